This is an optimization exercise on Yosys and OpenROAD, whose aim is small area, a short achievable clock period and few clock cycles, not a production implementation.
Function was checked by simulation only, so behaviour that the tests miss may differ from the original.
Runs are listed by start time; runs that overlapped did not see each other's results, and the first one shown may already differ from the original design.
The series may have gaps, and a smaller design here may also do less where the tests do not look.
Power is estimated from default activity; no workload was simulated. No driver is modelled on the clock port, so clocking that relies on it looks cheaper here than on a real chip.

==> design.v <==
`timescale 1 ns / 1 ps
module dec4
(
input [3:0] a,
output [15:0] y
);
assign y = 16'b1 << a;
endmodule
module rctl
(
input [3:0] c,
input rw,
output [15:0] lo,
output [15:0] hi
);
genvar b;
generate
for (b = 0; b < 16; b = b + 1) begin : g
  assign lo[b] = ~rw & (c <= b);
  assign hi[b] = ~rw & (c > b);
end
endgenerate
endmodule
module wctl
(
input [3:0] c,
input [3:0] ctrl,
input we,
output [15:0] lo,
output [15:0] hi
);
genvar b;
generate
for (b = 0; b < 16; b = b + 1) begin : g
  wire [3:0] off = b - c;
  wire in = we & (off < ctrl);
  assign lo[b] = in & (c <= b);
  assign hi[b] = in & (c > b);
end
endgenerate
endmodule
module selgen
(
input [15:0] oh,
input lo,
input hi,
output [15:0] y
);
assign y = ({16{lo}} & oh) | ({16{hi}} & {oh[14:0], 1'b0});
endmodule
module mxi
(
input a,
input b,
input s,
input sn,
output y
);
assign y = ~((a & s) | (b & sn));
endmodule
module mxo
(
input an,
input bn,
input n1,
input n2,
output y
);
assign y = ~((an | n1) & (bn | n2));
endmodule
module rot16
(
input [127:0] x,
input [3:0] s,
input [15:0] keep,
output [127:0] y
);
wire [127:0] t1n, t2, t4n;
wire [3:0] sn = ~s;
wire [15:0] n1 = ~(keep & {16{sn[3]}});
wire [15:0] n2 = ~(keep & {16{s[3]}});
genvar k, i;
generate
for (k = 0; k < 16; k = k + 1) begin : by
  for (i = 0; i < 8; i = i + 1) begin : bi
    mxi m1(.a(x [8*((k + 1) % 16) + i]), .b(x [8*k + i]), .s(s[0]), .sn(sn[0]), .y(t1n[8*k + i]));
    mxi m2(.a(t1n[8*((k + 2) % 16) + i]), .b(t1n[8*k + i]), .s(s[1]), .sn(sn[1]), .y(t2[8*k + i]));
    mxi m4(.a(t2 [8*((k + 4) % 16) + i]), .b(t2 [8*k + i]), .s(s[2]), .sn(sn[2]), .y(t4n[8*k + i]));
    mxo m8(.an(t4n[8*k + i]), .bn(t4n[8*((k + 8) % 16) + i]), .n1(n1[k]), .n2(n2[k]), .y(y[8*k + i]));
  end
end
endgenerate
endmodule
`timescale 1 ns / 1 ps
module slave_bank
(
input clk,
input a_rst,
input [15:0] wen,
input [7:0] wd,
input [15:0] rsel,
input [7:0] din,
output [7:0] x
);
wire [127:0] rows;
reg [7:0] acc;
integer r;
genvar g;
generate
for (g = 0; g < 16; g = g + 1) begin : row
  reg [7:0] q;
  always @(posedge clk, posedge a_rst)
    if (a_rst)
      q <= 8'd0;
    else if (wen[g])
      q <= wd;
  assign rows[8*g +: 8] = q;
end
endgenerate
always @* begin
  acc = din;
  for (r = 0; r < 16; r = r + 1)
    acc = acc | (rows[8*r +: 8] & {8{rsel[r]}});
end
assign x = acc;
endmodule
`timescale 1 ns / 1 ps
module memsys
(
input clk,
input a_rst,
input CMD_RCVD,
input rw,
input [7:0] addr,
input [3:0] ctrl,
input [119:0] data15,
output done,
output [119:0] answer
);
wire go = CMD_RCVD & ~a_rst;
wire we = go & rw;
assign done = go;
wire [3:0] c = addr[3:0];    
wire [15:0] oh;              
dec4 drow(.a(addr[7:4]), .y(oh));
wire [15:0] rlo, rhi, wlo, whi;
rctl rc(.c(c), .rw(rw), .lo(rlo), .hi(rhi));
wctl wc(.c(c), .ctrl(ctrl), .we(we), .lo(wlo), .hi(whi));
wire [15:0] keep;
genvar k;
generate
for (k = 0; k < 16; k = k + 1) begin : kp
  assign keep[k] = rw | (k < ctrl);
end
endgenerate
wire [127:0] x;     
wire [127:0] y;     
wire [127:0] din = rw ? {8'b0, data15} : 128'd0;
rot16 rot(.x(x), .s(rw ? 4'd0 - c : c), .keep(keep), .y(y));
assign answer = y[119:0];
genvar b;
generate
for (b = 0; b < 16; b = b + 1) begin : bank
  wire [15:0] wen, rsel;
  selgen ws(.oh(oh), .lo(wlo[b]), .hi(whi[b]), .y(wen));
  selgen rs(.oh(oh), .lo(rlo[b]), .hi(rhi[b]), .y(rsel));
  slave_bank sb(.clk(clk), .a_rst(a_rst), .wen(wen), .wd(y[8*b +: 8]),
                .rsel(rsel), .din(din[8*b +: 8]), .x(x[8*b +: 8]));
end
endgenerate
endmodule
==> run.sh <==
#!/bin/bash
# synth_recipe.tcl (not shown) runs the flow's synth.tcl, then flattens the netlist and writes it again
# the make line also repeats each setting of config.mk as NAME=value (left out here)
make -C /OpenROAD-flow-scripts/flow DESIGN_CONFIG=/design/flow/config.mk WORK_HOME=/design/flow/orfs CLKGATE_MAP_FILE= SYNTH_SCRIPT=/design/flow/synth_recipe.tcl finish
==> config.mk <==
export PLATFORM = sky130hd
export DESIGN_NAME = memsys
export DESIGN_NICKNAME = memsys
export VERILOG_FILES = /design/flow/design.v
export SDC_FILE = /design/flow/constraint.sdc
export NUM_CORES = 4
export LEC_CHECK = 0
export CAP_MARGIN = 30
export CORE_MARGIN = 2
export CORE_UTILIZATION = 30
export SETUP_SLACK_MARGIN = 2.5
export SLEW_MARGIN = 40
export SYNTH_HIERARCHICAL = 1
export SYNTH_MINIMUM_KEEP_SIZE = 0
==> constraint.sdc <==
create_clock -name core_clock -period 9.0 [get_ports {clk}]
set_input_delay 1.8000 -clock core_clock [delete_from_list [all_inputs] [get_ports {clk}]]
set_output_delay 1.8000 -clock core_clock [all_outputs]
set_load 0.01 [all_outputs]
==> impl_metrics.yaml, run 1 <==
grt:
  grt_usage_pct: 23.9
  grt_pass1_wl_mm: 608
  antenna_found_initial: 26
  first_global_vias: 79300
  grtUsageMet2_pct: 35.9
  gr-max-usage-layer: "met2"
  use_met1_pct: 30.8
  met3_usage_pct: 5.69
  grt_max_degree: 129
  overflow: 0
sta:
  period_needed_ns: 7.46
  fmax_mhz: 134
  slew_violations: 0
  setup_viol: 0
  final.setup_skew_ns: 0.120
  timing.final.crit_share_pct: 82.8
  worst_pin_slew_ns: 1.02
  setup_ws_ns: 1.54
  hold_viol: 0
  slew_headroom_pct: 31.7
  grt_setup_unrepaired: "true"
  tns_ns: 0
detailed_routing:
  wirelength_mm: 429
  ant_nets: 0
  num_vias: 78500
  wl_per_cell_microns: 32.4
  routed_via_density: 5.92
  drt_first_iter_violations: 9213
  drc: 0
  drt_first_pass_iters: 7
layout:
  drive_gt1_share_pct: 55.7
  area_growth_pct: 26.3
  finalNonFillerCells: 13300
  largest_reg_flops: 2048
  final_area_sq_um: 130000
  regMostFlops: "bank.sb.row.q"
  largestRegisters: "bank.sb.row.q x2048"
  layout_common_cells: "2048 x mux2_2, 2048 x dfrtp_1, 720 x buf_4, 455 x a22oi_2, 441 x a22oi_1"
  final_nets: 8671
floorplanning:
  die_h_microns: 591
  initial_core_util_pct: 30.1
  core_sq_um: 343000
  io_pins: 257
  row_count: 215
  die_w_microns: 591
  die-area_sq_um: 349000
pwr:
  p_switching_mw: 8.04
  irDropWorstVdd_v: 0.000177
  swShare_pct: 30.2
  total_power_mw: 26.6
  p_per_area_nw_per_um2: 204
  p_comb_share_pct: 21.5
  intPower_mw: 18.5
  p_leak_nw: 58.0
  seqPwrFrac_pct: 42.0
  p_clk_share_pct: 36.5
clocking:
  clkTransAtPathRegs_ns: 0.05
  cts-root-buf: "clkbuf_16"
  hold_buffers: 0
  htree_num_levels: 4
  tritoncts: "built"
  cts.sinks: 2048
  clk_path_buf_depth: 4
  cts_made_buffers: 222
  clk_latency_ns: 0.96
synth:
  yosysSeqAreaShare_pct: 49.6
  synth-seq-cells: 2048
  syn_avg_cell_area_sq_um: 13.5
  synth-edff-count: 0
  synthCells: 7653
  synth_area_sq_um: 103000
  synth_ff_type: "dfrtp_1"
  async_flop_share_pct: 100
  ys_warn_count: 7
  yosys.cell_types.count: 70
placed_design:
  dp_slack_ns: 0.0244
  hpwl_mm: 287
  gp_congestion: 0.958
  portBuffers: 256
  place_area_sq_um: 112000
  dp_cells: 12200
critical_path:
  end_kind: "primary output"
  cp.required_ns: 7.20
  critPathLaunchType: "primary input"
  path_class: "in -> out"
  worstPathArrival_ns: 5.66
  path_max_fanout: 7
hold_path:
  hold_path_class: "reg -> reg"
flow_run:
  maxCapViolCount: 0
status:
  outcome: "timing/DRC/antenna clean"
[power groups by stage]
stage,clock network [mW],logic (mW),registers (mW)
3_5_place_dp,0,4.75,11.3
6_report,9.70,5.72,11.2
2_1_floorplan,0,2.68,11.1
5_1_grt,10.2,5.91,11.3
3_3_place_gp,0,4.64,11.2
4_1_cts,9.80,5.47,11.1
[worst max-delay path, cell delays in order]
cell and delay [ns]:
buf_12 0.12, buf_6 0.12, and4bb_4 0.29, buf_6 0.18, buf_8 0.14, a22o_4 0.28, a222oi_1 0.46, nand4_1 0.57
buf_4 0.36, a22oi_2 0.20, buf_4 0.15, a22oi_2 0.05, buf_4 0.18, a22oi_2 0.26, o22ai_4 0.23, buf_6 0.23
[worst paths after layout]
path | slack [ns] | from | cells after the start | endpoint
worst max-delay path | 1.54 | addr[4] | 16 | answer[58]
worst min-delay path | 0.50 | bank[6].sb.row[15].q[5] | 1 | bank[6].sb.row[15].q[5]
worst max register to register | 5.27 | bank[4].sb.row[6].q[2] | 11 | bank[7].sb.row[10].q[2]
worst min register to register | 0.50 | bank[6].sb.row[15].q[5] | 1 | bank[6].sb.row[15].q[5]
max in group asynchronous | 5.79 | a_rst | 5 | bank[15].sb.row[0].q[1]
min in group asynchronous | 1.56 | a_rst | 3 | bank[7].sb.row[9].q[1]
[cell type report]
class / count / area (sq um)
Inverter: 54 / 277
Multi-Input combinational cell: 4784 / 51000
Timing Repair Buffer: 1383 / 14500
Clock buffer: 317 / 6490
Clock inverter: 98 / 1230
Sequential cell: 2048 / 51200
Antenna cell: 16 / 40.0
Tap cell: 4557 / 5700
Fill cell: 32200 / 212000
[cells in the mapped netlist (129+ instances only)]
cell type	count	share of area [%]
a22oi_2	384	4.7
a22o_1	480	4.1
buf_2	316	1.5
a21oi_1	151	0.73
and4_1	129	1.1
dfrtp_1	2048	50
mux2_2	2048	22
a22oi_1	512	3.7
clkbuf_1	148	0.54
[metrics by stage]
stage	util [%]	hold slack [ns]
floorplan	-	0.480
global placement	32.7	0.487
detailed placement	32.7	0.495
CTS	37.6	0.509
global route	38.1	0.515
finish	38.1	0.504
[Yosys stat by module (local to each module, per instance)]
module / cell area, sq um / cells inside / times used / flip-flops and latches
rot16: 189 / 38 / 1 / 0
dec4: 226 / 20 / 1 / 0
slave_bank: 5530 / 377 / 16 / 128
rctl: 323 / 54 / 1 / 0
mxi: 12.5 / 1 / 384 / 0
selgen: 181 / 19 / 32 / 0
wctl: 1590 / 214 / 1 / 0
mxo: 6.26 / 1 / 128 / 0
memsys: 1050 / 175 / 1 / 0
[layer usage]
metal / routed length (microns) / vias up
li1: - / 31600
met1: 171000 / 41700
met2: 187000 / 4100
met3: 38400 / 1034
met4: 32700 / 16
met5: 110 / -
[timing repair]
action	CTS	global route
setup buffers	499	104
gates resized for setup	1412	144
pin swaps	442	212
hold endpoints to repair	0	0
endpoints found under the setup margin	120	120
cloned	37	0
[cell families after synthesis]
kind of cell / share of synthesized area [%]
AO/OA/AOI/OAI: 18.7
XOR/XNOR: 0.119
adder cells (fa/ha/maj): 0.509
buffers and inverters: 4.90
flip-flops: 49.6
multiplexers: 22.3
other: 0.0109
AND/OR/NAND/NOR: 3.78
Testbench counts, summed over its fixed seeds: cycles 4,800.
==> run 2: changes to the inputs <==
==> flow/run.sh (new file) <==
#!/bin/bash
# Layout flow: the standard synthesis, then the standard ORFS layout
# with two changes: the port buffers are buf_4 cells (the default choice is
# a slow delay cell), and the resizer may swap cells across footprints.
set -euo pipefail
bash standard.sh synth > synth.log 2>&1
bash standard.sh 'BUFFER_PORTS_ARGS=-buffer_cell sky130_fd_sc_hd__buf_4' \
  MATCH_CELL_FOOTPRINT=0 finish > layout.log 2>&1
test -s out/final.def
==> standard.sh (new file) <==
#!/bin/bash
# synth_recipe.tcl (not shown) runs the flow's synth.tcl, then flattens the netlist and writes it again
# the make line also repeats each setting of config.mk as NAME=value (left out here)
make -C /OpenROAD-flow-scripts/flow DESIGN_CONFIG=/design/flow/config.mk WORK_HOME=/design/flow/orfs CLKGATE_MAP_FILE= SYNTH_SCRIPT=/design/flow/synth_recipe.tcl "${@:-finish}"
--- a/config.mk
+++ b/config.mk
@@ -9,3 +9,3 @@
 export CORE_MARGIN = 2
-export CORE_UTILIZATION = 30
+export CORE_UTILIZATION = 65
 export SETUP_SLACK_MARGIN = 2.5
removed: run.sh
==> run 2 against run 1 <==
  * Combinational power down 5.4%
  * Global-route usage is 24 points higher
  * Power fell by 4.7%
  * Maximum frequency rose by 4.8%
  * Hold slack better by 0.0017 ns
  * Register-to-register slack improved by 0.17 ns
  * Utilization rose by 40 points
==> impl_metrics.yaml, run 2 <==
status:
  outcome: "timing/DRC/antenna clean"
placed_design:
  dp_slack_ns: 0.657
  gp_congestion: 1.02
  dp_cells: 9514
  hpwl_mm: 250
  portBuffers: 256
synth:
  synth_area_sq_um: 103000
  async_flop_share_pct: 100
  yosys.cell_types.count: 70
  synth_top_area_share_pct: 49.6
  synth_ff_type: "dfrtp_1"
  syn_avg_cell_area_sq_um: 13.5
  synth_area_leader_cell: "dfrtp_1"
  yosysSeqAreaShare_pct: 49.6
  synth-edff-count: 0
  synth-seq-cells: 2048
  synthCells: 7653
  ys_warn_count: 7
  synthTopCellsByArea: "dfrtp_1 50%, mux2_2 22%, a22oi_2 4.7%"
  yosys-top-cells-count: "2048 x dfrtp_1, 2048 x mux2_2, 512 x a22oi_1, 480 x a22o_1, 384 x a22oi_2"
grt:
  grt_usage_pct: 47.8
  antenna_found_initial: 9
  grt_max_degree: 129
  overflow: 0
  met3_usage_pct: 14.8
  use_met1_pct: 61.2
  grt_pass1_wl_mm: 562
  gr-max-usage-layer: "met2"
  first_global_vias: 77500
  grtUsageMet2_pct: 68.3
clocking:
  clk_path_buf_depth: 3
  clk_latency_ns: 0.90
  tritoncts: "built"
  clkTransAtPathRegs_ns: 0.05
  htree_num_levels: 4
  cts_made_buffers: 206
  cts.sinks: 2048
  cts-root-buf: "clkbuf_16"
detailed_routing:
  num_vias: 78900
  ant_nets: 0
  drc: 0
  drt_first_iter_violations: 10800
  drt_first_pass_iters: 10
  routed_via_density: 7.53
  wl_per_cell_microns: 37.5
  wirelength_mm: 393
floorplanning:
  die_h_microns: 403
  core_sq_um: 158000
  die_w_microns: 403
  initial_core_util_pct: 65.4
  row_count: 146
  die-area_sq_um: 162000
  io_pins: 257
critical_path:
  cp.required_ns: 7.20
  critPathLaunchType: "primary input"
  cp-endpoint: "answer[6]"
  reg2reg_from: "bank[6].sb.row[0].q[6]"
  path_max_fanout: 7
  end_kind: "primary output"
  worstPathArrival_ns: 5.32
  r2r.worst_path.cells: 13
  worstSetupStartpoint: "addr[2]"
  reg2reg_slack_ns: 5.44
  path_class: "in -> out"
  reg2reg_to: "bank[7].sb.row[1].q[6]"
layout:
  layout_common_cells: "2048 x mux2_2, 2048 x dfrtp_1, 706 x buf_4, 456 x a22oi_1, 440 x a22oi_2"
  regMostFlops: "bank.sb.row.q"
  final_nets: 8415
  area_growth_pct: 19.6
  drive_gt1_share_pct: 55.3
  largestRegisters: "bank.sb.row.q x2048"
  largest_reg_flops: 2048
  finalNonFillerCells: 10500
pwr:
  irDropWorstVdd_v: 0.000242
  total_power_mw: 25.3
  p_leak_nw: 56.2
  p_per_area_nw_per_um2: 205
hold_path:
  hold_path_class: "reg -> reg"
  holdCritStartpoint: "bank[5].sb.row[2].q[4]"
flow_run:
  maxCapViolCount: 0
sta:
  slew_violations: 0
  hold_viol: 0
  tns_ns: 0
  timing.final.crit_share_pct: 79.1
  period_needed_ns: 7.12
  fmax_mhz: 141
  setup_ws_ns: 1.88
  worst_pin_slew_ns: 0.930
  setup_viol: 0
  grt_setup_unrepaired: "true"
  fin_hold_ws_ns: 0.506
  slew_headroom_pct: 38.0
  final.setup_skew_ns: 0.0629
==> run 2: cell count changes in the layout (fill, tap and decap cells not counted), moves of 15 or more <==
cell,delta
a22oi_1,+15
a22oi_2,-15
buf_12,-25
buf_6,-51
bufbuf_16,-16
clkbuf_1,+18
clkbuf_16,+16
clkdlybuf4s50_1,-126
clkinv_2,-29
==> run 2: kinds of logic after synthesis <==
group                    count (synthesis)  synth area share [%]
AO/OA/AOI/OAI                         2099                  18.7
buffers and inverters                  830                  4.90
AND/OR/NAND/NOR                        569                  3.78
multiplexers                          2048                  22.3
flip-flops                            2048                  49.6
adder cells (fa/ha/maj)                 42                 0.509
XOR/XNOR                                14                 0.119
other                                    3                0.0109
==> run 2: how the worst min path moves through the flow <==
stage	to	slack, ns	cells after the start
floorplan	bank[0].sb.row[10].q[0]	0.48	1
global placement	bank[5].sb.row[10].q[1]	0.49	1
detailed placement	bank[13].sb.row[10].q[0]	0.49	1
CTS	bank[15].sb.row[11].q[1]	0.51	1
global route	bank[8].sb.row[8].q[1]	0.51	1
finish	bank[5].sb.row[2].q[4]	0.51	1
==> run 2: what timing repair did <==
item,in CTS,in global routing
hold buffers,0,0
pin swaps,382,213
buffers inserted,449,91
endpoints found under the setup margin,120,120
cloned,44,1
gates resized for setup,815,165
==> run 2: critical path, stage by stage <==
cell and delay, ns:
buf_16 0.13, buf_12 0.14, nand2b_4 0.08, o21ai_4 0.09, buf_2 0.20, a22o_1 0.25, buf_4 0.20, a221oi_2 0.26
nand4_1 0.57, buf_4 0.38, a22oi_2 0.18, a22oi_2 0.16, a22oi_2 0.27, buf_6 0.16, o22ai_4 0.08, buf_12 0.20
buf_6 0.12
==> run 2: report_power, final <==
group          switching [mW]  internal [mW]  total (mW)
Sequential              0.766           10.4        11.2
Clock                    3.77           4.96        8.72
Combinational            3.11           2.30        5.41
Total                    7.64           17.7        25.3
==> run 2: final cells by class <==
cell class | count | area (sq um)
Antenna cell | 9 | 22.5
Clock buffer | 313 | 6110
Clock inverter | 56 | 656
Fill cell | 9511 | 34400
Inverter | 54 | 282
Multi-Input combinational cell | 4788 | 51000
Sequential cell | 2048 | 51200
Tap cell | 2072 | 2590
Timing Repair Buffer | 1139 | 11600
==> run 2: stage by stage <==
stage / instance area [sq um] / util, %
finish: 124000 / 78.2
global route: 124000 / 78.2
CTS: 122000 / 77.2
detailed placement: 107000 / 67.5
global placement: 106000 / 67.3
floorplan: 103000 / -
==> run 2: Yosys stat by module, one instance, submodules excluded <==
module	times used	flip-flops and latches
dec4	1	0
mxo	128	0
slave_bank	16	128
rctl	1	0
selgen	32	0
mxi	384	0
wctl	1	0
memsys	1	0
rot16	1	0
==> run 2: metal layers <==
| layer | routed length [microns] | share of wire [%] |
|---|---|---|
| met5 | 22 | 0.0056 |
| met4 | 37000 | 9.4 |
| met3 | 47600 | 12 |
| met2 | 166000 | 42 |
| met1 | 142000 | 36 |
==> run 3: changes to the inputs <==
--- a/design.v
+++ b/design.v
@@ -60,11 +60,11 @@
 endmodule
-module mxo
+module ao22
 (
-input an,
-input bn,
-input n1,
-input n2,
+input a,
+input b,
+input m1,
+input m2,
 output y
 );
-assign y = ~((an | n1) & (bn | n2));
+assign y = (a & m1) | (b & m2);
 endmodule
@@ -72,3 +72,3 @@
 (
-input [127:0] x,
+input [127:0] xn,
 input [3:0] s,
@@ -77,6 +77,6 @@
 );
-wire [127:0] t1n, t2, t4n;
+wire [127:0] t1, t2n, t4;
 wire [3:0] sn = ~s;
-wire [15:0] n1 = ~(keep & {16{sn[3]}});
-wire [15:0] n2 = ~(keep & {16{s[3]}});
+wire [15:0] mk1 = keep & {16{s[3]}};
+wire [15:0] mk2 = keep & {16{sn[3]}};
 genvar k, i;
@@ -85,6 +85,6 @@
   for (i = 0; i < 8; i = i + 1) begin : bi
-    mxi m1(.a(x [8*((k + 1) % 16) + i]), .b(x [8*k + i]), .s(s[0]), .sn(sn[0]), .y(t1n[8*k + i]));
-    mxi m2(.a(t1n[8*((k + 2) % 16) + i]), .b(t1n[8*k + i]), .s(s[1]), .sn(sn[1]), .y(t2[8*k + i]));
-    mxi m4(.a(t2 [8*((k + 4) % 16) + i]), .b(t2 [8*k + i]), .s(s[2]), .sn(sn[2]), .y(t4n[8*k + i]));
-    mxo m8(.an(t4n[8*k + i]), .bn(t4n[8*((k + 8) % 16) + i]), .n1(n1[k]), .n2(n2[k]), .y(y[8*k + i]));
+    mxi m1(.a(xn [8*((k + 1) % 16) + i]), .b(xn [8*k + i]), .s(s[0]), .sn(sn[0]), .y(t1[8*k + i]));
+    mxi m2(.a(t1 [8*((k + 2) % 16) + i]), .b(t1 [8*k + i]), .s(s[1]), .sn(sn[1]), .y(t2n[8*k + i]));
+    mxi m4(.a(t2n[8*((k + 4) % 16) + i]), .b(t2n[8*k + i]), .s(s[2]), .sn(sn[2]), .y(t4[8*k + i]));
+    ao22 m8(.a(t4 [8*((k + 8) % 16) + i]), .b(t4 [8*k + i]), .m1(mk1[k]), .m2(mk2[k]), .y(y[8*k + i]));
   end
@@ -102,8 +102,6 @@
 input [7:0] din,
-output [7:0] x
+output [7:0] xn
 );
 wire [127:0] rows;
-reg [7:0] acc;
-integer r;
-genvar g;
+genvar g, i, j;
 generate
@@ -118,9 +116,28 @@
 end
+for (i = 0; i < 8; i = i + 1) begin : rd
+  wire [7:0] l1;    
+  wire [1:0] p;     
+  for (j = 0; j < 7; j = j + 1) begin : pr
+    aoi22 u(.a1(rows[8*(2*j) + i]), .a2(rsel[2*j]),
+            .b1(rows[8*(2*j+1) + i]), .b2(rsel[2*j+1]), .y(l1[j]));
+  end
+  aoi221 u7(.a1(rows[8*14 + i]), .a2(rsel[14]), .b1(rows[8*15 + i]), .b2(rsel[15]),
+            .c1(din[i]), .y(l1[7]));
+  nand4g n0(.a(l1[0]), .b(l1[1]), .c(l1[2]), .d(l1[3]), .y(p[0]));
+  nand4g n1(.a(l1[4]), .b(l1[5]), .c(l1[6]), .d(l1[7]), .y(p[1]));
+  nor2g  o (.a(p[0]), .b(p[1]), .y(xn[i]));
+end
 endgenerate
-always @* begin
-  acc = din;
-  for (r = 0; r < 16; r = r + 1)
-    acc = acc | (rows[8*r +: 8] & {8{rsel[r]}});
-end
-assign x = acc;
+endmodule
+module aoi22 (input a1, input a2, input b1, input b2, output y);
+assign y = ~((a1 & a2) | (b1 & b2));
+endmodule
+module aoi221 (input a1, input a2, input b1, input b2, input c1, output y);
+assign y = ~((a1 & a2) | (b1 & b2) | c1);
+endmodule
+module nand4g (input a, input b, input c, input d, output y);
+assign y = ~(a & b & c & d);
+endmodule
+module nor2g (input a, input b, output y);
+assign y = ~(a | b);
 endmodule
@@ -155,6 +172,6 @@
 endgenerate
-wire [127:0] x;     
+wire [127:0] xn;    
 wire [127:0] y;     
 wire [127:0] din = rw ? {8'b0, data15} : 128'd0;
-rot16 rot(.x(x), .s(rw ? 4'd0 - c : c), .keep(keep), .y(y));
+rot16 rot(.xn(xn), .s(rw ? 4'd0 - c : c), .keep(keep), .y(y));
 assign answer = y[119:0];
@@ -167,3 +184,3 @@
   slave_bank sb(.clk(clk), .a_rst(a_rst), .wen(wen), .wd(y[8*b +: 8]),
-                .rsel(rsel), .din(din[8*b +: 8]), .x(x[8*b +: 8]));
+                .rsel(rsel), .din(din[8*b +: 8]), .xn(xn[8*b +: 8]));
 end
==> flow/run.sh (replaced) <==
#!/bin/bash
set -euo pipefail
bash standard.sh ABC_LOAD_IN_FF=0.5 synth > synth.log 2>&1
bash standard.sh 'BUFFER_PORTS_ARGS=-buffer_cell sky130_fd_sc_hd__buf_4' \
  MATCH_CELL_FOOTPRINT=0 finish > layout.log 2>&1
test -s out/final.def
==> run 3 against run 2 <==
  * Still clean
  * Register-to-register slack improved by 0.31 ns
  * Global-route usage down 3.0 points
  * Maximum frequency grew 2.3%
  * Critical path type unchanged
  * Critical endpoint is now answer[118]
  * Largest power group unchanged
==> impl_metrics.yaml, run 3 <==
detailed_routing:
  routed_via_density: 7.44
  drt_first_pass_iters: 9
  drc: 0
  wirelength_mm: 367
  wl_per_cell_microns: 35.9
  drt_first_iter_violations: 9220
  ant_nets: 0
  num_vias: 76000
critical_path:
  cp_cell_sequence: "buf_16, nand2b_4, buf_12, buf_6, o21ai_4, buf_8, a22o_4, a221oi_2, nand4_1, nor2_4, a22oi_1, a22oi_1, a22oi_2, buf_4, a22o_4, buf_4"
  critPathBufInv: 6
  crit_cells: 16
  r2r.worst_path.cells: 9
  reg2reg_from: "bank[14].sb.row[2].q[5]"
  path_max_fanout: 8
  cp-endpoint: "answer[118]"
  cp.required_ns: 7.20
  worstSetupStartpoint: "rw"
  cp_top_family: "compound AO/OA/AOI/OAI gates"
  reg2reg_to: "bank[15].sb.row[8].q[5]"
  end_kind: "primary output"
  critPathLaunchType: "primary input"
  reg2reg_slack_ns: 5.75
  slowest_delay_ns: 0.33
  path_class: "in -> out"
  cp_slowest_cell: "a22o_4"
  worstPathArrival_ns: 5.16
synth:
  synth_top_area_share_pct: 50.3
  synth_compound_area_share_pct: 16.5
  ys_warn_count: 7
  syn_avg_cell_area_sq_um: 13.5
  yosys.area_share.simple_pct: 3.98
  synth_top_family_by_area: "multiplexers"
  synth_mux_area_share_pct: 22.6
  synth.most_common_cell: "dfrtp_1"
  synthCells: 7525
  synth_ff_type: "dfrtp_1"
  synth-seq-cells: 2048
  synthTopCellsByArea: "dfrtp_1 50%, mux2_2 14%, a22oi_1 9.4%"
  synth_area_leader_cell: "dfrtp_1"
  yosys.cell_types.count: 62
  async_flop_share_pct: 100
  yosys-top-cells-count: "2048 x dfrtp_1, 1312 x mux2_2, 1280 x a22oi_1, 736 x mux2_1, 455 x buf_6"
  synth_xor_area_share_pct: 0.120
  synth_area_sq_um: 102000
  yosysSeqAreaShare_pct: 50.3
  synth-edff-count: 0
  synth_adder_area_share_pct: 0.516
layout:
  mostFrequentLayoutCell: "dfrtp_1"
  nFillCells: 9425
  finalNonFillerCells: 10200
  largestRegisters: "bank.sb.row.q x2048"
  final_nets: 8155
  drive_gt1_share_pct: 44.1
  regMostFlops: "bank.sb.row.q"
  area_growth_pct: 18.6
  utilization_pct: 77.5
  layout_common_cells: "2048 x dfrtp_1, 992 x mux2_2, 868 x a22oi_1, 736 x mux2_1, 500 x buf_4"
  final_area_sq_um: 121000
  largest_reg_flops: 2048
floorplanning:
  die_w_microns: 400
  die_h_microns: 400
  die-area_sq_um: 160000
  initial_core_util_pct: 65.3
  row_count: 145
  io_pins: 257
  core_sq_um: 156000
placed_design:
  gp_congestion: 1.05
  place_area_sq_um: 105000
  hpwl_mm: 233
  portBuffers: 256
  dp_cells: 9572
  dp_slack_ns: 0.682
clocking:
  tritoncts: "built"
  clk_latency_ns: 0.89
  clkTransAtPathRegs_ns: 0.06
  cts_made_buffers: 205
  cts.sinks: 2048
  htree_num_levels: 4
  clk_path_buf_depth: 3
  cts-root-buf: "clkbuf_16"
grt:
  grt_usage_pct: 44.8
  grt_max_degree: 93
  overflow: 0
  grt_pass1_wl_mm: 522
  first_global_vias: 74400
  antenna_found_initial: 13
hold_path:
  hold_path_class: "reg -> reg"
  holdCritStartpoint: "bank[13].sb.row[9].q[1]"
  hold_path_depth: 1
sta:
  final.setup_skew_ns: 0.0516
  fmax_mhz: 144
  tns_ns: 0
  worst_pin_slew_ns: 0.928
  period_needed_ns: 6.96
  slew_headroom_pct: 38.0
  setup_ws_ns: 2.04
  fin_hold_ws_ns: 0.486
  hold_viol: 0
  setup_viol: 0
  timing.final.crit_share_pct: 77.3
  grt_setup_unrepaired: "true"
  slew_violations: 0
pwr:
  p_per_area_nw_per_um2: 215
  total_power_mw: 26.0
  p_leak_nw: 55.7
  irDropWorstVdd_v: 0.000220
status:
  outcome: "timing/DRC/antenna clean"
flow_run:
  maxCapViolCount: 0
-- run 3: changes by cell type in the layout (fill, tap and decap cells not counted), moves of 116 or more --
| cell | delta |
|---|---|
| mux2_2 | -1056 |
| a22o_1 | -133 |
| and2_0 | +134 |
| buf_4 | -206 |
| buf_6 | -165 |
| nand4_1 | +128 |
| mux2_4 | +320 |
| a222oi_1 | -128 |
| mux2_1 | +736 |
| a22oi_1 | +412 |
| o22ai_4 | -119 |
| and2_1 | -116 |
| a21oi_1 | -121 |
-- run 3: power breakdown --
group / switching, mW / internal [mW]
combinational: 3.12 / 2.26
sequential: 0.893 / 10.7
clock: 3.81 / 5.23
-- run 3: area by class of cell --
type | count | area [sq um] | area share [%]
clock buffers | 301 | 6030 | 4.99
well taps | 2058 | 2570 | 2.13
diodes | 10 | 25.0 | 0.0207
repair buffers | 752 | 7760 | 6.42
inverters | 54 | 284 | 0.235
multi-input cells | 4916 | 51900 | 42.9
clock inverters | 76 | 1090 | 0.905
flip-flops and latches | 2048 | 51200 | 42.4
-- run 3: per-module statistics from Yosys (local to each module, per instance) --
| module | times used | cells |
|---|---|---|
| mxi | 384 | 1 |
| wctl | 1 | 214 |
| ao22 | 128 | 1 |
| slave_bank | 16 | 281 |
| aoi22 | 896 | 1 |
| rctl | 1 | 54 |
| memsys | 1 | 175 |
| nand4g | 256 | 1 |
| selgen | 32 | 19 |
| aoi221 | 128 | 1 |
| rot16 | 1 | 38 |
| dec4 | 1 | 20 |
| nor2g | 128 | 1 |
-- run 3: worst min path at each step --
stage,to,slack [ns]
after detailed placement,bank[4].sb.row[3].q[7],0.48
final,bank[13].sb.row[9].q[1],0.49
after floorplan,bank[0].sb.row[14].q[7],0.46
after global routing,bank[14].sb.row[2].q[1],0.50
after global placement,bank[15].sb.row[14].q[7],0.47
after CTS,bank[6].sb.row[5].q[5],0.49
-- run 3: logic make-up (layout without fill, tap and decap cells) --
logic type	count (synthesis)	in the layout
xor+xnor	14	14
flops	2048	2048
compound gates	2099	2100
fa+ha+maj	42	42
simple gates	697	702
other cells	3	20
mux	2048	2048
buf+inv	574	1183
-- run 3: layer usage --
metal  part of all wire [%]  track usage (%)  routed length (microns)
met5                  0.026                0                       94
met4                    7.8             28.7                    28600
met3                     12             13.6                    44200
met2                     43             63.9                   157000
met1                     37             59.6                   137000
-- run 3: timing repair --
item,4_1_cts,5_1_grt
buffers inserted,170,49
endpoints found under the setup margin,120,120
hold endpoints to repair,0,0
hold buffers,0,0
gates cloned,29,7
pin swaps,360,288
resized for setup,1045,275
Testbench counts for the RTL of run 3, summed over its fixed seeds: cycles 4,800.
==> run 4: changes to the inputs <==
--- a/design.v
+++ b/design.v
@@ -160,4 +160,11 @@
 wire [3:0] c = addr[3:0];    
-wire [15:0] oh;              
-dec4 drow(.a(addr[7:4]), .y(oh));
+wire [15:0] woh;
+dec4 dw(.a(addr[7:4]), .y(woh));
+wire [63:0] roh;
+genvar q;
+generate
+for (q = 0; q < 4; q = q + 1) begin : rdec
+  dec4 dr(.a(addr[7:4]), .y(roh[16*q +: 16]));
+end
+endgenerate
 wire [15:0] rlo, rhi, wlo, whi;
@@ -181,4 +188,4 @@
   wire [15:0] wen, rsel;
-  selgen ws(.oh(oh), .lo(wlo[b]), .hi(whi[b]), .y(wen));
-  selgen rs(.oh(oh), .lo(rlo[b]), .hi(rhi[b]), .y(rsel));
+  selgen ws(.oh(woh), .lo(wlo[b]), .hi(whi[b]), .y(wen));
+  selgen rs(.oh(roh[16*(b/4) +: 16]), .lo(rlo[b]), .hi(rhi[b]), .y(rsel));
   slave_bank sb(.clk(clk), .a_rst(a_rst), .wen(wen), .wd(y[8*b +: 8]),
==> flow/run.sh (replaced) <==
#!/bin/bash
set -euo pipefail
bash standard.sh ABC_LOAD_IN_FF=0.5 synth > synth.log 2>&1
bash standard.sh 'BUFFER_PORTS_ARGS=-buffer_cell sky130_fd_sc_hd__buf_4' \
  MATCH_CELL_FOOTPRINT=0 \
  'CTS_ARGS=-sink_clustering_enable -repair_clock_nets -dont_use_dummy_load' \
  finish > layout.log 2>&1
test -s out/final.def
--- a/config.mk
+++ b/config.mk
@@ -14 +14,2 @@
 export SYNTH_MINIMUM_KEEP_SIZE = 0
+export TNS_END_PERCENT = 0
==> run 4 against run 3 <==
  * Still clean on timing, DRC and antenna
  * Utilization fell by 3.1 points
  * Area after synthesis rose by 0.77%
  * Final cell count fell by 1.2%
  * Die area rose by 0.76%
  * Register-to-register slack got worse by 0.10 ns
  * Clock skew rose by 0.041 ns
  * Clock-buffer cell count fell by 95
  * Sequential cell count did not move
  * Hold slack got worse by 0.0029 ns
  * Worst setup slack got worse by 0.067 ns
  * Sequential share of layout area rose by 1.6 points
  * Critical endpoint is now answer[69]
  * Largest power group unchanged
==> impl_metrics.yaml, run 4 <==
status:
  outcome: "timing/DRC/antenna clean"
detailed_routing:
  num_vias: 75200
  drc: 0
  wirelength_mm: 357
  wl_per_cell_microns: 35.4
  routed_via_density: 7.45
  ant_nets: 0
  drt_first_iter_violations: 8740
  drt_first_pass_iters: 6
pwr:
  irDropWorstVdd_v: 0.000231
  p_leak_nw: 54.0
  seqPwrFrac_pct: 48.3
  intPower_mw: 16.7
  swShare_pct: 30.1
  p_comb_share_pct: 20.9
  p_switching_mw: 7.18
  p_clk_share_pct: 30.8
  p_per_area_nw_per_um2: 205
placed_design:
  portBuffers: 256
  hpwl_mm: 243
  gp_congestion: 1.05
  dp_cells: 9722
sta:
  slew_headroom_pct: 35.7
  slew_violations: 0
  final.setup_skew_ns: 0.0921
  hold_viol: 0
  timing.final.crit_share_pct: 78.1
  grt_setup_unrepaired: "true"
  worst_pin_slew_ns: 0.965
  setup_viol: 0
  tns_ns: 0
  fmax_mhz: 142
  period_needed_ns: 7.03
clocking:
  cts-root-buf: "clkbuf_16"
  tritoncts: "built"
  cts.sinks: 2048
  clk_path_buf_depth: 3
  htree_num_levels: 4
  cts_made_buffers: 206
  clkTransAtPathRegs_ns: 0.05
  clk_latency_ns: 0.86
critical_path:
  cp_cell_sequence: "buf_16, buf_12, nand2b_2, o21ai_4, buf_2, a22o_1, a22oi_1, nand4_1, nor2_4, a22oi_2, a22oi_2, a22oi_2, a22o_2, buf_4"
  critPathBufInv: 4
  cp_slowest_cell: "a22oi_2"
  path_class: "in -> out"
  slowest_delay_ns: 0.42
  cp_top_family: "compound AO/OA/AOI/OAI gates"
  worstPathArrival_ns: 5.23
  critPathLaunchType: "primary input"
  path_max_fanout: 8
  path_common_cell: "a22oi_2"
  end_kind: "primary output"
  cp.required_ns: 7.20
layout:
  drive_gt1_share_pct: 41.9
  layout_common_cells: "2048 x dfrtp_1, 1312 x mux2_2, 975 x a22oi_1, 736 x mux2_1, 608 x buf_4"
  regMostFlops: "bank.sb.row.q"
  utilization_pct: 74.4
  finalNonFillerCells: 10100
  area_growth_pct: 13.5
  mostFrequentLayoutCell: "dfrtp_1"
  largest_reg_flops: 2048
  largestRegisters: "bank.sb.row.q x2048"
  final_nets: 8200
  nFillCells: 10200
grt:
  antenna_found_initial: 15
  grt_usage_pct: 43.5
  first_global_vias: 74400
  grt_pass1_wl_mm: 517
  overflow: 0
  grt_max_degree: 129
flow_run:
  maxCapViolCount: 0
synth:
  yosys.cell_types.count: 62
  synth_top_area_share_pct: 49.9
  synth-edff-count: 0
  ys_warn_count: 7
  synth-seq-cells: 2048
  synth_area_sq_um: 103000
  synth.most_common_cell: "dfrtp_1"
  synthCells: 7605
  synth_area_leader_cell: "dfrtp_1"
  syn_avg_cell_area_sq_um: 13.5
  synth_ff_type: "dfrtp_1"
  yosys-top-cells-count: "2048 x dfrtp_1, 1312 x mux2_2, 1280 x a22oi_1, 736 x mux2_1, 463 x buf_6"
  yosysSeqAreaShare_pct: 49.9
  async_flop_share_pct: 100
  synthTopCellsByArea: "dfrtp_1 50%, mux2_2 14%, a22oi_1 9.4%"
floorplanning:
  die-area_sq_um: 161000
  io_pins: 257
  die_h_microns: 401
  initial_core_util_pct: 65.6
  core_sq_um: 157000
  die_w_microns: 401
  row_count: 145
hold_path:
  hold_path_class: "reg -> reg"
[run 4: final timing paths]
path	slack, ns	depth (start not counted)	to	start
worst min-delay path	0.48	1	bank[8].sb.row[13].q[7]	bank[8].sb.row[13].q[7]
worst max register to register	5.65	9	bank[15].sb.row[10].q[1]	bank[14].sb.row[14].q[1]
min in group asynchronous	1.35	2	bank[0].sb.row[14].q[2]	a_rst
max in group asynchronous	6.37	3	bank[9].sb.row[1].q[4]	a_rst
worst max-delay path	1.97	14	answer[69]	rw
worst min register to register	0.48	1	bank[8].sb.row[13].q[7]	bank[8].sb.row[13].q[7]
[run 4: cells by family (layout without fill, tap and decap cells)]
kind of cell / after synthesis / after routing / synth area share [%]
buffers and inverters: 590 / 998 / 6.05
other: 3 / 20 / 0.0110
xor gates and xnor gates: 14 / 14 / 0.119
and+or+nand+nor: 761 / 761 / 4.56
AOI/OAI and AO/OA: 2099 / 2099 / 16.4
adders and majority gates: 42 / 42 / 0.512
DFF: 2048 / 2048 / 49.9
muxes: 2048 / 2048 / 22.5
[run 4: cell type report]
class	count	area [sq um]	area share (%)
inverter	54	278	0.238
timing repair inverter	2	10.0	0.00859
clock buffer	206	5150	4.42
timing repair buffer	736	6880	5.90
sequential	2048	51200	44.0
antenna	10	25.0	0.0215
multi-input combinational	4974	50400	43.2
tap	2058	2570	2.21
[run 4: stage by stage]
step / hold slack (ns) / power [mW] / instance area, sq um / setup WS (ns)
3_5_place_dp: 0.475 / 15.9 / 104000 / 0.776
2_1_floorplan: 0.458 / 14.1 / 103000 / 0.495
5_1_grt: 0.491 / 24.6 / 116000 / 2.04
6_report: 0.483 / 23.9 / 117000 / 1.97
3_3_place_gp: 0.467 / 15.7 / 104000 / 0.422
4_1_cts: 0.487 / 23.6 / 115000 / 2.17
[run 4: worst register-to-register path, cell delays in order, from the launching register on]
cell and delay, ns:
dfrtp_1 0.40, a221oi_4 0.30, nand4_1 0.29, nor2_4 0.36, buf_6 0.16, a22oi_2 0.12, a22oi_2 0.38, a22oi_2 0.19
a22o_1 0.57, mux2_1 0.45
[run 4: repair_timing]
action                     in CTS  in global routing
hold buffers                    0                  0
resized for setup            1000                175
setup endpoints to repair     120                120
pin swaps                     266                139
setup buffers                 101                 25
cloned                         19                  5
[run 4: per-layer routing]
metal	routed length, microns	global-route usage (%)
met5	126	0
met4	26800	26.9
met3	38300	12.2
met1	138000	57.9
met2	154000	63.5
[run 4: per-module statistics from Yosys, one instance, submodules excluded, a selection]
module      area (sq um)  copies in the design  flops+latches
aoi22               7.51                   896              0
slave_bank          4920                    16            128
nor2g               3.75                   128              0
nand4g              6.26                   256              0
dec4                 195                     5              0
ao22                8.76                   128              0
wctl                1540                     1              0
selgen               184                    32              0
mxi                 7.51                   384              0
rot16                231                     1              0
memsys              1140                     1              0
rctl                 300                     1              0
[run 4: power by group through the flow]
stage               Sequential, mW  Clock (mW)  Combinational, mW
floorplan                     11.3           0               2.79
global placement              11.5           0               4.17
detailed placement            11.6           0               4.31
CTS                           11.5        7.36               4.74
global route                  11.7        7.73               5.17
finish                        11.5        7.34               5.00
Testbench counts for the RTL of run 4, summed over its fixed seeds: cycles 4,800.
==> run 5: changes to the inputs <==
--- a/flow/run.sh
+++ b/flow/run.sh
@@ -5,3 +5,3 @@
   MATCH_CELL_FOOTPRINT=0 \
-  'CTS_ARGS=-sink_clustering_enable -repair_clock_nets -dont_use_dummy_load' \
+  'CTS_ARGS=-sink_clustering_enable -repair_clock_nets -dont_use_dummy_load -sink_clustering_size 30 -sink_clustering_max_diameter 150' \
   finish > layout.log 2>&1
--- a/config.mk
+++ b/config.mk
@@ -7,7 +7,7 @@
 export LEC_CHECK = 0
-export CAP_MARGIN = 30
+export CAP_MARGIN = 20
 export CORE_MARGIN = 2
-export CORE_UTILIZATION = 65
+export CORE_UTILIZATION = 70
 export SETUP_SLACK_MARGIN = 2.5
-export SLEW_MARGIN = 40
+export SLEW_MARGIN = 20
 export SYNTH_HIERARCHICAL = 1
==> run 5 against run 4 <==
  * Combinational power decreased by 1%
  * Sequential power about the same
  * Critical path type unchanged
  * Sequential share of layout area increased by 1.9 points
  * Worst setup slack improved by 0.0059 ns
  * Largest cell class unchanged
  * Highest routed layer unchanged
==> impl_metrics.yaml, run 5 <==
status:
  outcome: "timing/DRC/antenna clean"
synth:
  synth_ff_type: "dfrtp_1"
  synth-edff-count: 0
  synthCells: 7605
  yosys.cell_types.count: 62
  synth_area_sq_um: 103000
  yosysSeqAreaShare_pct: 49.9
  synth_top_area_share_pct: 49.9
  synthTopCellsByArea: "dfrtp_1 50%, mux2_2 14%, a22oi_1 9.4%"
  synth.most_common_cell: "dfrtp_1"
  synth-seq-cells: 2048
  yosys-top-cells-count: "2048 x dfrtp_1, 1312 x mux2_2, 1280 x a22oi_1, 736 x mux2_1, 463 x buf_6"
  async_flop_share_pct: 100
  synth_area_leader_cell: "dfrtp_1"
  syn_avg_cell_area_sq_um: 13.5
  ys_warn_count: 7
floorplanning:
  initial_core_util_pct: 70.5
  core_sq_um: 146000
  die_w_microns: 387
  die_h_microns: 387
  io_pins: 257
  die-area_sq_um: 150000
  row_count: 140
detailed_routing:
  routed_via_density: 7.67
  drt_first_iter_violations: 8573
  num_vias: 74700
  ant_nets: 0
  drc: 0
  wirelength_mm: 350
  wl_per_cell_microns: 35.9
  drt_first_pass_iters: 7
grt:
  use_met1_pct: 61.0
  antenna_found_initial: 16
  grt_max_degree: 111
  grt_usage_pct: 45.9
  met3_usage_pct: 13.2
  gr-max-usage-layer: "met2"
  grtUsageMet2_pct: 66.8
  grt_pass1_wl_mm: 508
  first_global_vias: 73900
  overflow: 0
layout:
  layout_common_cells: "2048 x dfrtp_1, 1312 x mux2_2, 978 x a22oi_1, 736 x mux2_1, 562 x buf_4"
  regMostFlops: "bank.sb.row.q"
  largestRegisters: "bank.sb.row.q x2048"
  drive_gt1_share_pct: 39.9
  final_area_sq_um: 112000
  largest_reg_flops: 2048
  final_nets: 7990
  mostFrequentLayoutCell: "dfrtp_1"
  utilization_pct: 76.7
  finalNonFillerCells: 9732
  area_growth_pct: 8.87
critical_path:
  cp.required_ns: 7.20
  reg2reg_to: "bank[10].sb.row[7].q[7]"
  reg2reg_from: "bank[9].sb.row[6].q[7]"
  reg2reg_slack_ns: 5.73
  worstSetupStartpoint: "addr[7]"
  critPathLaunchType: "primary input"
  worstPathArrival_ns: 5.22
  path_max_fanout: 60
  r2r.worst_path.cells: 10
  cp-endpoint: "answer[3]"
  end_kind: "primary output"
  path_class: "in -> out"
flow_run:
  maxCapViolCount: 0
sta:
  final.setup_skew_ns: 0.0625
  hold_viol: 0
  fmax_mhz: 142
  timing.final.crit_share_pct: 78.0
  setup_ws_ns: 1.98
  slew_headroom_pct: 16.3
  slew_violations: 0
  setup_viol: 0
  worst_pin_slew_ns: 1.25
  period_needed_ns: 7.02
  grt_setup_unrepaired: "true"
  tns_ns: 0
hold_path:
  hold_path_class: "reg -> reg"
placed_design:
  hpwl_mm: 241
  portBuffers: 256
  gp_congestion: 1.06
  dp_slack_ns: 0.647
  place_area_sq_um: 104000
  dp_cells: 9540
clocking:
  clk_path_buf_depth: 3
  cts.sinks: 2048
  htree_num_levels: 3
  hold_buffers: 0
  tritoncts: "built"
  clkTransAtPathRegs_ns: 0.11
  clk_latency_ns: 0.77
  cts_made_buffers: 78
  cts-root-buf: "clkbuf_16"
pwr:
  irDropWorstVdd_v: 0.000159
  p_per_area_nw_per_um2: 186
  p_leak_nw: 51.8
-- run 5: critical path, cell delays in order --
cell and delay, ns:
buf_16 0.25, nor4bb_2 0.43, buf_4 0.21, a22o_1 0.34, a22oi_1 0.20, nand4_1 0.26, nor2_4 0.11, a22oi_2 0.37
buf_4 0.19, a22oi_2 0.09, a22oi_1 0.41, a22o_2 0.31, buf_4 0.14
-- run 5: final cells by class --
type / count / area, sq um
Inverter: 54 / 268
Tap cell: 1917 / 2400
Clock buffer: 78 / 1950
Timing Repair Buffer: 654 / 5830
Multi-Input combinational cell: 4976 / 50100
Sequential cell: 2048 / 51200
Antenna cell: 5 / 12.5
Fill cell: 9026 / 33900
-- run 5: logic make-up after synthesis --
kind of cell               after synthesis  synth area share (%)
and+or+nand+nor                        761                  4.56
buffers and inverters                  590                  6.05
AOI/OAI and AO/OA                     2099                  16.4
adders and majority gates               42                 0.512
xor gates and xnor gates                14                 0.119
muxes                                 2048                  22.5
other                                    3                0.0110
DFF                                   2048                  49.9
-- run 5: worst min-delay path by stage --
stage	start	to	slack (ns)	cells after the start
6_report	bank[14].sb.row[5].q[4]	bank[14].sb.row[5].q[4]	0.50	1
5_1_grt	bank[6].sb.row[5].q[4]	bank[6].sb.row[5].q[4]	0.51	1
4_1_cts	bank[2].sb.row[11].q[0]	bank[2].sb.row[11].q[0]	0.50	1
3_5_place_dp	bank[1].sb.row[5].q[3]	bank[1].sb.row[5].q[3]	0.48	1
3_3_place_gp	bank[0].sb.row[5].q[3]	bank[0].sb.row[5].q[3]	0.47	1
2_1_floorplan	bank[0].sb.row[14].q[7]	bank[0].sb.row[14].q[7]	0.46	1
-- run 5: power breakdown --
part	switching (mW)	total [mW]	internal, mW	leakage [nW]
clock	2.83	4.40	1.57	0.961
combinational	2.96	4.94	1.99	23.0
sequential	0.847	11.5	10.7	27.9
total	6.63	20.8	14.2	51.8
-- run 5: per-module statistics from Yosys, one instance, submodules excluded, excerpt --
module / cells inside / cell area [sq um] / times used
rctl: 54 / 300 / 1
nand4g: 1 / 6.26 / 256
wctl: 214 / 1540 / 1
selgen: 19 / 184 / 32
mxi: 1 / 7.51 / 384
dec4: 20 / 195 / 5
-- run 5: through the flow --
| step | hold WS, ns | power [mW] |
|---|---|---|
| after floorplan | 0.458 | 14.1 |
| after global placement | 0.467 | 15.6 |
| after detailed placement | 0.475 | 15.9 |
| after CTS | 0.500 | 20.5 |
| after global routing | 0.509 | 21.5 |
| final | 0.497 | 20.8 |
-- run 5: per-layer routing --
metal	routed length [microns]	up-vias	share of wire, %
li1	-	30100	-
met1	130000	39000	37
met2	150000	4409	43
met3	41100	1159	12
met4	28200	16	8.1
met5	98	-	0.028
-- run 5: repair_timing --
item                       4_1_cts  5_1_grt
buffers inserted                77       16
pin swaps                      310      112
gates resized for setup       1001      143
setup endpoints to repair      120      120
gates cloned                    13        3
==> run 6: changes to the inputs <==
--- a/design.v
+++ b/design.v
@@ -8,2 +8,10 @@
 endmodule
+module dec4n
+(
+input [3:0] a,
+input en_n,
+output [15:0] y
+);
+assign y = en_n ? 16'd0 : (16'b1 << a);
+endmodule
 module rctl
@@ -11,3 +19,2 @@
 input [3:0] c,
-input rw,
 output [15:0] lo,
@@ -18,4 +25,4 @@
 for (b = 0; b < 16; b = b + 1) begin : g
-  assign lo[b] = ~rw & (c <= b);
-  assign hi[b] = ~rw & (c > b);
+  assign lo[b] = c <= b;
+  assign hi[b] = c > b;
 end
@@ -166,7 +173,8 @@
 for (q = 0; q < 4; q = q + 1) begin : rdec
-  dec4 dr(.a(addr[7:4]), .y(roh[16*q +: 16]));
-end
-endgenerate
-wire [15:0] rlo, rhi, wlo, whi;
-rctl rc(.c(c), .rw(rw), .lo(rlo), .hi(rhi));
+  dec4n dr(.a(addr[7:4]), .en_n(rw), .y(roh[16*q +: 16]));
+end
+endgenerate
+wire [15:0] rlo0, rhi0, rlo1, rhi1, wlo, whi;
+rctl rc0(.c(c), .lo(rlo0), .hi(rhi0));
+rctl rc1(.c(c), .lo(rlo1), .hi(rhi1));
 wctl wc(.c(c), .ctrl(ctrl), .we(we), .lo(wlo), .hi(whi));
@@ -187,5 +195,7 @@
 for (b = 0; b < 16; b = b + 1) begin : bank
-  wire [15:0] wen, rsel;
+  wire [15:0] wen, rsel0, rsel1;
   selgen ws(.oh(woh), .lo(wlo[b]), .hi(whi[b]), .y(wen));
-  selgen rs(.oh(roh[16*(b/4) +: 16]), .lo(rlo[b]), .hi(rhi[b]), .y(rsel));
+  selgen rs0(.oh(roh[16*(b/4) +: 16]), .lo(rlo0[b]), .hi(rhi0[b]), .y(rsel0));
+  selgen rs1(.oh(roh[16*(b/4) +: 16]), .lo(rlo1[b]), .hi(rhi1[b]), .y(rsel1));
+  wire [15:0] rsel = {rsel1[15:8], rsel0[7:0]};
   slave_bank sb(.clk(clk), .a_rst(a_rst), .wen(wen), .wd(y[8*b +: 8]),
==> flow/run.sh (replaced) <==
#!/bin/bash
set -euo pipefail
bash standard.sh ABC_LOAD_IN_FF=0.5 synth > synth.log 2>&1
bash standard.sh 'BUFFER_PORTS_ARGS=-buffer_cell sky130_fd_sc_hd__buf_4' \
  MATCH_CELL_FOOTPRINT=0 \
  'CTS_ARGS=-sink_clustering_enable -repair_clock_nets -dont_use_dummy_load -sink_clustering_size 20 -sink_clustering_max_diameter 100' \
  finish > layout.log 2>&1
test -s out/final.def
==> run 6 against run 5 <==
  * Still clean
  * Sequential power hardly changed
  * Maximum frequency is essentially flat
  * Hold slack worse by 0.0074 ns
  * Clock-buffer cell count increased by 34
  * Critical path depth increased by 1
  * Utilization shrank 0.86 points
  * Register-to-register slack worse by 0.14 ns
  * Final area fell by 0.18%
  * Non-clock buffer count is 27 lower
  * Sequential share of layout area increased by 0.081 points
  * Power grew 2.7%
  * Critical path type unchanged
  * Critical endpoint is now answer[5]
  * Largest power group unchanged
==> impl_metrics.yaml, run 6 <==
synth:
  synth_area_sq_um: 103000
  ys_warn_count: 7
  syn_avg_cell_area_sq_um: 13.4
  synthCells: 7719
layout:
  regMostFlops: "bank.sb.row.q"
  drive_gt1_share_pct: 38.7
  seq_area_sq_um: 51200
  layout_common_cells: "2048 x dfrtp_1, 1312 x mux2_2, 1054 x a22oi_1, 736 x mux2_1, 574 x buf_4"
  finalNonFillerCells: 9809
  multi_input_area_sq_um: 49500
  utilization_pct: 75.9
  mostFrequentLayoutCell: "dfrtp_1"
  area_growth_pct: 7.93
  largest_reg_flops: 2048
  final_nets: 8051
  largestRegisters: "bank.sb.row.q x2048"
  nFillCells: 9411
  final_area_sq_um: 112000
floorplanning:
  initial_core_util_pct: 70.3
  io_pins: 257
  die-area_sq_um: 151000
  row_count: 141
  die_h_microns: 388
  core_sq_um: 147000
  die_w_microns: 388
sta:
  final.setup_skew_ns: 0.0648
  slew_headroom_pct: 10.2
  timing.final.crit_share_pct: 78.1
  slew_violations: 0
  setup_viol: 0
  grt_setup_unrepaired: "true"
  period_needed_ns: 7.03
  fin_hold_ws_ns: 0.489
  worst_pin_slew_ns: 1.34
  hold_viol: 0
  setup_ws_ns: 1.97
  fmax_mhz: 142
  tns_ns: 0
grt:
  grtUsageMet2_pct: 66.1
  use_met1_pct: 60.2
  grt_max_degree: 129
  antenna_found_initial: 11
  grt_usage_pct: 45.5
  grt_pass1_wl_mm: 506
  met3_usage_pct: 13.8
  first_global_vias: 73200
  overflow: 0
  gr-max-usage-layer: "met2"
hold_path:
  holdCritStartpoint: "bank[5].sb.row[5].q[0]"
  hold_path_class: "reg -> reg"
critical_path:
  critPathLaunchType: "primary input"
  r2r.worst_path.cells: 11
  worstSetupStartpoint: "addr[4]"
  cp.required_ns: 7.20
  reg2reg_to: "bank[13].sb.row[4].q[5]"
  path_max_fanout: 34
  cp-endpoint: "answer[5]"
  reg2reg_slack_ns: 5.59
  path_class: "in -> out"
  worstPathArrival_ns: 5.23
  end_kind: "primary output"
  reg2reg_from: "bank[11].sb.row[14].q[5]"
pwr:
  total_power_mw: 21.4
  p_leak_nw: 51.8
  irDropWorstVdd_v: 0.000210
  p_per_area_nw_per_um2: 192
detailed_routing:
  wirelength_mm: 347
  num_vias: 74400
  drt_first_iter_violations: 8725
  routed_via_density: 7.58
  drc: 0
  wl_per_cell_microns: 35.4
  drt_first_pass_iters: 7
  ant_nets: 0
placed_design:
  place_area_sq_um: 104000
  dp_cells: 9613
  portBuffers: 256
  gp_congestion: 1.05
  dp_slack_ns: 0.591
  hpwl_mm: 241
status:
  outcome: "timing/DRC/antenna clean"
clocking:
  tritoncts: "built"
  cts_made_buffers: 112
  hold_buffers: 0
  cts-root-buf: "clkbuf_16"
  clk_latency_ns: 0.79
  htree_num_levels: 3
  cts.sinks: 2048
  clk_path_buf_depth: 3
  clkTransAtPathRegs_ns: 0.08
flow_run:
  maxCapViolCount: 0
run 6: how the worst min path moves through the flow:
stage                                          to  cells after the start
after floorplan           bank[0].sb.row[14].q[7]                      1
after CTS                  bank[1].sb.row[9].q[2]                      1
after detailed placement   bank[2].sb.row[9].q[1]                      1
after global placement    bank[1].sb.row[14].q[7]                      1
after global routing       bank[4].sb.row[9].q[3]                      1
final                      bank[5].sb.row[5].q[0]                      1
run 6: critical path, cell delays in order:
cell and delay, ns:
buf_16 0.25, buf_4 0.21, nor2_1 0.06, and3b_2 0.31, a22o_2 0.36, a22oi_1 0.30
nand4_1 0.22, nor2_4 0.36, a22oi_1 0.20, a22oi_2 0.29, a22oi_2 0.09, buf_6 0.19
a22o_4 0.34, buf_4 0.17
run 6: cell type report:
cell class                 count  area share (%)
antenna                        8          0.0179
clock buffer                 112            2.51
inverter                      65           0.268
multi-input combinational   5019            44.4
sequential                  2048            45.9
tap                         1930            2.16
timing repair buffer         627            4.75
run 6: metal layers:
layer	up-vias	part of all wire (%)	wire, microns
met1	38800	37	129000
met5	-	0.015	52
met2	4321	43	150000
li1	30200	-	-
met3	1062	12	41500
met4	8	7.7	26800
run 6: what timing repair did:
| item | CTS | global route |
|---|---|---|
| hold endpoints to repair | 0 | 0 |
| pin swaps | 302 | 25 |
| cloned | 6 | 0 |
| gates resized for setup | 960 | 37 |
| buffers inserted | 64 | 4 |
| endpoints found under the setup margin | 120 | 120 |
run 6: where the power goes:
part	switching [mW]	internal, mW	leakage, nW
combinational	2.88	1.92	22.6
sequential	0.811	10.7	27.9
clock	2.95	2.20	1.38
total	6.63	14.8	51.8
Testbench counts for the RTL of run 6, summed over its fixed seeds: cycles 4,800.
==> run 7: changes to the inputs <==
--- a/config.mk
+++ b/config.mk
@@ -9,3 +9,3 @@
 export CORE_MARGIN = 2
-export CORE_UTILIZATION = 70
+export CORE_UTILIZATION = 75
 export SETUP_SLACK_MARGIN = 2.5
==> run 7 against run 6 <==
  * Die area is 6.6% lower
  * Via count is 4.1% higher
  * Wire length rose by 4.9%
  * Critical path depth increased by 1
  * Still clean
==> impl_metrics.yaml, run 7 <==
status:
  outcome: "timing/DRC/antenna clean"
placed_design:
  gp_congestion: 1.10
  hpwl_mm: 246
  dp_slack_ns: 0.671
  portBuffers: 256
clocking:
  htree_num_levels: 3
  cts.sinks: 2048
  clk_latency_ns: 0.81
  cts_made_buffers: 112
  clkTransAtPathRegs_ns: 0.08
  cts-root-buf: "clkbuf_16"
  tritoncts: "built"
  clk_path_buf_depth: 3
  hold_buffers: 0
floorplanning:
  die_w_microns: 375
  core_sq_um: 137000
  io_pins: 257
  die_h_microns: 375
  row_count: 136
  die-area_sq_um: 141000
  initial_core_util_pct: 75.4
detailed_routing:
  wl_per_cell_microns: 37.6
  drt_first_pass_iters: 6
  drc: 0
  drt_first_iter_violations: 9908
  ant_nets: 0
  wl_met2_mm: 155
  num_vias: 77500
  wirelength_mm: 364
  routed.top_layer: "met5"
  routed_via_density: 8.00
  met3WireLength_mm: 49.7
  wl_met1_mm: 126
sta:
  period_needed_ns: 7.01
  slew_violations: 0
  fmax_mhz: 143
  worst_pin_slew_ns: 1.21
  hold_viol: 0
  timing.final.crit_share_pct: 77.9
  grt_setup_unrepaired: "true"
  tns_ns: 0
  setup_viol: 0
  final.setup_skew_ns: 0.110
  slew_headroom_pct: 19.4
  setup_ws_ns: 1.99
hold_path:
  holdCritStartpoint: "bank[13].sb.row[13].q[7]"
  holdPathEnd: "bank[13].sb.row[13].q[7]"
  hold_path_class: "reg -> reg"
  hold_path_depth: 1
pwr:
  p_switching_mw: 6.87
  total_power_mw: 21.7
  swShare_pct: 31.7
  irDropWorstVdd_v: 0.000207
  p_comb_share_pct: 22.8
  p_per_area_nw_per_um2: 193
  p_leak_nw: 52.1
  intPower_mw: 14.8
  p_clk_share_pct: 23.9
  seqPwrFrac_pct: 53.2
critical_path:
  reg2reg_to: "bank[0].sb.row[9].q[2]"
  critPathLaunchType: "primary input"
  cp_slowest_cell: "a22o_2"
  slowest_delay_ns: 0.41
  end_kind: "primary output"
  cp.required_ns: 7.20
  reg2reg_from: "bank[11].sb.row[15].q[2]"
  path_class: "in -> out"
  critPathBufInv: 5
  worstPathArrival_ns: 5.21
  r2r.worst_path.cells: 10
  path_max_fanout: 8
  cp_top_family: "compound AO/OA/AOI/OAI gates"
  cp_cell_sequence: "buf_16, buf_12, nor2_4, nor2_1, buf_4, a22o_4, buf_4, a221oi_1, nand4_1, nor2_4, a22oi_1, a22oi_2, a22oi_2, a22o_2, buf_4"
  path_common_cell: "buf_4"
  reg2reg_slack_ns: 5.61
synth:
  syn_avg_cell_area_sq_um: 13.4
  ys_warn_count: 7
  synth_area_sq_um: 103000
  synthCells: 7719
layout:
  utilization_pct: 81.8
  mostFrequentLayoutCell: "dfrtp_1"
  largest_reg_flops: 2048
  drive_gt1_share_pct: 39.1
  largestRegisters: "bank.sb.row.q x2048"
  final_nets: 8052
  layout_common_cells: "2048 x dfrtp_1, 1312 x mux2_2, 1023 x a22oi_1, 736 x mux2_1, 549 x buf_4"
  regMostFlops: "bank.sb.row.q"
  nFillCells: 7259
  area_growth_pct: 8.44
grt:
  grt_pass1_wl_mm: 523
  grt_max_degree: 129
  first_global_vias: 76600
  overflow: 0
  grt_usage_pct: 50.5
  antenna_found_initial: 27
flow_run:
  maxCapViolCount: 0
[run 7: cell types whose count changed in the layout (fill, tap and decap cells not counted), moves of 7 or more]
cell	previous run	this run
buf_4	574	549
a22oi_1	1054	1023
a22o_4	102	109
nor2_1	51	41
a22o_1	197	212
nor2_4	95	107
a22oi_2	226	257
clkbuf_16	118	126
buf_12	17	25
a22o_2	309	287
diode_2	8	20
[run 7: power groups by stage]
stage	registers [mW]	clock network (mW)	logic [mW]
6_report	11.5	5.19	4.95
5_1_grt	11.7	5.44	5.06
4_1_cts	11.5	5.12	4.64
3_5_place_dp	11.6	0	4.22
3_3_place_gp	11.5	0	4.05
2_1_floorplan	11.3	0	2.80
[run 7: timing repair]
item | 4_1_cts | 5_1_grt
hold endpoints to repair | 0 | 0
cloned | 10 | 5
setup buffers | 57 | 19
resized for setup | 962 | 116
endpoints found under the setup margin | 120 | 120
pin swaps | 217 | 114
[run 7: worst max-delay path by stage]
stage	depth (start not counted)	from	end	slack, ns
floorplan	7	addr[1]	answer[0]	0.49
global placement	12	addr[2]	answer[86]	0.67
detailed placement	13	addr[1]	answer[42]	0.67
CTS	15	addr[1]	answer[11]	2.20
global route	14	rw	answer[54]	2.04
finish	15	addr[1]	answer[111]	1.99
[run 7: layout make-up]
| cell class | count | area, sq um | area share [%] |
|---|---|---|---|
| diodes | 20 | 50.0 | 0.0446 |
| well taps | 1794 | 2240 | 2.00 |
| flip-flops and latches | 2048 | 51200 | 45.7 |
| clock buffers | 112 | 2800 | 2.50 |
| inverters | 65 | 302 | 0.269 |
| multi-input cells | 5020 | 49900 | 44.5 |
| repair buffers | 627 | 5630 | 5.02 |
[run 7: routing by layer]
metal | vias to the layer above | track usage, %
li1 | 30300 | -
met1 | 40000 | 64.1
met2 | 5598 | 72.6
met3 | 1573 | 16.9
met4 | 20 | 37.0
met5 | - | 0
[run 7: through the flow]
step	instance area, sq um	std cells	hold WS, ns
4_1_cts	111000	9641	0.493
6_report	112000	9686	0.491
5_1_grt	112000	9669	0.503
2_1_floorplan	103000	7726	0.458
3_3_place_gp	103000	9460	0.467
3_5_place_dp	104000	9462	0.475
==> run 8: changes to the inputs <==
--- a/design.v
+++ b/design.v
@@ -8,3 +8,3 @@
 endmodule
-module dec4n
+module dec4e
 (
@@ -35,4 +35,4 @@
 input we,
-output [15:0] lo,
-output [15:0] hi
+output [15:0] lo_n,
+output [15:0] hi_n
 );
@@ -43,6 +43,22 @@
   wire in = we & (off < ctrl);
-  assign lo[b] = in & (c <= b);
-  assign hi[b] = in & (c > b);
-end
-endgenerate
+  assign lo_n[b] = ~(in & (c <= b));
+  assign hi_n[b] = ~(in & (c > b));
+end
+endgenerate
+endmodule
+module dec4n
+(
+input [3:0] a,
+output [15:0] yn
+);
+assign yn = ~(16'b1 << a);
+endmodule
+module wselgen
+(
+input [15:0] oh_n,
+input lo_n,
+input hi_n,
+output [15:0] y
+);
+assign y = ~(({16{lo_n}} | oh_n) & ({16{hi_n}} | {oh_n[14:0], 1'b1}));
 endmodule
@@ -167,4 +183,4 @@
 wire [3:0] c = addr[3:0];    
-wire [15:0] woh;
-dec4 dw(.a(addr[7:4]), .y(woh));
+wire [15:0] woh_n;
+dec4n dw(.a(addr[7:4]), .yn(woh_n));
 wire [63:0] roh;
@@ -173,9 +189,9 @@
 for (q = 0; q < 4; q = q + 1) begin : rdec
-  dec4n dr(.a(addr[7:4]), .en_n(rw), .y(roh[16*q +: 16]));
-end
-endgenerate
-wire [15:0] rlo0, rhi0, rlo1, rhi1, wlo, whi;
+  dec4e dr(.a(addr[7:4]), .en_n(rw), .y(roh[16*q +: 16]));
+end
+endgenerate
+wire [15:0] rlo0, rhi0, rlo1, rhi1, wlo_n, whi_n;
 rctl rc0(.c(c), .lo(rlo0), .hi(rhi0));
 rctl rc1(.c(c), .lo(rlo1), .hi(rhi1));
-wctl wc(.c(c), .ctrl(ctrl), .we(we), .lo(wlo), .hi(whi));
+wctl wc(.c(c), .ctrl(ctrl), .we(we), .lo_n(wlo_n), .hi_n(whi_n));
 wire [15:0] keep;
@@ -196,3 +212,3 @@
   wire [15:0] wen, rsel0, rsel1;
-  selgen ws(.oh(woh), .lo(wlo[b]), .hi(whi[b]), .y(wen));
+  wselgen ws(.oh_n(woh_n), .lo_n(wlo_n[b]), .hi_n(whi_n[b]), .y(wen));
   selgen rs0(.oh(roh[16*(b/4) +: 16]), .lo(rlo0[b]), .hi(rhi0[b]), .y(rsel0));
--- a/config.mk
+++ b/config.mk
@@ -9,3 +9,3 @@
 export CORE_MARGIN = 2
-export CORE_UTILIZATION = 75
+export CORE_UTILIZATION = 70
 export SETUP_SLACK_MARGIN = 2.5
==> run 8 against run 7 <==
  * Clock skew rose by 0.011 ns
  * Utilization fell by 5.3 points
  * Sequential cell count did not move
==> impl_metrics.yaml, run 8 <==
clocking:
  clkTransAtPathRegs_ns: 0.08
  cts-root-buf: "clkbuf_16"
  tritoncts: "built"
  clk_latency_ns: 0.81
  clk_path_buf_depth: 3
  htree_num_levels: 3
  cts_made_buffers: 113
  cts.sinks: 2048
  hold_buffers: 0
critical_path:
  cp.required_ns: 7.20
  end_kind: "primary output"
  path_max_fanout: 16
  critPathLaunchType: "primary input"
  worstPathArrival_ns: 5.25
  path_class: "in -> out"
layout:
  nFillCells: 9123
  multi_input_area_sq_um: 48700
  seq_area_sq_um: 51200
  layout_common_cells: "2048 x dfrtp_1, 1312 x mux2_2, 1029 x a22oi_1, 736 x mux2_1, 587 x buf_4"
  final_area_sq_um: 111000
  mostFrequentLayoutCell: "dfrtp_1"
  largestRegisters: "bank.sb.row.q x2048"
  largest_reg_flops: 2048
  regMostFlops: "bank.sb.row.q"
  final_nets: 8062
  utilization_pct: 76.5
  drive_gt1_share_pct: 37.5
  area_growth_pct: 8.56
pwr:
  p_comb_share_pct: 22.7
  seqPwrFrac_pct: 53.4
  irDropWorstVdd_v: 0.000209
  total_power_mw: 21.8
  p_clk_share_pct: 23.9
  intPower_mw: 15.0
  swShare_pct: 31.3
  p_switching_mw: 6.80
  p_per_area_nw_per_um2: 196
  p_leak_nw: 51.1
detailed_routing:
  drc: 0
  drt_first_iter_violations: 9176
  ant_nets: 0
  drt_first_pass_iters: 6
  wl_per_cell_microns: 35.2
  wirelength_mm: 346
  num_vias: 75400
  routed_via_density: 7.68
grt:
  grt_pass1_wl_mm: 502
  antenna_found_initial: 16
  overflow: 0
  first_global_vias: 73500
  grt_max_degree: 129
  grt_usage_pct: 45.2
sta:
  grt_setup_unrepaired: "true"
  slew_headroom_pct: 8.08
  fmax_mhz: 142
  timing.final.crit_share_pct: 78.3
  final.setup_skew_ns: 0.121
  slew_violations: 0
  hold_viol: 0
  worst_pin_slew_ns: 1.38
  fin_hold_ws_ns: 0.490
  setup_viol: 0
  period_needed_ns: 7.05
  tns_ns: 0
synth:
  ys_warn_count: 7
  syn_avg_cell_area_sq_um: 13.3
  synth_area_sq_um: 102000
  synthCells: 7703
flow_run:
  maxCapViolCount: 0
placed_design:
  portBuffers: 256
  hpwl_mm: 242
  gp_congestion: 1.04
  place_area_sq_um: 103000
floorplanning:
  die-area_sq_um: 149000
  die_h_microns: 386
  row_count: 140
  io_pins: 257
  initial_core_util_pct: 70.4
  die_w_microns: 386
  core_sq_um: 145000
status:
  outcome: "timing/DRC/antenna clean"
hold_path:
  hold_path_class: "reg -> reg"
## run 8: power groups by stage
stage | Sequential [mW] | Clock, mW | Combinational (mW)
3_3_place_gp | 11.6 | 0 | 4.15
3_5_place_dp | 11.7 | 0 | 4.30
5_1_grt | 11.8 | 5.52 | 5.10
4_1_cts | 11.6 | 5.17 | 4.66
2_1_floorplan | 11.4 | 0 | 2.86
6_report | 11.6 | 5.20 | 4.93
## run 8: layout make-up
cell class	instances	area share, %
sequential	2048	46.1
inverter	54	0.233
tap	1917	2.16
clock buffer	113	2.54
timing repair buffer	649	5.08
multi-input combinational	5017	43.8
antenna	13	0.0293
## run 8: metal layers
layer / wire, microns / global-route usage [%] / share of wire, % / vias to the layer above
met3: 41400 / 12.7 / 12 / 1125
met2: 149000 / 65.2 / 43 / 4646
met4: 24400 / 26.2 / 7.1 / 16
li1: - / - / - / 30300
met5: 99 / 0 / 0.029 / -
met1: 131000 / 61.5 / 38 / 39300
## run 8: what timing repair did
| item | CTS | global route |
|---|---|---|
| resized for setup | 843 | 160 |
| buffers inserted | 45 | 36 |
| cloned | 10 | 5 |
| hold endpoints to repair | 0 | 0 |
| pin swaps | 210 | 131 |
| endpoints found under the setup margin | 120 | 120 |
## run 8: worst paths after layout
kind | start | endpoint | slack, ns | cells past startpoint
min in group asynchronous | a_rst | bank[5].sb.row[6].q[4] | 1.37 | 2
hold / removal | bank[14].sb.row[5].q[6] | bank[14].sb.row[5].q[6] | 0.49 | 1
setup / recovery | addr[4] | answer[35] | 1.95 | 13
setup reg to reg | bank[5].sb.row[14].q[3] | bank[7].sb.row[2].q[3] | 5.53 | 10
max in group asynchronous | a_rst | bank[0].sb.row[11].q[7] | 5.78 | 4
hold reg to reg | bank[14].sb.row[5].q[6] | bank[14].sb.row[5].q[6] | 0.49 | 1
## run 8: worst max-delay path, stage by stage
cell,delay (ns)
buf_16,0.16
nand2b_4,0.19
nor4b_2,0.40
buf_4,0.27
a22o_2,0.29
a22oi_2,0.13
nand4_1,0.38
nor2_4,0.15
a22oi_2,0.38
a22oi_2,0.17
a22oi_2,0.38
a22o_1,0.35
buf_4,0.18
## run 8: stage by stage
| stage | cells | setup WS (ns) |
|---|---|---|
| CTS | 9757 | 2.18 |
| global route | 9801 | 2.05 |
| detailed placement | 9589 | 0.691 |
| finish | 9811 | 1.95 |
| floorplan | 7710 | 0.495 |
| global placement | 9588 | 0.632 |
Testbench counts for the RTL of run 8, summed over its fixed seeds: cycles 4,800.
==> run 9: changes to the inputs <==
--- a/design.v
+++ b/design.v
@@ -8,3 +8,3 @@
 endmodule
-module dec4e
+module dec4n
 (
@@ -35,4 +35,4 @@
 input we,
-output [15:0] lo_n,
-output [15:0] hi_n
+output [15:0] lo,
+output [15:0] hi
 );
@@ -43,22 +43,6 @@
   wire in = we & (off < ctrl);
-  assign lo_n[b] = ~(in & (c <= b));
-  assign hi_n[b] = ~(in & (c > b));
-end
-endgenerate
-endmodule
-module dec4n
-(
-input [3:0] a,
-output [15:0] yn
-);
-assign yn = ~(16'b1 << a);
-endmodule
-module wselgen
-(
-input [15:0] oh_n,
-input lo_n,
-input hi_n,
-output [15:0] y
-);
-assign y = ~(({16{lo_n}} | oh_n) & ({16{hi_n}} | {oh_n[14:0], 1'b1}));
+  assign lo[b] = in & (c <= b);
+  assign hi[b] = in & (c > b);
+end
+endgenerate
 endmodule
@@ -183,4 +167,4 @@
 wire [3:0] c = addr[3:0];    
-wire [15:0] woh_n;
-dec4n dw(.a(addr[7:4]), .yn(woh_n));
+wire [15:0] woh;
+dec4 dw(.a(addr[7:4]), .y(woh));
 wire [63:0] roh;
@@ -189,9 +173,9 @@
 for (q = 0; q < 4; q = q + 1) begin : rdec
-  dec4e dr(.a(addr[7:4]), .en_n(rw), .y(roh[16*q +: 16]));
-end
-endgenerate
-wire [15:0] rlo0, rhi0, rlo1, rhi1, wlo_n, whi_n;
+  dec4n dr(.a(addr[7:4]), .en_n(rw), .y(roh[16*q +: 16]));
+end
+endgenerate
+wire [15:0] rlo0, rhi0, rlo1, rhi1, wlo, whi;
 rctl rc0(.c(c), .lo(rlo0), .hi(rhi0));
 rctl rc1(.c(c), .lo(rlo1), .hi(rhi1));
-wctl wc(.c(c), .ctrl(ctrl), .we(we), .lo_n(wlo_n), .hi_n(whi_n));
+wctl wc(.c(c), .ctrl(ctrl), .we(we), .lo(wlo), .hi(whi));
 wire [15:0] keep;
@@ -212,3 +196,3 @@
   wire [15:0] wen, rsel0, rsel1;
-  wselgen ws(.oh_n(woh_n), .lo_n(wlo_n[b]), .hi_n(whi_n[b]), .y(wen));
+  selgen ws(.oh(woh), .lo(wlo[b]), .hi(whi[b]), .y(wen));
   selgen rs0(.oh(roh[16*(b/4) +: 16]), .lo(rlo0[b]), .hi(rhi0[b]), .y(rsel0));
--- a/config.mk
+++ b/config.mk
@@ -7,3 +7,3 @@
 export LEC_CHECK = 0
-export CAP_MARGIN = 20
+export CAP_MARGIN = 10
 export CORE_MARGIN = 2
@@ -11,3 +11,3 @@
 export SETUP_SLACK_MARGIN = 2.5
-export SLEW_MARGIN = 20
+export SLEW_MARGIN = 10
 export SYNTH_HIERARCHICAL = 1
==> run 9 against run 8 <==
  * Sequential share of layout area is 0.17 points lower
  * Combinational power decreased by 3%
  * Utilization decreased by 0.63 points
  * Sequential power is essentially flat
  * Critical path depth grew 1
  * Die area increased by 0.99%
  * Synthesized cell count up 0.21%
  * Largest cell class unchanged
==> impl_metrics.yaml, run 9 <==
sta:
  grt_setup_unrepaired: "true"
  setup_ws_ns: 1.99
  tns_ns: 0
  final.setup_skew_ns: 0.0744
  worst_pin_slew_ns: 1.34
  period_needed_ns: 7.01
  fmax_mhz: 143
  slew_headroom_pct: 10.4
  timing.final.crit_share_pct: 77.9
  setup_viol: 0
  hold_viol: 0
  slew_violations: 0
pwr:
  p_per_area_nw_per_um2: 192
  p_clk_share_pct: 24.0
  irDropWorstVdd_v: 0.000210
  intPower_mw: 14.8
  p_comb_share_pct: 22.4
  p_switching_mw: 6.63
  p_leak_nw: 51.8
  seqPwrFrac_pct: 53.6
  swShare_pct: 31.0
critical_path:
  path_class: "in -> out"
  worstPathArrival_ns: 5.21
  cp.required_ns: 7.20
  path_max_fanout: 13
  end_kind: "primary output"
  critPathLaunchType: "primary input"
  r2r.worst_path.cells: 11
clocking:
  clk_latency_ns: 0.80
  clk_path_buf_depth: 3
  cts-root-buf: "clkbuf_16"
  htree_num_levels: 3
  hold_buffers: 0
  cts.sinks: 2048
  cts_made_buffers: 112
  clkTransAtPathRegs_ns: 0.08
  tritoncts: "built"
floorplanning:
  io_pins: 257
  die_w_microns: 388
  die-area_sq_um: 151000
  initial_core_util_pct: 70.3
  die_h_microns: 388
  core_sq_um: 147000
  row_count: 141
layout:
  finalNonFillerCells: 9808
  final_nets: 8050
  utilization_pct: 75.8
  largest_reg_flops: 2048
  largestRegisters: "bank.sb.row.q x2048"
  layout_common_cells: "2048 x dfrtp_1, 1312 x mux2_2, 1054 x a22oi_1, 736 x mux2_1, 577 x buf_4"
  area_growth_pct: 7.87
  regMostFlops: "bank.sb.row.q"
  drive_gt1_share_pct: 38.6
  mostFrequentLayoutCell: "dfrtp_1"
placed_design:
  gp_congestion: 1.05
  dp_slack_ns: 0.591
  portBuffers: 256
  dp_cells: 9613
  hpwl_mm: 241
flow_run:
  maxCapViolCount: 0
synth:
  ys_warn_count: 7
  synth_area_sq_um: 103000
  syn_avg_cell_area_sq_um: 13.4
  synthCells: 7719
detailed_routing:
  drt_first_iter_violations: 9017
  num_vias: 74100
  wl_per_cell_microns: 35.4
  wirelength_mm: 347
  routed_via_density: 7.56
  drt_first_pass_iters: 8
  drc: 0
  ant_nets: 0
grt:
  overflow: 0
  grt_max_degree: 129
  grt_pass1_wl_mm: 506
  first_global_vias: 73200
  grt_usage_pct: 45.5
  antenna_found_initial: 11
hold_path:
  hold_path_depth: 1
  hold_path_class: "reg -> reg"
status:
  outcome: "timing/DRC/antenna clean"
run 9: area by class of cell:
class | count | area, sq um
flip-flops and latches | 2048 | 51200
multi-input cells | 5019 | 49500
repair buffers | 626 | 5260
diodes | 8 | 20.0
well taps | 1930 | 2410
inverters | 65 | 299
fillers | 9423 | 35600
clock buffers | 112 | 2800
run 9: power groups by stage:
stage | Sequential (mW) | Combinational [mW] | Clock [mW]
floorplan | 11.3 | 2.80 | 0
global placement | 11.5 | 4.04 | 0
detailed placement | 11.6 | 4.18 | 0
CTS | 11.4 | 4.61 | 5.15
global route | 11.6 | 4.97 | 5.46
finish | 11.5 | 4.80 | 5.14
run 9: worst max-delay path, cell delays in order:
cell        delay, ns
buf_16           0.16
buf_12           0.18
nand2_8          0.20
clkinvlp_4       0.22
a22o_4           0.36
a221oi_2         0.32
nand4_1          0.23
nor2_4           0.38
a22oi_1          0.20
a22oi_2          0.30
a22oi_2          0.09
buf_6            0.19
a22o_4           0.34
buf_4            0.17
run 9: worst paths after layout:
| path | startpoint | endpoint | slack, ns |
|---|---|---|---|
| min | bank[6].sb.row[11].q[3] | bank[6].sb.row[11].q[3] | 0.49 |
| max | addr[2] | answer[5] | 1.99 |
| max reg2reg | bank[11].sb.row[14].q[5] | bank[13].sb.row[4].q[5] | 5.59 |
| max in group asynchronous | a_rst | bank[2].sb.row[4].q[3] | 5.66 |
| min in group asynchronous | a_rst | bank[14].sb.row[3].q[4] | 1.27 |
| min reg2reg | bank[6].sb.row[11].q[3] | bank[6].sb.row[11].q[3] | 0.49 |
run 9: timing repair:
item | in CTS | in global routing
setup endpoints to repair | 120 | 120
buffers inserted | 64 | 4
pin swaps | 302 | 25
resized for setup | 960 | 37
cloned | 6 | 0
run 9: through the flow:
step / power [mW] / cell area [sq um] / hold slack (ns)
detailed placement: 15.8 / 104000 / 0.475
finish: 21.4 / 112000 / 0.490
CTS: 21.2 / 111000 / 0.493
global route: 22.1 / 112000 / 0.499
floorplan: 14.1 / 103000 / 0.458
global placement: 15.5 / 104000 / 0.467
run 9: layer usage:
layer / wire, microns / track usage (%)
met4: 27200 / 28.4
met3: 40800 / 13.8
met1: 129000 / 60.2
met5: 45 / 0
met2: 150000 / 66.1
Testbench counts for the RTL of run 9, summed over its fixed seeds: cycles 4,800.
==> run 10: changes to the inputs <==
--- a/design.v
+++ b/design.v
@@ -8,3 +8,3 @@
 endmodule
-module dec4n
+module dec4e
 (
@@ -35,4 +35,4 @@
 input we,
-output [15:0] lo,
-output [15:0] hi
+output [15:0] lo_n,
+output [15:0] hi_n
 );
@@ -43,6 +43,22 @@
   wire in = we & (off < ctrl);
-  assign lo[b] = in & (c <= b);
-  assign hi[b] = in & (c > b);
-end
-endgenerate
+  assign lo_n[b] = ~(in & (c <= b));
+  assign hi_n[b] = ~(in & (c > b));
+end
+endgenerate
+endmodule
+module dec4n
+(
+input [3:0] a,
+output [15:0] yn
+);
+assign yn = ~(16'b1 << a);
+endmodule
+module wselgen
+(
+input [15:0] oh_n,
+input lo_n,
+input hi_n,
+output [15:0] y
+);
+assign y = ~(({16{lo_n}} | oh_n) & ({16{hi_n}} | {oh_n[14:0], 1'b1}));
 endmodule
@@ -167,4 +183,4 @@
 wire [3:0] c = addr[3:0];    
-wire [15:0] woh;
-dec4 dw(.a(addr[7:4]), .y(woh));
+wire [15:0] woh_n;
+dec4n dw(.a(addr[7:4]), .yn(woh_n));
 wire [63:0] roh;
@@ -173,9 +189,9 @@
 for (q = 0; q < 4; q = q + 1) begin : rdec
-  dec4n dr(.a(addr[7:4]), .en_n(rw), .y(roh[16*q +: 16]));
-end
-endgenerate
-wire [15:0] rlo0, rhi0, rlo1, rhi1, wlo, whi;
+  dec4e dr(.a(addr[7:4]), .en_n(rw), .y(roh[16*q +: 16]));
+end
+endgenerate
+wire [15:0] rlo0, rhi0, rlo1, rhi1, wlo_n, whi_n;
 rctl rc0(.c(c), .lo(rlo0), .hi(rhi0));
 rctl rc1(.c(c), .lo(rlo1), .hi(rhi1));
-wctl wc(.c(c), .ctrl(ctrl), .we(we), .lo(wlo), .hi(whi));
+wctl wc(.c(c), .ctrl(ctrl), .we(we), .lo_n(wlo_n), .hi_n(whi_n));
 wire [15:0] keep;
@@ -196,3 +212,3 @@
   wire [15:0] wen, rsel0, rsel1;
-  selgen ws(.oh(woh), .lo(wlo[b]), .hi(whi[b]), .y(wen));
+  wselgen ws(.oh_n(woh_n), .lo_n(wlo_n[b]), .hi_n(whi_n[b]), .y(wen));
   selgen rs0(.oh(roh[16*(b/4) +: 16]), .lo(rlo0[b]), .hi(rhi0[b]), .y(rsel0));
==> run 10 against run 9 <==
  * Worst setup slack worse by 0.014 ns
  * Sequential cell count stayed put
  * Final cell count is 0.14% lower
  * Critical path depth is 1 lower
  * Final area is 0.30% lower
  * Clock power is 0.8% higher
  * Maximum frequency is 0.20% lower
==> impl_metrics.yaml, run 10 <==
status:
  outcome: "timing/DRC/antenna clean"
clocking:
  tritoncts: "built"
  clk_path_buf_depth: 3
  cts.sinks: 2048
  cts_made_buffers: 113
  cts-root-buf: "clkbuf_16"
  clk_latency_ns: 0.80
  htree_num_levels: 3
  clkTransAtPathRegs_ns: 0.08
critical_path:
  r2r.worst_path.cells: 11
  end_kind: "primary output"
  reg2reg_to: "bank[5].sb.row[2].q[5]"
  path_common_cell: "a22oi_2"
  critPathLaunchType: "primary input"
  reg2reg_from: "bank[11].sb.row[14].q[5]"
  worstPathArrival_ns: 5.22
  reg2reg_slack_ns: 5.51
  cp_cell_sequence: "buf_16, nand2b_4, nor3_1, buf_4, a22o_1, a22oi_1, nand4_1, nor2_4, a22oi_2, a22oi_2, a22oi_2, a22o_1, buf_4"
  cp.required_ns: 7.20
  path_class: "in -> out"
  cp_slowest_cell: "a22oi_2"
  worstSetupStartpoint: "rw"
  path_max_fanout: 12
  slowest_delay_ns: 0.40
layout:
  largestRegisters: "bank.sb.row.q x2048"
  utilization_pct: 76.5
  finalNonFillerCells: 9794
  regMostFlops: "bank.sb.row.q"
  nFillCells: 9055
  final_area_sq_um: 111000
  mostFrequentLayoutCell: "dfrtp_1"
  area_growth_pct: 8.63
  drive_gt1_share_pct: 37.7
  final_nets: 8049
  largest_reg_flops: 2048
  layout_common_cells: "2048 x dfrtp_1, 1312 x mux2_2, 1015 x a22oi_1, 736 x mux2_1, 572 x buf_4"
hold_path:
  hold_path_depth: 1
  holdCritStartpoint: "bank[8].sb.row[5].q[1]"
  holdPathEnd: "bank[8].sb.row[5].q[1]"
  hold_path_class: "reg -> reg"
detailed_routing:
  wl_per_cell_microns: 35.2
  num_vias: 75100
  drt_first_iter_violations: 8848
  drc: 0
  ant_nets: 0
  routed_via_density: 7.67
  wirelength_mm: 345
  drt_first_pass_iters: 6
floorplanning:
  io_pins: 257
  core_sq_um: 145000
  die_h_microns: 386
  row_count: 140
  die-area_sq_um: 149000
  initial_core_util_pct: 70.4
  die_w_microns: 386
synth:
  syn_avg_cell_area_sq_um: 13.3
  synthCells: 7703
  synth_area_sq_um: 102000
  ys_warn_count: 7
grt:
  first_global_vias: 73800
  grt_max_degree: 129
  overflow: 0
  grt_pass1_wl_mm: 503
  antenna_found_initial: 10
  grt_usage_pct: 45.2
pwr:
  p_leak_nw: 51.1
  p_per_area_nw_per_um2: 196
  irDropWorstVdd_v: 0.000204
  total_power_mw: 21.8
sta:
  timing.final.crit_share_pct: 78.0
  tns_ns: 0
  fin_hold_ws_ns: 0.489
  setup_viol: 0
  setup_ws_ns: 1.98
  period_needed_ns: 7.02
  hold_viol: 0
  slew_violations: 0
  slew_headroom_pct: 10.3
  fmax_mhz: 142
  grt_setup_unrepaired: "true"
  final.setup_skew_ns: 0.114
  worst_pin_slew_ns: 1.35
placed_design:
  dp_cells: 9588
  hpwl_mm: 241
  dp_slack_ns: 0.666
  gp_congestion: 1.04
  portBuffers: 256
  place_area_sq_um: 103000
flow_run:
  maxCapViolCount: 0
## run 10: changes by cell type in the layout (fill, tap and decap cells not counted), moves of 11 or more
cell,delta
o22ai_1,+241
a22o_1,-138
and2_2,-15
nor2_4,-13
nand2b_1,+13
a22o_2,-94
a22oi_2,+39
nor4b_1,-11
nor3_1,-12
or4b_1,+12
a22oi_1,-39
## run 10: repair_timing
| action | CTS | global route |
|---|---|---|
| gates resized for setup | 867 | 185 |
| setup endpoints to repair | 120 | 120 |
| buffers inserted | 43 | 27 |
| pin swaps | 218 | 154 |
| gates cloned | 10 | 3 |
| hold buffers | 0 | 0 |
## run 10: metal layers
metal	GRT usage, %	part of all wire, %	up-vias
met1	60.8	37	39100
met5	0	0.019	-
li1	-	-	30300
met4	27.2	7.5	10
met3	13.0	12	1101
met2	65.2	43	4617
## run 10: worst max path at each step
stage	to	slack (ns)	depth (start not counted)
floorplan	answer[0]	0.49	7
finish	answer[35]	1.98	13
global route	answer[28]	2.05	13
CTS	answer[85]	2.19	14
detailed placement	answer[94]	0.67	13
global placement	answer[94]	0.63	13
## run 10: worst max-delay path: cells and delay by family
kind	cells	cell delay, ns
buffers and inverters	3	0.58
AO/OA/AOI/OAI	6	1.80
AND/OR/NAND/NOR	4	0.99
## run 10: area by class of cell
class	instances	area, sq um	area share (%)
Antenna cell	9	22.5	0.0202
Clock buffer	113	2830	2.54
Inverter	54	264	0.237
Multi-Input combinational cell	5018	48900	44.0
Sequential cell	2048	51200	46.1
Tap cell	1917	2400	2.16
Timing Repair Buffer	635	5550	4.99
## run 10: power breakdown
group	internal (mW)	switching (mW)
Sequential	10.7	0.893
Clock	2.22	2.96
Combinational	2.00	2.94
Total	15.0	6.79
Testbench counts for the RTL of run 10, summed over its fixed seeds: cycles 4,800.

==> what the ideal ports hide <==
Ports are ideal in the flow. The routed layouts listed here were re-timed in OpenROAD. Step 1, drivers: a clkbuf_16 drives clk and a buf_2 each remaining input, both assumed. Step 2 times the ports against the registers' clock, not the clock port: input delays grow and output delays shrink by t, the midpoint of the rising clock arrivals with the driver on. Three values: no drivers, after step 1, after step 2; two values: the first two.
| run | shift t [ns] | setup WS [ns] | clock arrival spread, ns | cell pins on the clock port's net |
|---|---|---|---|---|
| run 1 | 0.997 | 1.544 / 1.250 / 1.250 | 0.120 / 0.119 | 1 |
| run 2 | 0.958 | 1.884 / 1.603 / 1.603 | 0.063 / 0.063 | 1 |
| run 3 | 0.957 | 2.040 / 1.557 / 1.557 | 0.052 / 0.051 | 1 |
| run 4 | 0.904 | 1.974 / 1.637 / 1.637 | 0.093 / 0.092 | 1 |
| run 5 | 0.828 | 1.980 / 1.703 / 1.703 | 0.063 / 0.063 | 1 |
| run 6 | 0.849 | 1.974 / 1.648 / 1.648 | 0.065 / 0.066 | 1 |
| run 7 | 0.857 | 1.989 / 1.613 / 1.613 | 0.111 / 0.111 | 1 |
| run 8 | 0.836 | 1.950 / 1.647 / 1.647 | 0.121 / 0.121 | 1 |
| run 9 | 0.851 | 1.992 / 1.650 / 1.650 | 0.075 / 0.075 | 1 |
| run 10 | 0.834 | 1.978 / 1.735 / 1.735 | 0.114 / 0.114 | 1 |
After both steps every run listed still meets setup and hold. For run 3, which loses most, drivers alone change the setup slack by -0.483 ns; drivers and shift together by -0.483 ns.
